This design comes from an exercise in tuning for small area on the open sky130 flow, not from production work. At most, simulation tests tie the RTL to the original design; equivalence was not proved. Order is by start time. A run may have started before the one above it ended, and the first run may already hold edits. Some runs may be left out. An edit can pass the tests and still lose a function that they never use. Only the layout flow was run in run 2; the RTL was not checked for function there. In runs 3 to 5 and 7 to 9 the design's own scripts or RTL, not TritonCTS, make the clock network. No driver is modelled on the clock port, so clock power and skew are understated where the tree is cut down; a real chip needs a root buffer or a tree. Power is estimated from default activity; no workload was simulated.

`flow/flow/run.sh`:
```
#!/bin/bash
# Standard ORFS layout with smaller port buffers, one shared tie cell and no
# CTS dummy loads.
set -e
export BUFFER_PORTS_ARGS="-buffer_cell sky130_fd_sc_hd__buf_1"
export SKIP_REPAIR_TIE_FANOUT=1
export CTS_ARGS="-sink_clustering_enable -repair_clock_nets -dont_use_dummy_load"
bash standard.sh > standard.log 2>&1
```
`flow/standard.sh`:
```
#!/bin/bash
# synth_recipe.tcl (not shown) runs the flow's synth.tcl, then flattens the netlist and writes it again
# the make line also repeats each setting of config.mk as NAME=value (left out here)
make -C /OpenROAD-flow-scripts/flow DESIGN_CONFIG=/design/flow/config.mk WORK_HOME=/design/flow/orfs CLKGATE_MAP_FILE= SYNTH_SCRIPT=/design/flow/synth_recipe.tcl "${@:-finish}"
```
`flow/config.mk`:
```
export PLATFORM = sky130hd
export DESIGN_NAME = uart_axil_wrap
export DESIGN_NICKNAME = uart_axil_wrap
export VERILOG_FILES = /design/flow/design.v
export SDC_FILE = /design/flow/constraint.sdc
export NUM_CORES = 4
export LEC_CHECK = 0
export CAP_MARGIN = 20
export CORE_MARGIN = 2
export CORE_UTILIZATION = 40
export SLEW_MARGIN = 20
```
`flow/constraint.sdc`:
```
create_clock -name core_clock -period 4.0 [get_ports {clk}]
set_input_delay 0.8000 -clock core_clock [delete_from_list [all_inputs] [get_ports {clk}]]
set_output_delay 0.8000 -clock core_clock [all_outputs]
set_load 0.01 [all_outputs]
```
`flow/design.v`:
```
`timescale 1ns / 1ps
module uart_axil_wrap #
(
    parameter ADDR_WIDTH = 32,     
    parameter DATA_WIDTH = 32      
)
(
    input wire clk,
    input wire rstn,
    input wire [ADDR_WIDTH-1:0] s_axil_awaddr,
    input wire s_axil_awvalid,
    output wire s_axil_awready,
    input wire [DATA_WIDTH-1:0] s_axil_wdata,
    input wire s_axil_wvalid,
    output wire s_axil_wready,
    output wire [1:0] s_axil_bresp,
    output wire s_axil_bvalid,
    input wire s_axil_bready,
    input wire [ADDR_WIDTH-1:0] s_axil_araddr,
    input wire s_axil_arvalid,
    output wire s_axil_arready,
    output wire [DATA_WIDTH-1:0] s_axil_rdata,
    output wire [1:0] s_axil_rresp,
    output wire s_axil_rvalid,
    input wire s_axil_rready,
    output wire [7:0] uart_tx_data,
    output wire uart_tx_start,
    input wire [7:0] uart_rx_data,
    input wire uart_rx_valid,
    input wire uart_tx_busy
);
reg wr_i1, wr_d0, wr_d1, wr_r0, wr_r1;
reg wr_is_tx, wr_is_baud;      
reg bresp_err;
reg [7:0] tx_data_reg;
reg [2:0] baud_sel;
wire aw_zero = (s_axil_awaddr[ADDR_WIDTH-1:4] == 0) && (s_axil_awaddr[1:0] == 2'b00);
wire aw_tx   = aw_zero && (s_axil_awaddr[3:2] == 2'b00);
wire aw_baud = aw_zero && (s_axil_awaddr[3:2] == 2'b11);
wire wr_i0   = !(wr_i1 | wr_d0 | wr_d1 | wr_r0 | wr_r1);
wire wr_go   = wr_d1 && s_axil_wvalid;
always @(posedge clk) begin
    if (!rstn) begin
        wr_i1 <= 1'b0;
        wr_d0 <= 1'b0;
        wr_d1 <= 1'b0;
        wr_r0 <= 1'b0;
        wr_r1 <= 1'b0;
        bresp_err <= 1'b0;
        tx_data_reg <= 8'b0;
        baud_sel <= 3'b0;
    end else begin
        wr_i1 <= wr_i0 | (wr_i1 & !s_axil_awvalid);
        wr_d0 <= wr_i1 & s_axil_awvalid;
        wr_d1 <= wr_d0 | (wr_d1 & !s_axil_wvalid);
        wr_r0 <= wr_go;
        wr_r1 <= (wr_r0 | wr_r1) & !s_axil_bready;
        if (wr_go) begin
            if (wr_is_tx) tx_data_reg <= s_axil_wdata[7:0];
            if (wr_is_baud) baud_sel <= s_axil_wdata[2:0];
            if (!wr_is_tx && !wr_is_baud) bresp_err <= 1'b1;
        end
    end
end
always @(posedge clk) begin
    if (wr_i1) begin
        wr_is_tx <= aw_tx;
        wr_is_baud <= aw_baud;
    end
end
assign s_axil_awready = wr_i1;
assign s_axil_wready  = wr_d1;
assign s_axil_bvalid  = wr_r1;
assign s_axil_bresp   = {bresp_err, 1'b0};
assign uart_tx_data   = tx_data_reg;
assign uart_tx_start  = wr_r0 & wr_is_tx;
reg rd_i1, rd_d, rd_r;
reg [1:0] rd_cls;              
reg [7:0] rdata_reg;
reg rresp_err;
wire ar_zero = (s_axil_araddr[ADDR_WIDTH-1:4] == 0) && (s_axil_araddr[1:0] == 2'b00);
wire rd_i0   = !(rd_i1 | rd_d | rd_r);
wire c_rx    = !rd_cls[1] &  rd_cls[0];
wire c_st    =  rd_cls[1] & !rd_cls[0];
wire c_bd    =  rd_cls[1] &  rd_cls[0];
always @(posedge clk) begin
    rd_cls <= ar_zero ? s_axil_araddr[3:2] : 2'b00;
end
always @(posedge clk) begin
    if (!rstn) begin
        rd_i1 <= 1'b0;
        rd_d <= 1'b0;
        rd_r <= 1'b0;
        rdata_reg <= 8'b0;
        rresp_err <= 1'b0;
    end else begin
        rd_i1 <= rd_i0 | (rd_i1 & !s_axil_arvalid);
        rd_d <= rd_i1 & s_axil_arvalid;
        rd_r <= rd_d | (rd_r & !s_axil_rready);
        if (rd_d) begin
            rdata_reg <= ({8{c_rx}} & uart_rx_data)
                       | ({8{c_st}} & {6'b0, uart_rx_valid, uart_tx_busy})
                       | ({8{c_bd}} & {5'b0, baud_sel});
            rresp_err <= (rd_cls == 2'b00);
        end
    end
end
assign s_axil_arready = rd_i1;
assign s_axil_rvalid  = rd_r;
assign s_axil_rdata   = {{(DATA_WIDTH-8){1'b0}}, rdata_reg};
assign s_axil_rresp   = {rresp_err, 1'b0};
endmodule
```
==> impl_results.md, run 1 <==
- Vias in the first global route: around 1200
- Final Slew Violations: 0
- Htree depth: 2
- Routed vias: approximately 1500
- DP HPWL: 2742 um
- Seq cells post-synth: 33
- Combinational power share: 0.116
- Initial antenna violation count: 0
- Endpoints failing setup: 0
- Reg2reg start: rd_cls[0]
- CP bufs+invs: 1
- Final Util: 0.4897
- CP Cell Sequence: and2_1 > buf_1
- Clk slew on worst S/H paths: ~60 ps
- # hold bufs at CTS: 0
- Status: no timing/DRC/antenna violations
- NumNets Final: between 300 and 400
- # IOs: 163
- Post-Syn Instances: around 170
- Synth Area per Inst: approximately 9.4 sq um
- Cell variety after synth: 29
- Clk buf depth: 2
- Synth area leaders: dfxtp_1, buf_4, mux2i_1, nor2b_1, nor4_1
- P_sw: about 0.15 mW
- Worst hold path cell count: 1
- Cells after DPL: 300
- Worst skew pair latency: 280 ps
- Largest stage delay, worst path: slightly above 400 ps
- Final GP Congestion: approximately 0.81
- Startpoint types: flip-flop
- CTS tree: built
- Number of failing hold endpoints at the final stage: 0
- Core Footprint: slightly below 4000 sq um
- Most frequent cells in the layout: buf_1, dfxtp_1, nor4_1, nor2b_1, mux2i_1
- Max FO, Critical Path: 3
- Fraction of layout cells with a size suffix above 1: 0.03922
- Die height: around 67 um
- Ys Warns: 1
- P per Cell Area: between 300 and 400 nW/um^2
- DR iter-0 viols: 46
- Post-route DRC: 0
- Commonest non-fill, non-tap cell in the layout: buf_1
- Pin count of the biggest net entering global routing: 30
- Starting Density: 0.4091
- Clock sink total: 33
- Area leader, netlist: dfxtp_1
- Non-filler cells, final: approximately 310
- Pleak: between 0.6 and 0.7 nW
- Syn Std Cell Area: roughly 1600 sq um
- Postcts setup bufs: 0
- Relative slew margins: 0.3320
- CP Class: flip-flop to output pin
- Worst Hold Class: flip-flop to flip-flop
- Root Driver: clkbuf_8
- Fmax: around 0.56 GHz
- Crit path max-delay family: flip-flops
- Post-DRT Antenna Nets: 0
- Die area: 4556 sq um
- Syn_nets: between 200 and 300
- Peak supply drop: about 0.00011 V
- Worst hold endpoint: wr_d1
- Seq pwr share: 0.544
- Port bufs: between 100 and 150
- First-pass iteration count of the detailed router: 4
- TritonCTS buffer count: 5
- WP data required: roughly 3200 ps
- Tmin final: between 1500 and 2000 ps
- Internal power: 0.4868 mW
- R2R setup slack: 2790 ps
- Share of the synthesized area in the top cell type: 0.3848
- Tcrit/Tclk final: 0.4478
- Critical R2R Capture: rdata_reg[6]
- # diodes: 0
- Max-cap violations: 0
- Final hold slack: 458.1 ps
- Chip Width: about 67 um
- Hold_sp: wr_d0
- Clock skew: 13.17 ps
- Row count: 23
- GRT Util Overall: 0.1518
- Wire per inst: around 11 um
- Setup TNS: 0 ps
- R2R depth: 3
- Detailed Route WL: 3458 um
- Slowest CP cell: edfxtp_1
- Total gr overflow: 0
- Seq/Total Area, Yosys: 0.4220
- PostCTS Resize Cnt: 0
- Global-route wire length before repair: 5092 um
- Clock group share of total power: 0.340
- RSZ-0062 raised after global routing: no
- Measured slew at the worst slew-check pin: between 1000 and 1500 ps
- DR vias/cell: 4.800
- Area Growth Syn to Fin: 19.71%
- CP endpoint kind: output pin
- Total power: 0.6383 mW
- Switching share of power: 0.2372
- Worst Path Arrival: between 900 and 1000 ps
-- logic make-up (layout without fill, tap and decap cells) --
group	after synthesis	count (layout)	share of synthesized area
flops	33	33	0.4220
buf+inv	35	118	0.1474
simple gates	71	71	0.2599
mux	16	16	0.1008
other cells	1	1	0.002325
compound gates	16	16	0.06750
-- area by class of cell --
class / instances / area, sq um
clock buffers: 5 / 68.82
fillers: 397 / 2012
inverters: 1 / 3.754
multi-input cells: 104 / 694.4
flip-flops and latches: 33 / 680.7
well taps: 50 / 62.56
repair buffers: 112 / 420.4
-- power by group through the flow --
stage / logic [mW] / clock network [mW] / registers [mW]
6_report: 0.0739 / 0.217 / 0.347
5_1_grt: 0.0829 / 0.241 / 0.348
4_1_cts: 0.0747 / 0.229 / 0.347
3_5_place_dp: 0.0742 / 0 / 0.355
3_3_place_gp: 0.0739 / 0 / 0.355
2_1_floorplan: 0.0542 / 0 / 0.354
-- synth_stat cells --
| cell | n |
|---|---|
| buf_4 | 28 |
| o21a_1 | 4 |
| nor4_1 | 16 |
| nand2b_1 | 5 |
| conb_1 | 1 |
| inv_1 | 1 |
| nand3_2 | 1 |
| nor3b_1 | 1 |
| nand2_1 | 7 |
| or4_4 | 2 |
| nand3_1 | 7 |
| a21boi_0 | 5 |
| nand4_1 | 2 |
| a22oi_1 | 2 |
| o22ai_1 | 1 |
| nor3_1 | 2 |
| mux2_2 | 2 |
| clkbuf_1 | 5 |
| and3_1 | 3 |
| a21oi_1 | 2 |
| o21ai_0 | 2 |
| mux2i_1 | 14 |
| buf_2 | 1 |
| and2_1 | 3 |
| nor2b_1 | 16 |
| dfxtp_1 | 31 |
| or4_1 | 1 |
| edfxtp_1 | 2 |
| nor2_1 | 5 |
-- routing by layer --
metal / part of all wire / GRT usage
met5: 0 / 0
met1: 0.44 / 0.1864
met2: 0.47 / 0.2488
met3: 0.071 / 0.04833
met4: 0.014 / 0.05357
-- worst max-delay path by stage --
stage / depth (start not counted) / start / endpoint / slack (ps)
5_1_grt: 3 / rstn / rdata_reg[0] / 2100
4_1_cts: 2 / wr_is_tx / uart_tx_start / 2190
2_1_floorplan: 2 / s_axil_awaddr[7] / wr_is_baud / 2310
6_report: 2 / wr_is_tx / uart_tx_start / 2210
3_3_place_gp: 3 / rstn / rdata_reg[0] / 1990
3_5_place_dp: 3 / rstn / rdata_reg[0] / 1960
-- stage by stage --
| stage | setup slack, ps | cell area, sq um |
|---|---|---|
| final | 2209 | 1931 |
| after global routing | 2104 | 1931 |
| after CTS | 2192 | 1931 |
| after detailed placement | 1958 | 1862 |
| after global placement | 1989 | 1862 |
| after floorplan | 2311 | 1613 |
-- worst reg2reg max path, cell delays in order (launching register included) --
cell and delay [ps]:
dfxtp_1 390, nor2b_1 410, nand3_1 150, a21boi_0 190
==> run 2, diff against run 1 <==
==> flow/design.v (replaced) <==
`timescale 1ns / 1ps
module uart_axil_wrap #
(
    parameter ADDR_WIDTH = 32,     
    parameter DATA_WIDTH = 32      
)
(
    input wire clk,
    input wire rstn,
    input wire [ADDR_WIDTH-1:0] s_axil_awaddr,
    input wire s_axil_awvalid,
    output wire s_axil_awready,
    input wire [DATA_WIDTH-1:0] s_axil_wdata,
    input wire s_axil_wvalid,
    output wire s_axil_wready,
    output wire [1:0] s_axil_bresp,
    output wire s_axil_bvalid,
    input wire s_axil_bready,
    input wire [ADDR_WIDTH-1:0] s_axil_araddr,
    input wire s_axil_arvalid,
    output wire s_axil_arready,
    output wire [DATA_WIDTH-1:0] s_axil_rdata,
    output wire [1:0] s_axil_rresp,
    output wire s_axil_rvalid,
    input wire s_axil_rready,
    output wire [7:0] uart_tx_data,
    output wire uart_tx_start,
    input wire [7:0] uart_rx_data,
    input wire uart_rx_valid,
    input wire uart_tx_busy
);
reg wr_i1, wr_d0, wr_d1, wr_r0, wr_r1;
reg wr_is_tx, wr_is_baud;      
reg bresp_err;
reg [7:0] tx_data_reg;
reg [2:0] baud_sel;
wire aw_zero = ~|{s_axil_awaddr[ADDR_WIDTH-1:4], s_axil_awaddr[1:0]};
wire aw_tx   = aw_zero & ~s_axil_awaddr[3] & ~s_axil_awaddr[2];
wire aw_baud = aw_zero &  s_axil_awaddr[3] &  s_axil_awaddr[2];
wire wr_i0   = ~(wr_i1 | wr_d0 | wr_d1 | wr_r0 | wr_r1);
wire wr_go   = wr_d1 & s_axil_wvalid;
wire tx_load  = rstn & wr_go & wr_is_tx;
wire tx_hold  = rstn & ~(wr_go & wr_is_tx);
wire bd_load  = rstn & wr_go & wr_is_baud;
wire bd_hold  = rstn & ~(wr_go & wr_is_baud);
always @(posedge clk) begin
    wr_i1 <= rstn & (wr_i0 | (wr_i1 & ~s_axil_awvalid));
    wr_d0 <= rstn & wr_i1 & s_axil_awvalid;
    wr_d1 <= rstn & (wr_d0 | (wr_d1 & ~s_axil_wvalid));
    wr_r0 <= rstn & wr_go;
    wr_r1 <= rstn & (wr_r0 | wr_r1) & ~s_axil_bready;
    bresp_err <= rstn & (bresp_err | (wr_go & ~wr_is_tx & ~wr_is_baud));
    tx_data_reg <= ({8{tx_load}} & s_axil_wdata[7:0]) | ({8{tx_hold}} & tx_data_reg);
    baud_sel <= ({3{bd_load}} & s_axil_wdata[2:0]) | ({3{bd_hold}} & baud_sel);
    wr_is_tx <= (wr_i1 & aw_tx) | (~wr_i1 & wr_is_tx);
    wr_is_baud <= (wr_i1 & aw_baud) | (~wr_i1 & wr_is_baud);
end
assign s_axil_awready = wr_i1;
assign s_axil_wready  = wr_d1;
assign s_axil_bvalid  = wr_r1;
assign s_axil_bresp   = {bresp_err, 1'b0};
assign uart_tx_data   = tx_data_reg;
assign uart_tx_start  = wr_r0 & wr_is_tx;
reg rd_i1, rd_d, rd_r;
reg [1:0] rd_cls;              
reg [7:0] rdata_reg;
reg rresp_err;
wire ar_zero = ~|{s_axil_araddr[ADDR_WIDTH-1:4], s_axil_araddr[1:0]};
wire rd_i0   = ~(rd_i1 | rd_d | rd_r);
wire ld_rx   = rstn & rd_d & ~rd_cls[1] &  rd_cls[0];
wire ld_st   = rstn & rd_d &  rd_cls[1] & ~rd_cls[0];
wire ld_bd   = rstn & rd_d &  rd_cls[1] &  rd_cls[0];
wire rd_hold = rstn & ~rd_d;
always @(posedge clk) begin
    rd_cls <= {ar_zero & s_axil_araddr[3], ar_zero & s_axil_araddr[2]};
    rd_i1 <= rstn & (rd_i0 | (rd_i1 & ~s_axil_arvalid));
    rd_d  <= rstn & rd_i1 & s_axil_arvalid;
    rd_r  <= rstn & (rd_d | (rd_r & ~s_axil_rready));
    rdata_reg <= ({8{ld_rx}} & uart_rx_data)
               | ({8{ld_st}} & {6'b0, uart_rx_valid, uart_tx_busy})
               | ({8{ld_bd}} & {5'b0, baud_sel})
               | ({8{rd_hold}} & rdata_reg);
    rresp_err <= (rstn & rd_d & ~rd_cls[1] & ~rd_cls[0]) | (rd_hold & rresp_err);
end
assign s_axil_arready = rd_i1;
assign s_axil_rvalid  = rd_r;
assign s_axil_rdata   = {{(DATA_WIDTH-8){1'b0}}, rdata_reg};
assign s_axil_rresp   = {rresp_err, 1'b0};
endmodule
==> flow/flow/run.sh (replaced) <==
#!/bin/bash
# The standard ORFS layout (standard.sh) with these changes:
#  - synthesis maps logic with an area-oriented ABC script (flow/synth.tcl);
#  - ports are buffered with buf_1 instead of the default buffer;
#  - one shared tie cell drives the constant outputs;
#  - CTS builds one cluster level without dummy loads.
set -e
here=$(pwd)
export MY_ABC_SCRIPT=$here/flow/abc.script
bash standard.sh \
  SYNTH_SCRIPT=$here/flow/synth.tcl \
  "BUFFER_PORTS_ARGS=-buffer_cell sky130_fd_sc_hd__buf_1" \
  SKIP_REPAIR_TIE_FANOUT=1 \
  "CTS_ARGS=${CTS_ARGS_OVERRIDE:--sink_clustering_enable -sink_clustering_size 50 -sink_clustering_max_diameter 300 -repair_clock_nets -dont_use_dummy_load}" \
  finish > standard.log 2>&1
==> flow/flow/abc.script (new file) <==
strash
dc2
&get -n
&dch -f
&nf -R 1000
&put
topo
==> flow/flow/synth.tcl (new file) <==
# The standard flow's synthesis script (synth_recipe.tcl) with one change: ABC maps the
# combinational logic with an area-oriented script (abc.script beside this).
proc synth {args} { yosys synth -nofsm -noshare {*}$args }
proc abc {args} {
  set i [lsearch -exact $args -script]
  if { $i >= 0 } { lset args [expr {$i + 1}] $::env(MY_ABC_SCRIPT) }
  yosys abc {*}$args
}
source $::env(SCRIPTS_DIR)/synth.tcl
# left out here: clear keep_hierarchy, flatten, clean up, hide names made inside functions, write 1_2_yosys.v
==> run 2 against run 1 <==
Combinational power decreased by 7.4%. Power decreased by 10%. Clock-buffer cell count unchanged. Largest power group unchanged.
==> impl_results.md, run 2 <==
- Status: no timing/DRC/antenna violations
- Max-cap violations: 0
- Hold_sp: rdata_reg[1]
- R2R depth: 3
- Port bufs: 112
- DR vias/cell: approximately 4.8
- Reg2reg start: wr_d1
- Measured slew at the worst slew-check pin: between 700 and 800 ps
- Fmax: about 0.5 GHz
- Commonest non-fill, non-tap cell in the layout: buf_1
- Prevailing post-synth register cell: dfxtp_1
- Area leader, netlist: dfxtp_1
- Synth Area per Inst: 9.682 sq um
- Pleak: between 0.5 and 0.6 nW
- Area Growth Syn to Fin: 22.28%
- Setup TNS: 0 ps
- DP HPWL: 2768 um
- Max FO, Critical Path: 9
- Detailed Route WL: 3415 um
- P per Cell Area: between 300 and 400 nW/um^2
- Syn Std Cell Area: 1404 sq um
- Worst Path Arrival: 2300 ps
- # diodes: 0
- Wire per inst: 12.15 um
- Worst hold path cell count: 2
- Startpoint types: input port
- Synth Area in XOR/XNOR: 0
- Endpoints failing setup: 0
- Peak supply drop: approximately 0.00014 V
- Clock skew: 23.28 ps
- Worst Hold Class: flip-flop to flip-flop
- WP data required: 4270 ps
- Cell variety after synth: 23
- Initial antenna violation count: 0
- TritonCTS buffer count: 5
- Total gr overflow: 0
- Pin count of the biggest net entering global routing: 27
- Postcts setup bufs: 0
- Routed vias: roughly 1400
- Commonest cells post-synth: dfxtp_1, buf_4, nor4_1
- Worst Setup SP: rstn
- Share of the synthesized area in the top cell type: 0.4421
- Post-synthesis simple-gate area fraction: 0.1881
- Row count: 21
- Fraction of layout cells with a size suffix above 1: 0.02553
- Worst hold endpoint: rdata_reg[1]
- Clock sink total: 33
- Post-DRT Antenna Nets: 0
- Post-Syn Instances: 145
- # IOs: 163
- Die height: about 63 um
- Number of failing hold endpoints at the final stage: 0
- Root Driver: clkbuf_4
- Area after DPL: 1679 sq um
- Die area: around 4000 sq um
- Largest family of logic cells by synthesized area: simple AND/OR/NAND/NOR gates
- Final GP Congestion: just under 0.8
- Final hold slack: approximately 440 ps
- Tmin final: approximately 2000 ps
- CP Class: input port to flip-flop
- Filler cell count: around 360
- GRT Util Overall: 0.1754
- NumNets Final: 350
- Htree depth: 2
- Clk slew on worst S/H paths: 90 ps
- Chip Width: 63.24 um
- CP endpoint kind: flip-flop
- Starting Density: 0.4174
- DR iter-0 viols: 72
- Number of synthesized flops with an enable pin: 2
- Finished Cell Area: 1717 sq um
- Tcrit/Tclk final: 0.5082
- Compound-Gate Fraction of Synth Area: 0.1640
- Final Slew Violations: 0
- PostCTS Resize Cnt: 0
- Most frequent cells in the layout: buf_1, dfxtp_1, nor4_1
- Relative slew margins: 0.4983
- Vias in the first global route: approximately 1300
- Adder-Cell Fraction of Synth Area: 0
- Seq/Total Area, Yosys: 0.4848
- Core Footprint: 3363 sq um
- Async S/R FF share, synth: 0
- # hold bufs at CTS: 0
- Global-route wire length before repair: 5561 um
- Post-route DRC: 0
- Clk buf depth: 2
- Count leader, synth: dfxtp_1
- Post-synthesis mux area share: 0
- RSZ-0062 raised after global routing: no
- R2R setup slack: about 2600 ps
- Ys Warns: 1
- Syn_nets: between 200 and 300
- Worst skew pair latency: roughly 330 ps
- First-pass iteration count of the detailed router: 4
- Synth area leaders: dfxtp_1, buf_4, a22o_1, nor4_1, edfxtp_1
- CTS tree: built
- Seq cells post-synth: 33
- Critical R2R Capture: tx_data_reg[3]
run 2: layout make-up:
type / instances / area, sq um / area share
timing repair buffer: 113 / 427.9 / 0.2493
tap: 46 / 57.56 / 0.03353
inverter: 4 / 15.01 / 0.008746
sequential: 33 / 680.7 / 0.3965
clock buffer: 5 / 37.54 / 0.02187
multi-input combinational: 80 / 498.0 / 0.2901
run 2: power by group:
| group | internal (mW) | total [mW] | switching (mW) |
|---|---|---|---|
| clock | 0.0586 | 0.156 | 0.0970 |
| sequential | 0.340 | 0.349 | 0.00839 |
| combinational | 0.0285 | 0.0684 | 0.0400 |
| total | 0.427 | 0.573 | 0.145 |
run 2: metal layers:
layer,up-vias,track usage,part of all wire
li1,696,-,-
met1,582,0.2195,0.44
met3,4,0.03929,0.085
met4,0,0.08152,0.012
met2,78,0.2872,0.46
met5,-,0,0
run 2: per-stage QoR:
stage,instances,power (mW),setup slack (ps),utilization
6_report,281,0.5729,1967,0.5104
5_1_grt,281,0.6065,1832,0.5104
4_1_cts,281,0.5805,1952,0.5104
3_5_place_dp,276,0.4249,1617,0.4993
3_3_place_gp,276,0.4249,1623,0.4993
2_1_floorplan,145,0.4024,1933,-
run 2: logic make-up after synthesis:
family / Yosys count
other cells: 1
flops: 33
simple gates: 51
compound gates: 28
buf+inv: 32
run 2: worst max-delay path: stages:
cell and delay (ps):
buf_1 290, clkinv_1 310, a31oi_1 640, a22o_1 260
run 2: worst max-delay path by stage:
| stage | slack [ps] | to | depth (start not counted) |
|---|---|---|---|
| 2_1_floorplan | 1930 | rdata_reg[0] | 4 |
| 3_3_place_gp | 1620 | tx_data_reg[3] | 4 |
| 3_5_place_dp | 1620 | tx_data_reg[3] | 4 |
| 4_1_cts | 1950 | tx_data_reg[3] | 4 |
| 5_1_grt | 1830 | tx_data_reg[3] | 4 |
| 6_report | 1970 | tx_data_reg[3] | 4 |
==> run 3, diff against run 2 <==
==> flow/design.v (replaced) <==
`timescale 1ns / 1ps
module uart_axil_wrap #
(
    parameter ADDR_WIDTH = 32,     
    parameter DATA_WIDTH = 32      
)
(
    input wire clk,
    input wire rstn,
    input wire [ADDR_WIDTH-1:0] s_axil_awaddr,
    input wire s_axil_awvalid,
    output wire s_axil_awready,
    input wire [DATA_WIDTH-1:0] s_axil_wdata,
    input wire s_axil_wvalid,
    output wire s_axil_wready,
    output wire [1:0] s_axil_bresp,
    output wire s_axil_bvalid,
    input wire s_axil_bready,
    input wire [ADDR_WIDTH-1:0] s_axil_araddr,
    input wire s_axil_arvalid,
    output wire s_axil_arready,
    output wire [DATA_WIDTH-1:0] s_axil_rdata,
    output wire [1:0] s_axil_rresp,
    output wire s_axil_rvalid,
    input wire s_axil_rready,
    output wire [7:0] uart_tx_data,
    output wire uart_tx_start,
    input wire [7:0] uart_rx_data,
    input wire uart_rx_valid,
    input wire uart_tx_busy
);
reg [1:0] wp, wc;
reg bresp_err;
reg [7:0] tx_data_reg;
reg [2:0] baud_sel;
wire aw_zero = ~|{s_axil_awaddr[ADDR_WIDTH-1:4], s_axil_awaddr[1:0]};
wire aw_tx   = aw_zero & ~s_axil_awaddr[3] & ~s_axil_awaddr[2];
wire aw_baud = aw_zero &  s_axil_awaddr[3] &  s_axil_awaddr[2];
wire w_idle = ~wp[1] & ~wp[0];
wire w_i1   = w_idle & (wc[1] | wc[0]);
wire w_d1   = wp[1] & ~wp[0];
wire w_r    = wp[1] & wp[0];
wire w_go   = w_d1 & s_axil_wvalid;
wire tx_load = rstn & w_go & ~wc[1] &  wc[0];
wire tx_hold = rstn & ~(w_go & ~wc[1] & wc[0]);
wire bd_load = rstn & w_go &  wc[1] & ~wc[0];
wire bd_hold = rstn & ~(w_go & wc[1] & ~wc[0]);
always @(posedge clk) begin
    wp[0] <= rstn & ((w_i1 & s_axil_awvalid) | w_go | (w_r & ~s_axil_bready));
    wp[1] <= rstn & (wp[1] | wp[0]) & ~(w_r & s_axil_bready);
    wc    <= {2{rstn}} & (w_idle ? {~aw_tx, ~aw_baud} : (wc & {2{~w_r}}));
    bresp_err <= rstn & (bresp_err | (w_go & wc[1] & wc[0]));
    tx_data_reg <= ({8{tx_load}} & s_axil_wdata[7:0]) | ({8{tx_hold}} & tx_data_reg);
    baud_sel <= ({3{bd_load}} & s_axil_wdata[2:0]) | ({3{bd_hold}} & baud_sel);
end
assign s_axil_awready = w_i1;
assign s_axil_wready  = w_d1;
assign s_axil_bvalid  = w_r & ~wc[1] & ~wc[0];
assign s_axil_bresp   = {bresp_err, 1'b0};
assign uart_tx_data   = tx_data_reg;
assign uart_tx_start  = w_r & ~wc[1] & wc[0];
reg [2:0] rs;
reg [7:0] rdata_reg;
reg rresp_err;
wire ar_zero = ~|{s_axil_araddr[ADDR_WIDTH-1:4], s_axil_araddr[1:0]};
wire r_i1    = ~rs[2] & rs[0];
wire r_hs    = r_i1 & s_axil_arvalid;
wire ld_rx   = rstn & rs[2] & ~rs[1] &  rs[0];
wire ld_st   = rstn & rs[2] &  rs[1] & ~rs[0];
wire ld_bd   = rstn & rs[2] &  rs[1] &  rs[0];
wire rd_hold = rstn & ~rs[2];
always @(posedge clk) begin
    rs[2] <= rstn & r_hs;
    rs[1] <= rstn & (rs[2] | (rs[1] & ~s_axil_rready) | (r_hs & ar_zero & s_axil_araddr[3]));
    rs[0] <= rstn & ~rs[2] & ~rs[1] & (~rs[0] | ~s_axil_arvalid | (ar_zero & s_axil_araddr[2]));
    rdata_reg <= ({8{ld_rx}} & uart_rx_data)
               | ({8{ld_st}} & {6'b0, uart_rx_valid, uart_tx_busy})
               | ({8{ld_bd}} & {5'b0, baud_sel})
               | ({8{rd_hold}} & rdata_reg);
    rresp_err <= (rstn & rs[2] & ~rs[1] & ~rs[0]) | (rd_hold & rresp_err);
end
assign s_axil_arready = r_i1;
assign s_axil_rvalid  = ~rs[2] & rs[1];
assign s_axil_rdata   = {{(DATA_WIDTH-8){1'b0}}, rdata_reg};
assign s_axil_rresp   = {rresp_err, 1'b0};
endmodule
==> flow/flow/run.sh (replaced) <==
#!/bin/bash
# The standard ORFS layout (standard.sh) with these changes:
#  - synthesis maps logic with an area-oriented ABC script (flow/synth.tcl,
#    flow/abc.script);
#  - ports are buffered with buf_1 instead of the default buffer;
#  - one shared tie cell drives the constant outputs;
#  - the clock tree is one level of buffers placed by flow/cts_hook.tcl.
# All tool output goes to standard.log (and ORFS's own logs under orfs/).
set -e
here=$(pwd)
export MY_ABC_SCRIPT=$here/flow/abc.script
export CLK_GROUPS=${CLK_GROUPS:-2}
export CLK_BUF=${CLK_BUF:-sky130_fd_sc_hd__clkbuf_8}
bash standard.sh \
  SYNTH_SCRIPT=$here/flow/synth.tcl \
  "BUFFER_PORTS_ARGS=-buffer_cell sky130_fd_sc_hd__buf_1" \
  SKIP_REPAIR_TIE_FANOUT=1 \
  PRE_CTS_TCL=$here/flow/cts_hook.tcl \
  finish > standard.log 2>&1
==> flow/flow/cts_hook.tcl (new file) <==
# Sourced by ORFS's cts.tcl before clock tree synthesis (PRE_CTS_TCL).
# Replaces the H-tree with one level of clock buffers: the sinks are split
# into CLK_GROUPS groups by k-means on their placement and each group gets
# one CLK_BUF buffer at its centroid, driven straight from the clock port.

proc cluster_clock { netname k cell } {
  set block [ord::get_db_block]
  set net [$block findNet $netname]
  set dbu [$block getDbUnitsPerMicron]
  set pts {}
  foreach it [$net getITerms] {
    set bb [[$it getInst] getBBox]
    lappend pts [list [expr { ([$bb xMin] + [$bb xMax]) / 2.0 / $dbu }] \
      [expr { ([$bb yMin] + [$bb yMax]) / 2.0 / $dbu }] [$it getName]]
  }
  set srt [lsort -real -index 0 $pts]
  set n [llength $pts]
  set cs {}
  for { set i 0 } { $i < $k } { incr i } {
    set p [lindex $srt [expr { int(($i + 0.5) * $n / $k) }]]
    lappend cs [lrange $p 0 1]
  }
  for { set iter 0 } { $iter < 50 } { incr iter } {
    set groups [lrepeat $k {}]
    foreach p $pts {
      set best 0
      set bd 1e30
      for { set i 0 } { $i < $k } { incr i } {
        set c [lindex $cs $i]
        set d [expr { abs([lindex $p 0] - [lindex $c 0]) + abs([lindex $p 1] - [lindex $c 1]) }]
        if { $d < $bd } {
          set bd $d
          set best $i
        }
      }
      lset groups $best [concat [lindex $groups $best] [list $p]]
    }
    set cs {}
    foreach g $groups {
      set sx 0
      set sy 0
      foreach p $g {
        set sx [expr { $sx + [lindex $p 0] }]
        set sy [expr { $sy + [lindex $p 1] }]
      }
      set m [expr { max(1, [llength $g]) }]
      lappend cs [list [expr { $sx / $m }] [expr { $sy / $m }]]
    }
  }
  for { set i 0 } { $i < $k } { incr i } {
    set g [lindex $groups $i]
    if { [llength $g] == 0 } { continue }
    set pins {}
    foreach p $g { lappend pins [get_pins [lindex $p 2]] }
    puts "clock group $i: [llength $g] sinks at [lindex $cs $i]"
    insert_buffer -buffer_cell $cell -net $netname -load_pins $pins \
      -location [lindex $cs $i] -buffer_name clkbuf_leaf_$i -net_name clknet_leaf_$i
  }
}

proc clock_tree_synthesis { args } {
  cluster_clock clk $::env(CLK_GROUPS) $::env(CLK_BUF)
  set_propagated_clock [all_clocks]
}
==> run 3 against run 2 <==
Wire length decreased by 6.3%. Cell area down 4.7%. Synthesized cell count grew 2.1%. Combinational power is 23% higher. Critical endpoint is now rdata_reg[1]. Clock power fell by 28%. Hold slack lost 1.4 ps. Flip-flop and latch count down 5. First-iteration DRC count down 22%. Worst setup slack worse by 210 ps. Largest power group unchanged. Sequential power is 15% lower. Critical path depth grew 1. Core utilization shrank 1.3 points. Largest cell class unchanged.
==> impl_results.md, run 3 <==
- Seq/Total Area, Yosys: 0.4183
- Chip Width: approximately 62 um
- Pin count of the biggest net entering global routing: 27
- Vias in the first global route: 1144
- Post-route DRC: 0
- CP Cell Sequence: buf_1 > nand2_1 > nor3_1 > a222oi_1 > nand2_1
- Ys Warns: 1
- Seq pwr share: 0.603
- Clk slew on worst S/H paths: around 100 ps
- Filler cell count: between 300 and 400
- # diodes: 0
- CP bufs+invs: 1
- RSZ-0062 raised after global routing: no
- Worst path most repeated cell: nand2_1
- Slowest CP cell: nor3_1
- Total gr overflow: 0
- Global-route wire length before repair: ~4600 um
- Largest stage delay, worst path: about 690 ps
- Area leader, netlist: dfxtp_1
- Tcrit/Tclk final: 0.5604
- Clock skew: about 24 ps
- Seq cells post-synth: 28
- Relative slew margins: 0.4221
- Final GP Congestion: about 0.75
- Switching share of power: 0.2522
- Synth Area per Inst: roughly 9 sq um
- Commonest cells post-synth: buf_4, dfxtp_1, a22o_1
- Post-Syn Instances: 148
- Critical path depth: 5
- Prevailing post-synth register cell: dfxtp_1
- DR vias/cell: 4.889
- R2R depth: 4
- Post-DRT Antenna Nets: 0
- Status: no timing/DRC/antenna violations
- PostCTS Resize Cnt: 0
- Async S/R FF share, synth: 0
- Most frequent cells in the layout: buf_1, dfxtp_1, a22o_1
- Final hold slack: around 440 ps
- Critical R2R Capture: rdata_reg[1]
- Postcts setup bufs: 0
- Reg2reg start: rs[0]
- Endpoints failing setup: 0
- Area after DPL: about 1600 sq um
- Number of synthesized flops with an enable pin: 0
- Core Footprint: roughly 3300 sq um
- Peak supply drop: 0.0001526 V
- R2R setup slack: roughly 2300 ps
- Combinational power share: 0.170
- Die height: ~62 um
- P_sw: 0.1248 mW
- Syn_nets: ~260
- Syn Std Cell Area: 1340 sq um
- Measured slew at the worst slew-check pin: about 860 ps
- NumNets Final: ~350
- Area Growth Syn to Fin: 22.04%
- Wire per inst: about 11 um
- CP endpoint kind: flip-flop
- Clock group share of total power: 0.227
- Fmax: between 0.4 and 0.5 GHz
- Share of the synthesized area in the top cell type: 0.4183
- Setup TNS: 0 ps
- Number of failing hold endpoints at the final stage: 0
- Fraction of layout cells with a size suffix above 1: 0.008547
- DP HPWL: about 2700 um
- # hold bufs at CTS: 0
- Cell variety after synth: 23
- Worst Path Arrival: ~2400 ps
- Tmin final: 2242 ps
- Crit path max-delay family: simple AND/OR/NAND/NOR gates
- Crit path to: rdata_reg[1]
- # IOs: approximately 160
- Final Slew Violations: 0
- Internal power: 0.3700 mW
- Detailed Route WL: roughly 3200 um
- GRT Util Overall: 0.1528
- Startpoint types: input port
- Finished Cell Area: 1635 sq um
- Worst skew pair latency: approximately 160 ps
- Worst Hold Class: flip-flop to flip-flop
- Initial antenna violation count: 0
- Routed vias: 1369
- Starting Density: 0.4080
- First-pass iteration count of the detailed router: 5
- Worst Setup SP: rstn
- Row count: 21
- Die area: around 3800 sq um
- DR iter-0 viols: 56
- Synth area leaders: dfxtp_1, buf_4, a22o_1, nor4_1, nand2_1
- Commonest non-fill, non-tap cell in the layout: buf_1
- Port bufs: 112
- CP Class: input port to flip-flop
- P per Cell Area: slightly above 300 nW/um^2
- WP data required: roughly 4100 ps
- Max FO, Critical Path: 12
- Total power: about 0.49 mW
- Max-cap violations: 0
- Pleak: 0.5482 nW
==> run 3: worst min-delay path by stage <==
stage / start / end / slack (ps) / cells past startpoint
after global placement: rdata_reg[1] / rdata_reg[1] / 430 / 2
after CTS: rdata_reg[1] / rdata_reg[1] / 450 / 2
after floorplan: rresp_err / rresp_err / 430 / 2
after global routing: rresp_err / rresp_err / 500 / 2
final: rdata_reg[1] / rdata_reg[1] / 440 / 2
after detailed placement: rdata_reg[1] / rdata_reg[1] / 430 / 2
==> run 3: per-stage QoR <==
stage / utilization / setup WS (ps) / std cells
global placement: 0.4895 / 1567 / 278
floorplan: - / 2279 / 148
finish: 0.4979 / 1758 / 280
CTS: 0.4979 / 1734 / 280
global route: 0.4979 / 1549 / 280
detailed placement: 0.4895 / 1527 / 278
==> run 3: worst register-to-register path, delay by kind of cell (launching register included) <==
kind / cells / cell delay (ps)
flops: 1 / 430
compound gates: 1 / 270
simple gates: 2 / 810
buf+inv: 1 / 130
==> run 3: cell families (layout without fill, tap and decap cells) <==
logic type             after synthesis  after routing  synth area share
buffers and inverters               31            117            0.1653
AO/OA/AOI/OAI                       32             32            0.1895
AND/OR/NAND/NOR                     56             56            0.2241
other                                1              1          0.002798
flip-flops                          28             28            0.4183
==> run 3: layout make-up, without the clock buffers <==
class	count	area [sq um]	share of cell area
Sequential cell	28	560.5	0.3428
Multi-Input combinational cell	89	558.0	0.3412
Inverter	3	11.26	0.006886
Timing Repair Buffer	112	420.4	0.2571
Tap cell	46	57.56	0.03520
==> run 3: power groups by stage <==
| stage | Clock [mW] | Combinational, mW | Sequential [mW] |
|---|---|---|---|
| global placement | 0 | 0.0837 | 0.305 |
| global route | 0.126 | 0.0955 | 0.301 |
| detailed placement | 0 | 0.0841 | 0.305 |
| finish | 0.112 | 0.0841 | 0.298 |
| CTS | 0.117 | 0.0846 | 0.298 |
| floorplan | 0 | 0.0592 | 0.304 |
==> run 3: layer usage <==
metal,vias up,wire length (um),GRT usage
met5,-,0,0
met4,0,19,0.009119
met3,3,296,0.01449
met2,80,1536,0.2947
met1,586,1346,0.1914
li1,700,-,-
==> run 4, diff against run 3 <==
--- a/flow/flow/run.sh
+++ b/flow/flow/run.sh
@@ -9,8 +9,8 @@
 set -e
 here=$(pwd)
 export MY_ABC_SCRIPT=$here/flow/abc.script
-export CLK_GROUPS=${CLK_GROUPS:-2}
-export CLK_BUF=${CLK_BUF:-sky130_fd_sc_hd__clkbuf_8}
+export CLK_GROUPS=${CLK_GROUPS:-3}
+export CLK_BUF=${CLK_BUF:-sky130_fd_sc_hd__clkbuf_4}
 bash standard.sh \
   SYNTH_SCRIPT=$here/flow/synth.tcl \
   "BUFFER_PORTS_ARGS=-buffer_cell sky130_fd_sc_hd__buf_1" \
==> run 4 against run 3 <==
Still clean on timing, DRC and antenna. Core utilization decreased by 0.15 points. Cell area decreased by 0.31%. Sequential share of layout area increased by 0.11 points. Critical path type unchanged. Critical endpoint unchanged. Largest power group unchanged. Highest routed layer unchanged.
==> impl_results.md, run 4 <==
- Setup TNS: 0 ps
- R2R setup slack: 2360 ps
- # IOs: around 160
- DR vias/cell: 4.836
- Post-DRT Antenna Nets: 0
- Async S/R FF share, synth: 0
- Commonest cells post-synth: buf_4, dfxtp_1, a22o_1
- Core Footprint: roughly 3300 sq um
- Wire per inst: between 10 and 15 um
- Area after DPL: between 1500 and 2000 sq um
- Worst skew pair latency: ~170 ps
- Row count: 21
- Adder-Cell Fraction of Synth Area: 0
- RSZ-0062 raised after global routing: no
- Worst Path Arrival: 2350 ps
- Pleak: roughly 0.55 nW
- Port bufs: around 110
- Measured slew at the worst slew-check pin: around 860 ps
- Syn Std Cell Area: between 1000 and 1500 sq um
- Cell variety after synth: 23
- Hold_sp: rdata_reg[1]
- Seq/Total Area, Yosys: 0.4183
- Starting Density: 0.4080
- First-pass iteration count of the detailed router: 4
- Chip Width: ~62 um
- CP endpoint kind: flip-flop
- Pin count of the biggest net entering global routing: 27
- Global-route wire length before repair: 4636 um
- Max-cap violations: 0
- Tmin final: between 2000 and 2500 ps
- R2R depth: 4
- Post-route DRC: 0
- Initial antenna violation count: 0
- Startpoint types: input port
- Status: no timing/DRC/antenna violations
- CP Class: input port to flip-flop
- Peak supply drop: ~0.00012 V
- Critical R2R Capture: rdata_reg[1]
- Largest family of logic cells by synthesized area: simple AND/OR/NAND/NOR gates
- Multi-input logic area: 558.0 sq um
- Post-synthesis simple-gate area fraction: 0.2241
- Sequential Area: between 500 and 600 sq um
- Post-Syn Instances: approximately 150
- Filler cell count: ~330
- P per Cell Area: a little under 300 nW/um^2
- GRT Util Overall: 0.1528
- WP data required: 4130 ps
- Synth Area per Inst: just over 9 sq um
- Die area: 3829 sq um
- Synth Area in XOR/XNOR: 0
- Finished Cell Area: 1630 sq um
- PostCTS Resize Cnt: 0
- Synth area leaders: dfxtp_1, buf_4, a22o_1, nor4_1, nand2_1
- Endpoints failing setup: 0
- Worst hold path cell count: 2
- Tcrit/Tclk final: 0.5550
- Ys Warns: 1
- Max FO, Critical Path: 12
- Clk slew on worst S/H paths: 120 ps
- Vias in the first global route: approximately 1100
- Routed vias: approximately 1400
- Area leader, netlist: dfxtp_1
- Detailed Route WL: ~3200 um
- Compound-Gate Fraction of Synth Area: 0.1895
- NumNets Final: between 300 and 400
- Fraction of layout cells with a size suffix above 1: 0.01277
- Final hold slack: approximately 440 ps
- Postcts setup bufs: 0
- Final Slew Violations: 0
- Non-filler cells, final: 281
- # diodes: 0
- Share of the synthesized area in the top cell type: 0.4183
- Reg2reg start: rs[0]
- # hold bufs at CTS: 0
- Number of failing hold endpoints at the final stage: 0
- Most frequent cells in the layout: buf_1, dfxtp_1, a22o_1
- Prevailing post-synth register cell: dfxtp_1
- Clock skew: 36.70 ps
- Fmax: between 0.4 and 0.5 GHz
- Relative slew margins: 0.4229
- Die height: 61.88 um
- Total gr overflow: 0
- Cells after DPL: between 200 and 300
- Worst hold endpoint: rdata_reg[1]
- Seq cells post-synth: 28
- Total power: 0.4859 mW
- Worst Hold Class: flip-flop to flip-flop
- DR iter-0 viols: 44
- Syn_nets: 261
- Number of synthesized flops with an enable pin: 0
- Commonest non-fill, non-tap cell in the layout: buf_1
- Post-synthesis mux area share: 0
- Area Growth Syn to Fin: 21.66%
- Final GP Congestion: ~0.75
- DP HPWL: roughly 2700 um
==> run 4: cell counts after synthesis <==
No cell type changed its count.
==> run 4: kinds of logic after synthesis <==
logic type | count (synthesis)
flip-flops | 28
buffers and inverters | 31
AND/OR/NAND/NOR | 56
AO/OA/AOI/OAI | 32
other | 1
==> run 4: metrics by stage <==
stage / utilization / worst slack (ps)
2_1_floorplan: - / 2279
3_3_place_gp: 0.4895 / 1567
3_5_place_dp: 0.4895 / 1527
4_1_cts: 0.4964 / 1758
5_1_grt: 0.4964 / 1576
6_report: 0.4964 / 1780
==> run 4: metal layers <==
metal / part of all wire / track usage / up-vias
li1: - / - / 703
met1: 0.42 / 0.1977 / 576
met2: 0.49 / 0.2887 / 78
met3: 0.089 / 0.01449 / 2
met4: 0.0031 / 0.006079 / 0
met5: 0 / 0 / -
==> run 4: area by class of cell, without the clock buffers <==
type | count | area share
Inverter | 3 | 0.006907
Tap cell | 46 | 0.03530
Sequential cell | 28 | 0.3438
Timing Repair Buffer | 112 | 0.2579
Multi-Input combinational cell | 89 | 0.3423
==> run 4: worst max path at each step <==
stage | start | endpoint | slack [ps] | depth (start not counted)
final | rstn | rdata_reg[1] | 1780 | 5
after CTS | rstn | rdata_reg[1] | 1760 | 5
after floorplan | s_axil_wvalid | tx_data_reg[0] | 2280 | 4
after detailed placement | rstn | rdata_reg[1] | 1530 | 5
after global routing | rstn | rdata_reg[1] | 1580 | 5
after global placement | rstn | rdata_reg[1] | 1570 | 5
==> run 4: worst max-delay path, stage by stage <==
cell and delay (ps):
buf_1 310, nand2_1 170, nor3_1 690, a222oi_1 270
nand2_1 100
==> run 4: power by group <==
part           internal (mW)  switching (mW)
logic                 0.0357          0.0483
registers              0.288          0.0100
clock network         0.0359          0.0675
total                  0.360           0.126
==> run 5, diff against run 4 <==
--- a/flow/config.mk
+++ b/flow/config.mk
@@ -7,5 +7,6 @@
 export LEC_CHECK = 0
 export CAP_MARGIN = 20
 export CORE_MARGIN = 2
-export CORE_UTILIZATION = 40
+export CORE_UTILIZATION = 65
+export PLACE_DENSITY = 0.75
 export SLEW_MARGIN = 20
==> run 5 against run 4 <==
Still clean. Worst setup slack got worse by 76 ps. Synthesized area stayed put. Final cell count is 6.8% lower. Sequential power about the same. Hold slack better by 24 ps. Register-to-register slack worse by 130 ps. Core utilization increased by 32 points. Power up 0.17%. Clock skew is 22 ps lower. Critical path type unchanged.
==> impl_results.md, run 5 <==
- Pleak: between 0.5 and 0.6 nW
- Measured slew at the worst slew-check pin: 951.4 ps
- Tmin final: 2296 ps
- R2R setup slack: about 2200 ps
- Clock skew: 14.84 ps
- Endpoints failing setup: 0
- WL met2: between 2000 and 2500 um
- Post-route DRC: 0
- NumNets Final: between 300 and 400
- Adder-Cell Fraction of Synth Area: 0
- Synth area leaders: dfxtp_1, buf_4, a22o_1, nor4_1, nand2_1
- CP endpoint kind: flip-flop
- Number of synthesized flops with an enable pin: 0
- DR iter-0 viols: 42
- DP HPWL: around 3300 um
- Max-cap violations: 0
- Fraction of layout cells with a size suffix above 1: 0.01277
- Chip Width: between 40 and 50 um
- Final Util: 0.8189
- Post-synthesis mux area share: 0
- PostCTS Resize Cnt: 0
- Startpoint types: input port
- Max layer used: met4
- Post-Syn Instances: 148
- Postcts setup bufs: 0
- Final GP Congestion: between 0.8 and 0.9
- Starting Density: 0.6830
- Cell variety after synth: 23
- Peak supply drop: 0.0002434 V
- Global-route wire length before repair: a little over 6000 um
- DRT met1 WL: around 1400 um
- Worst Path Arrival: ~2400 ps
- Area Growth Syn to Fin: 19.89%
- Syn_nets: ~260
- Worst Hold Class: flip-flop to flip-flop
- Share of the synthesized area in the top cell type: 0.4183
- Wire per inst: around 15 um
- Initial antenna violation count: 0
- Clk slew on worst S/H paths: about 100 ps
- Number of failing hold endpoints at the final stage: 0
- Prevailing post-synth register cell: dfxtp_1
- Post-synthesis simple-gate area fraction: 0.2241
- RSZ-0062 raised after global routing: no
- Seq/Total Area, Yosys: 0.4183
- Commonest cells post-synth: buf_4, dfxtp_1, a22o_1
- Setup TNS: 0 ps
- GRT Util Overall: 0.3161
- Total gr overflow: 0
- Area leader, netlist: dfxtp_1
- Synth Area in XOR/XNOR: 0
- # IOs: approximately 160
- Seq cells post-synth: 28
- Detailed Route WL: 3909 um
- Ys Warns: 1
- DR vias/cell: between 5 and 6
- Compound-Gate Fraction of Synth Area: 0.1895
- First-pass iteration count of the detailed router: 4
- Largest family of logic cells by synthesized area: simple AND/OR/NAND/NOR gates
- Syn Std Cell Area: around 1300 sq um
- Pin count of the biggest net entering global routing: 27
- Port bufs: approximately 110
- P per Cell Area: 303.0 nW/um^2
- Fmax: approximately 0.44 GHz
- # diodes: 0
- WP data required: between 4000 and 5000 ps
- Vias in the first global route: 1360
- Status: no timing/DRC/antenna violations
- Core Footprint: slightly below 2000 sq um
- Worst skew pair latency: ~160 ps
- Async S/R FF share, synth: 0
- Die area: 2441 sq um
- CP Class: input port to flip-flop
- Most frequent cells in the layout: buf_1, dfxtp_1, a22o_1
- Final Slew Violations: 0
- Row count: 16
- Relative slew margins: 0.3608
- Commonest non-fill, non-tap cell in the layout: buf_1
- Routed vias: 1472
- Max FO, Critical Path: 12
- Die height: ~49 um
- Synth Area per Inst: between 9 and 10 sq um
- Area after DPL: around 1600 sq um
- Finished Cell Area: roughly 1600 sq um
- Final hold slack: 467.5 ps
- Met3 routed WL: ~280 um
- # hold bufs at CTS: 0
- Tcrit/Tclk final: 0.5741
- Post-DRT Antenna Nets: 0
[run 5: cell counts after synthesis]
No cell type changed its count.
[run 5: layer usage]
metal	track usage	vias up
met5	0	-
met1	0.3837	672
met4	0.05556	0
met2	0.6149	85
li1	-	704
met3	0.01534	11
[run 5: layout make-up, without the clock buffers]
type	count	area, sq um
Sequential cell	28	560.5
Multi-Input combinational cell	89	558.0
Timing Repair Buffer	112	420.4
Fill cell	147	355.3
Tap cell	27	33.78
Inverter	3	11.26
[run 5: cells by family after synthesis]
family | after synthesis
and+or+nand+nor | 56
AOI/OAI and AO/OA | 32
buffers and inverters | 31
DFF | 28
other | 1
[run 5: worst max-delay path, stage by stage]
cell	delay, ps
buf_1	300
nand2_1	170
nor3_1	750
a222oi_1	260
nand2_1	110
[run 5: path summary, 6_finish.rpt]
check                                   from      endpoint  cells after the start
worst max-delay path                    rstn  rdata_reg[1]                      5
worst min-delay path            rdata_reg[1]  rdata_reg[1]                      2
worst max register to register         rs[0]  rdata_reg[1]                      4
worst min register to register  rdata_reg[1]  rdata_reg[1]                      2
[run 5: stage by stage]
stage                     power, mW  instances  worst slack (ps)
after floorplan              0.3628        148              2279
after global placement       0.3862        259              1699
after detailed placement     0.3905        259              1593
after CTS                    0.4857        262              1763
after global routing         0.5076        262              1559
final                        0.4867        262              1704
[run 5: power by group]
| part | internal (mW) | leakage, nW | total (mW) | switching, mW |
|---|---|---|---|---|
| clock network | 0.0359 | 0.0138 | 0.101 | 0.0647 |
| logic | 0.0358 | 0.307 | 0.0870 | 0.0512 |
| registers | 0.288 | 0.227 | 0.299 | 0.0110 |
| total | 0.360 | 0.548 | 0.487 | 0.127 |
==> run 6, diff against run 5 <==
--- a/flow/flow/run.sh
+++ b/flow/flow/run.sh
@@ -9,8 +9,8 @@
 set -e
 here=$(pwd)
 export MY_ABC_SCRIPT=$here/flow/abc.script
-export CLK_GROUPS=${CLK_GROUPS:-3}
-export CLK_BUF=${CLK_BUF:-sky130_fd_sc_hd__clkbuf_4}
+export CLK_GROUPS=${CLK_GROUPS:-1}
+export CLK_BUF=${CLK_BUF:-sky130_fd_sc_hd__clkbuf_8}
 bash standard.sh \
   SYNTH_SCRIPT=$here/flow/synth.tcl \
   "BUFFER_PORTS_ARGS=-buffer_cell sky130_fd_sc_hd__buf_1" \
--- a/flow/config.mk
+++ b/flow/config.mk
@@ -7,6 +7,6 @@
 export LEC_CHECK = 0
 export CAP_MARGIN = 20
 export CORE_MARGIN = 2
-export CORE_UTILIZATION = 65
-export PLACE_DENSITY = 0.75
+export CORE_UTILIZATION = 75
+export PLACE_DENSITY = 0.85
 export SLEW_MARGIN = 20
==> run 6 against run 5 <==
The flow now stops in I/O pin placement (3_2_place_iop). Synthesized area unchanged. Synthesized cell count is the same.
==> impl_results.md, run 6 <==
- Cell variety after synth: 23
- Synth area leaders: dfxtp_1, buf_4, a22o_1, nor4_1, nand2_1
- Stop err: [ERROR PPL-0024] Number of IO pins (163) exceeds maximum number of available positions (156). Increase the die perimeter from 185.08um to 221.68um.
- Number of synthesized flops with an enable pin: 0
- Row count: 15
- Share of the synthesized area in the top cell type: 0.4183
- Prevailing post-synth register cell: dfxtp_1
- Seq/Total Area, Yosys: 0.4183
- Async S/R FF share, synth: 0
- Stage reached: I/O pin placement (3_2_place_iop)
- Syn_nets: approximately 260
- Ys Warns: 1
- Post-Syn Instances: approximately 150
- Commonest cells post-synth: buf_4, dfxtp_1, a22o_1
- Chip Width: 46.27 um
- Area leader, netlist: dfxtp_1
- Seq cells post-synth: 28
- Die height: 46.27 um
- Starting Density: 0.7846
- Status: aborted with a tool error
- Syn Std Cell Area: roughly 1300 sq um
- Synth Area per Inst: 9.054 sq um
==> run 6: cell counts after synthesis <==
No cell type changed its count.
==> run 6: cells by family after synthesis <==
group | count (synthesis) | synth area share
other | 1 | 0.002798
AOI/OAI and AO/OA | 32 | 0.1895
and+or+nand+nor | 56 | 0.2241
buffers and inverters | 31 | 0.1653
DFF | 28 | 0.4183
==> run 7, diff against run 6 <==
--- a/flow/flow/run.sh
+++ b/flow/flow/run.sh
@@ -10,7 +10,7 @@
 here=$(pwd)
 export MY_ABC_SCRIPT=$here/flow/abc.script
 export CLK_GROUPS=${CLK_GROUPS:-1}
-export CLK_BUF=${CLK_BUF:-sky130_fd_sc_hd__clkbuf_8}
+export CLK_BUF=${CLK_BUF:-sky130_fd_sc_hd__clkbuf_16}
 bash standard.sh \
   SYNTH_SCRIPT=$here/flow/synth.tcl \
   "BUFFER_PORTS_ARGS=-buffer_cell sky130_fd_sc_hd__buf_1" \
--- a/flow/config.mk
+++ b/flow/config.mk
@@ -7,6 +7,6 @@
 export LEC_CHECK = 0
 export CAP_MARGIN = 20
 export CORE_MARGIN = 2
-export CORE_UTILIZATION = 75
-export PLACE_DENSITY = 0.85
+export CORE_UTILIZATION = 40
+export PLACE_DENSITY = 0.9
 export SLEW_MARGIN = 20
==> run 7 against run 6 <==
Synthesized area unchanged. Synthesized cell count unchanged. The run now finishes clean.
==> impl_results.md, run 7 <==
- Area leader, netlist: dfxtp_1
- Post-Syn Instances: 148
- Share of the synthesized area in the top cell type: 0.4183
- Wire per inst: about 11 um
- Post-route DRC: 0
- P per Cell Area: between 300 and 400 nW/um^2
- # IOs: between 150 and 200
- Internal power: between 0.3 and 0.4 mW
- Synth area leaders: dfxtp_1, buf_4, a22o_1, nor4_1, nand2_1
- Die area: around 3800 sq um
- Measured slew at the worst slew-check pin: slightly above 800 ps
- Post-DRT Antenna Nets: 0
- CP bufs+invs: 2
- Detailed Route WL: ~3100 um
- Slowest CP cell: nor3_1
- Starting Density: 0.4080
- Seq cells post-synth: 28
- Endpoints failing setup: 0
- Largest stage delay, worst path: around 660 ps
- Synth Area in XOR/XNOR: 0
- Most frequent cells in the layout: buf_1, dfxtp_1, a22o_1
- Port bufs: approximately 110
- Compound-Gate Fraction of Synth Area: 0.1895
- Setup TNS: 0 ps
- Die height: approximately 62 um
- Pin count of the biggest net entering global routing: 29
- Clk slew on worst S/H paths: 100 ps
- Switching share of power: 0.2527
- Number of synthesized flops with an enable pin: 0
- Max FO, Critical Path: 12
- Chip Width: 61.88 um
- CP Class: input port to flip-flop
- # diodes: 0
- Fmax: 0.4493 GHz
- Reg2reg start: rs[0]
- Row count: 21
- Commonest non-fill, non-tap cell in the layout: buf_1
- Syn_nets: between 200 and 300
- Clock group share of total power: 0.228
- Clock skew: ~5.4 ps
- Peak supply drop: about 0.0002 V
- Crit path max-delay family: simple AND/OR/NAND/NOR gates
- Relative slew margins: 0.4465
- Worst Path Arrival: approximately 2300 ps
- Startpoint types: input port
- Syn Std Cell Area: roughly 1300 sq um
- RSZ-0062 raised after global routing: no
- DR vias/cell: approximately 5.0
- Combinational power share: 0.171
- Number of failing hold endpoints at the final stage: 0
- Initial antenna violation count: 0
- R2R setup slack: 2340 ps
- Filler cell count: roughly 320
- Pleak: approximately 0.55 nW
- Seq/Total Area, Yosys: 0.4183
- Seq pwr share: 0.602
- Core Footprint: approximately 3300 sq um
- Adder-Cell Fraction of Synth Area: 0
- Hold_sp: rdata_reg[1]
- DP HPWL: approximately 2700 um
- # hold bufs at CTS: 0
- Cell variety after synth: 23
- Routed vias: roughly 1400
- Largest family of logic cells by synthesized area: simple AND/OR/NAND/NOR gates
- CP endpoint kind: flip-flop
- Total power: between 0.4 and 0.5 mW
- Status: no timing/DRC/antenna violations
- Fraction of layout cells with a size suffix above 1: 0.004292
- Worst Hold Class: flip-flop to flip-flop
- Tmin final: ~2200 ps
- Post-synthesis mux area share: 0
- Worst Setup SP: rstn
- Global-route wire length before repair: 4395 um
- First-pass iteration count of the detailed router: 4
- PostCTS Resize Cnt: 0
- Async S/R FF share, synth: 0
- Final Slew Violations: 0
- WP data required: roughly 4100 ps
- Vias in the first global route: between 1000 and 1500
- Ys Warns: 1
- P_sw: ~0.13 mW
- Commonest cells post-synth: buf_4, dfxtp_1, a22o_1
- Tcrit/Tclk final: 0.5565
- Final GP Congestion: just under 0.8
- Synth Area per Inst: 9.054 sq um
- GRT Util Overall: 0.1446
- Max-cap violations: 0
- NumNets Final: approximately 350
- DR iter-0 viols: 97
- CP Cell Sequence: buf_1 > nand2_1 > nor3_1 > a222oi_1 > clkinv_1
- Postcts setup bufs: 0
- Total gr overflow: 0
- Prevailing post-synth register cell: dfxtp_1
- Area Growth Syn to Fin: 21.85%
- Post-synthesis simple-gate area fraction: 0.2241
- Worst skew pair latency: approximately 160 ps
-- run 7: cell counts after synthesis --
No cell type changed its count.
-- run 7: layout make-up, without the clock buffers --
cell class	count	area, sq um	area share
Timing Repair Buffer	112	420.4	0.2575
Inverter	3	11.26	0.006897
Multi-Input combinational cell	89	558.0	0.3418
Sequential cell	28	560.5	0.3433
Tap cell	46	57.56	0.03525
-- run 7: per-layer routing --
layer	vias up	routed length, um	track usage
met5	-	0	0
met4	0	13	0.01216
met3	2	279	0.01449
met2	67	1655	0.2872
met1	617	1193	0.1719
li1	696	-	-
-- run 7: path summary, 6_finish.rpt --
check                                    end  cells past startpoint
worst min-delay path            rdata_reg[1]                      2
worst max-delay path            rdata_reg[2]                      5
worst max register to register  rdata_reg[2]                      4
worst min register to register  rdata_reg[1]                      2
-- run 7: logic make-up (layout without fill, tap and decap cells) --
family | count (synthesis) | count (layout)
flops | 28 | 28
simple gates | 56 | 56
other cells | 1 | 1
compound gates | 32 | 32
buf+inv | 31 | 116
-- run 7: through the flow --
step	utilization	cell area [sq um]	hold WS (ps)	setup WS, ps	std cells
global route	0.4971	1633	454.3	1587	279
global placement	0.4895	1608	426.8	1637	278
CTS	0.4971	1633	444.6	1765	279
detailed placement	0.4895	1608	430.4	1594	278
floorplan	-	1340	426.3	2279	148
finish	0.4971	1633	446.0	1774	279
-- run 7: worst reg2reg max path, stage by stage, from the launching register on --
cell      delay (ps)
dfxtp_1          430
clkinv_1         150
nor3_1           690
a222oi_1         250
clkinv_1         100
-- run 7: power by group through the flow --
stage | combinational, mW | sequential, mW | clock [mW]
after global placement | 0.0832 | 0.304 | 0
after detailed placement | 0.0849 | 0.305 | 0
after global routing | 0.0960 | 0.300 | 0.124
final | 0.0845 | 0.298 | 0.113
after CTS | 0.0853 | 0.298 | 0.115
after floorplan | 0.0592 | 0.304 | 0
==> run 8, diff against run 7 <==
--- a/flow/flow/run.sh
+++ b/flow/flow/run.sh
@@ -9,8 +9,8 @@
 set -e
 here=$(pwd)
 export MY_ABC_SCRIPT=$here/flow/abc.script
-export CLK_GROUPS=${CLK_GROUPS:-1}
-export CLK_BUF=${CLK_BUF:-sky130_fd_sc_hd__clkbuf_16}
+export CLK_GROUPS=${CLK_GROUPS:-3}
+export CLK_BUF=${CLK_BUF:-sky130_fd_sc_hd__clkbuf_4}
 bash standard.sh \
   SYNTH_SCRIPT=$here/flow/synth.tcl \
   "BUFFER_PORTS_ARGS=-buffer_cell sky130_fd_sc_hd__buf_1" \
==> run 8 against run 7 <==
Die area did not move. Largest cell class unchanged. Still clean on timing, DRC and antenna. Sequential power barely moved. Critical path type unchanged. Synthesized area did not move. First-iteration DRC count fell by 12%. Global-route usage rose by 0.24 points.
==> impl_results.md, run 8 <==
- Status: no timing/DRC/antenna violations
- Number of failing hold endpoints at the final stage: 0
- Postcts setup bufs: 0
- Commonest cells post-synth: buf_4, dfxtp_1, a22o_1
- CP bufs+invs: 1
- Relative slew margins: 0.4493
- # IOs: 163
- Area leader, netlist: dfxtp_1
- Tmin final: 2218 ps
- Seq/Total Area, Yosys: 0.4183
- Largest family of logic cells by synthesized area: simple AND/OR/NAND/NOR gates
- Fraction of layout cells with a size suffix above 1: 0.01277
- Pleak: 0.5477 nW
- Syn_nets: around 260
- Starting Density: 0.4080
- Synth area leaders: dfxtp_1, buf_4, a22o_1, nor4_1, nand2_1
- Final Slew Violations: 0
- Row count: 21
- Commonest non-fill, non-tap cell in the layout: buf_1
- R2R setup slack: around 2300 ps
- Number of synthesized flops with an enable pin: 0
- Post-Syn Instances: 148
- Reg2reg start: rs[0]
- CP endpoint kind: flip-flop
- Chip Width: a little over 60 um
- Largest stage delay, worst path: 660 ps
- Ys Warns: 1
- Final GP Congestion: just under 0.8
- Worst Hold Class: flip-flop to flip-flop
- Worst skew pair latency: between 150 and 200 ps
- Setup TNS: 0 ps
- CP Cell Sequence: buf_1 > nand2_1 > nor3_1 > a222oi_1 > nand2_1
- P per Cell Area: approximately 300 nW/um^2
- Post-route DRC: 0
- Pin count of the biggest net entering global routing: 27
- Clk slew on worst S/H paths: 90 ps
- Synth Area per Inst: just over 9 sq um
- Syn Std Cell Area: around 1300 sq um
- Tcrit/Tclk final: 0.5544
- Hold_sp: rdata_reg[1]
- DR iter-0 viols: 85
- Most frequent cells in the layout: buf_1, dfxtp_1, a22o_1
- Die area: 3829 sq um
- First-pass iteration count of the detailed router: 4
- Port bufs: 112
- Worst Setup SP: rstn
- Initial antenna violation count: 0
- DR vias/cell: a little under 5
- Core Footprint: ~3300 sq um
- NumNets Final: 350
- # hold bufs at CTS: 0
- Post-synthesis mux area share: 0
- Seq cells post-synth: 28
- Critical path depth: 5
- RSZ-0062 raised after global routing: no
- Async S/R FF share, synth: 0
- Synth Area in XOR/XNOR: 0
- Global-route wire length before repair: approximately 4500 um
- R2R depth: 4
- Post-synthesis simple-gate area fraction: 0.2241
- Worst path most repeated cell: nand2_1
- Adder-Cell Fraction of Synth Area: 0
- Worst Path Arrival: 2320 ps
- Detailed Route WL: about 3200 um
- Endpoints failing setup: 0
- Prevailing post-synth register cell: dfxtp_1
- PostCTS Resize Cnt: 0
- WP data required: 4100 ps
- Wire per inst: approximately 11 um
- Crit path max-delay family: simple AND/OR/NAND/NOR gates
- Sequential Area: between 500 and 600 sq um
- Worst hold path cell count: 2
- Peak supply drop: ~0.00011 V
- Post-DRT Antenna Nets: 0
- # diodes: 0
- Final Util: 0.4964
- Cell variety after synth: 23
- Clock skew: 15.69 ps
- Vias in the first global route: 1091
- Measured slew at the worst slew-check pin: 819.8 ps
- Filler cell count: 320
- DP HPWL: ~2700 um
- Routed vias: approximately 1400
- Share of the synthesized area in the top cell type: 0.4183
- Die height: a little over 60 um
- Total gr overflow: 0
- Fmax: ~0.45 GHz
- Area Growth Syn to Fin: 21.66%
- GRT Util Overall: 0.1470
- Slowest CP cell: nor3_1
- CP Class: input port to flip-flop
- Startpoint types: input port
- Max FO, Critical Path: 12
- Max-cap violations: 0
- Multi-input logic area: approximately 560 sq um
- Compound-Gate Fraction of Synth Area: 0.1895
==> run 8: cell types whose count changed in the layout (fill, tap and decap cells not counted) <==
cell	previous run	this run
clkbuf_4	0	3
clkbuf_16	1	0
==> run 8: layout make-up, without the clock buffers <==
class,count,area share
Inverter,3,0.006907
Multi-Input combinational cell,89,0.3423
Sequential cell,28,0.3438
Tap cell,46,0.03530
Timing Repair Buffer,112,0.2579
==> run 8: cell families after synthesis <==
family / after synthesis
other: 1
AND/OR/NAND/NOR: 56
buffers and inverters: 31
flip-flops: 28
AO/OA/AOI/OAI: 32
==> run 8: final timing paths <==
path | end
worst max-delay path | rdata_reg[1]
worst min-delay path | rdata_reg[1]
worst max register to register | rdata_reg[1]
worst min register to register | rdata_reg[1]
==> run 8: power by group <==
part / internal [mW] / total, mW / switching [mW]
clock network: 0.0359 / 0.102 / 0.0661
registers: 0.288 / 0.298 / 0.0102
logic: 0.0358 / 0.0845 / 0.0487
total: 0.360 / 0.485 / 0.125
==> run 8: layer usage <==
metal	global-route usage	share of wire	up-vias
li1	-	-	701
met1	0.1765	0.38	620
met2	0.2842	0.51	67
met3	0.01863	0.099	4
met4	0.01824	0.0091	0
met5	0	0	-
==> run 8: metrics by stage <==
step	hold WS, ps	setup slack [ps]	area, sq um	power, mW	instances
after floorplan	426.3	2279	1340	0.3628	148
after CTS	443.6	1772	1630	0.4875	281
after detailed placement	430.4	1594	1608	0.3895	278
after global placement	426.8	1637	1608	0.3872	278
after global routing	454.7	1590	1630	0.5139	281
final	444.2	1782	1630	0.4850	281
==> run 8: tightest hold or removal path: stages, from the launching register on <==
cell	delay [ps]
dfxtp_1	320
nand2_1	50
nand2_1	40
==> run 9, diff against run 8 <==
--- a/flow/flow/run.sh
+++ b/flow/flow/run.sh
@@ -4,7 +4,9 @@
 #    flow/abc.script);
 #  - ports are buffered with buf_1 instead of the default buffer;
 #  - one shared tie cell drives the constant outputs;
-#  - the clock tree is one level of buffers placed by flow/cts_hook.tcl.
+#  - the clock tree is one level of buffers placed by flow/cts_hook.tcl
+#    (three clkbuf_4, each at the centroid of a group of registers; the
+#    registers are packed densely, PLACE_DENSITY 0.9, to keep clock wires short).
 # All tool output goes to standard.log (and ORFS's own logs under orfs/).
 set -e
 here=$(pwd)
==> run 9 against run 8 <==
Still clean on timing, DRC and antenna. Sequential share of layout area did not move. Worst setup slack did not move. Final cell count did not move. Via count did not move. Synthesized area did not move. First-iteration DRC count did not move. Critical path type unchanged.
==> impl_results.md, run 9 <==
- P per Cell Area: 297.5 nW/um^2
- Die height: roughly 62 um
- Starting Density: 0.4080
- CP endpoint kind: flip-flop
- Port bufs: between 100 and 150
- Synth Area per Inst: ~9.1 sq um
- Number of synthesized flops with an enable pin: 0
- Commonest non-fill, non-tap cell in the layout: buf_1
- Seq cells post-synth: 28
- Combinational power share: 0.174
- CP Cell Sequence: buf_1 > nand2_1 > nor3_1 > a222oi_1 > nand2_1
- Die area: around 3800 sq um
- Clock skew: about 16 ps
- Fmax: roughly 0.45 GHz
- Wire per inst: 11.35 um
- CP Class: input port to flip-flop
- DR vias/cell: between 4 and 5
- Post-route DRC: 0
- Critical R2R Capture: rdata_reg[1]
- Switching share of power: 0.2579
- Most frequent cells in the layout: buf_1, dfxtp_1, a22o_1
- P_sw: around 0.13 mW
- Final GP Congestion: ~0.8
- Number of failing hold endpoints at the final stage: 0
- Post-Syn Instances: approximately 150
- Cells after DPL: approximately 280
- RSZ-0062 raised after global routing: no
- Global-route wire length before repair: roughly 4500 um
- PostCTS Resize Cnt: 0
- Async S/R FF share, synth: 0
- Reg2reg start: rs[0]
- Worst path most repeated cell: nand2_1
- Worst hold path cell count: 2
- WP data required: about 4100 ps
- Routed vias: ~1400
- Vias in the first global route: 1091
- Core Footprint: between 3000 and 4000 sq um
- DP HPWL: 2706 um
- Syn Std Cell Area: 1340 sq um
- Ys Warns: 1
- NumNets Final: 350
- Total power: around 0.48 mW
- Fraction of layout cells with a size suffix above 1: 0.01277
- Crit path to: rdata_reg[1]
- Setup TNS: 0 ps
- Area leader, netlist: dfxtp_1
- Final hold slack: between 400 and 500 ps
- Clock group share of total power: 0.210
- Relative slew margins: 0.4493
- R2R depth: 4
- Worst Hold Class: flip-flop to flip-flop
- Row count: 21
- Prevailing post-synth register cell: dfxtp_1
- # IOs: roughly 160
- Status: no timing/DRC/antenna violations
- Total gr overflow: 0
- Worst Setup SP: rstn
- Largest stage delay, worst path: ~660 ps
- GRT Util Overall: 0.1470
- Area Growth Syn to Fin: 21.66%
- Worst skew pair latency: approximately 160 ps
- Slowest CP cell: nor3_1
- Postcts setup bufs: 0
- Chip Width: between 60 and 70 um
- # diodes: 0
- Detailed Route WL: ~3200 um
- Share of the synthesized area in the top cell type: 0.4183
- Worst Path Arrival: 2320 ps
- Seq pwr share: 0.615
- Non-filler cells, final: ~280
- Measured slew at the worst slew-check pin: between 800 and 900 ps
- Pleak: approximately 0.55 nW
- Pin count of the biggest net entering global routing: 27
- Max FO, Critical Path: 12
- Final Slew Violations: 0
- Post-DRT Antenna Nets: 0
- Peak supply drop: about 0.00011 V
- # hold bufs at CTS: 0
- First-pass iteration count of the detailed router: 4
- R2R setup slack: ~2300 ps
- Synth area leaders: dfxtp_1, buf_4, a22o_1, nor4_1, nand2_1
- Cell variety after synth: 23
- Tcrit/Tclk final: 0.5544
- Syn_nets: between 200 and 300
- Clk slew on worst S/H paths: 90 ps
- Internal power: ~0.36 mW
- DR iter-0 viols: 85
- Max-cap violations: 0
- Tmin final: approximately 2200 ps
- Commonest cells post-synth: buf_4, dfxtp_1, a22o_1
- Initial antenna violation count: 0
- Seq/Total Area, Yosys: 0.4183
- Endpoints failing setup: 0
- Startpoint types: input port
run 9: cell families (layout without fill, tap and decap cells):
logic type      count (synthesis)  after routing  share of synthesized area
buf+inv                        31            118                     0.1653
flops                          28             28                     0.4183
compound gates                 32             32                     0.1895
simple gates                   56             56                     0.2241
other cells                     1              1                   0.002798
run 9: critical path: cells and delay by family:
| kind | cells | cell delay [ps] |
|---|---|---|
| AND/OR/NAND/NOR | 3 | 940 |
| buffers and inverters | 1 | 340 |
| AO/OA/AOI/OAI | 1 | 240 |
run 9: routing by layer:
metal / part of all wire / vias to the layer above / GRT usage
met5: 0 / - / 0
met4: 0.0091 / 0 / 0.01824
met3: 0.099 / 4 / 0.01863
met2: 0.51 / 67 / 0.2842
met1: 0.38 / 620 / 0.1765
li1: - / 701 / -
run 9: worst min-delay path by stage:
stage            startpoint            to
2_1_floorplan     rresp_err     rresp_err
3_3_place_gp   rdata_reg[1]  rdata_reg[1]
3_5_place_dp   rdata_reg[1]  rdata_reg[1]
4_1_cts        rdata_reg[1]  rdata_reg[1]
5_1_grt        rdata_reg[1]  rdata_reg[1]
6_report       rdata_reg[1]  rdata_reg[1]
run 9: cell type report, without the clock buffers:
class / count / area [sq um]
multi-input combinational: 89 / 558.0
timing repair buffer: 112 / 420.4
sequential: 28 / 560.5
fill: 320 / 1654
tap: 46 / 57.56
inverter: 3 / 11.26
run 9: power by group through the flow:
stage          logic [mW]  clock network (mW)  registers, mW
6_report           0.0845               0.102          0.298
3_3_place_gp       0.0832                   0          0.304
5_1_grt            0.0960               0.118          0.300
2_1_floorplan      0.0592                   0          0.304
3_5_place_dp       0.0849                   0          0.305
4_1_cts            0.0853               0.104          0.298
run 9: metrics by stage:
step | worst slack (ps) | utilization | cell area (sq um)
floorplan | 2279 | - | 1340
finish | 1782 | 0.4964 | 1630
detailed placement | 1594 | 0.4895 | 1608
global route | 1590 | 0.4964 | 1630
CTS | 1772 | 0.4964 | 1630
global placement | 1637 | 0.4895 | 1608

## separate check: timing with driven ports
The flow's constraints put no driver on any port. The routed layouts listed below were extracted and timed again, unchanged, in two steps.
Step 1 assumes that a clkbuf_16 drives the clock port and a buf_2 every other input.
Step 2 also shifts input and output timing later by t, the mid clock arrival at the registers, as if the neighbouring blocks saw the same clock.
a / b / c = no drivers / after step 1 / after step 2; a / b = the first two.
run	shift t [ns]	slack for setup (ns)	latest minus earliest clock arrival (ns)
run 1	0.297	2.209 / 2.186 / 2.002	0.013 / 0.013
run 2	0.337	1.967 / 1.961 / 1.624	0.023 / 0.024
run 3	0.176	1.758 / 1.763 / 1.587	0.026 / 0.026
run 4	0.186	1.780 / 1.782 / 1.596	0.037 / 0.036
run 5	0.188	1.704 / 1.712 / 1.525	0.015 / 0.015
run 7	0.188	1.774 / 1.774 / 1.586	0.006 / 0.005
run 8	0.191	1.782 / 1.790 / 1.600	0.016 / 0.015
run 9	0.191	1.782 / 1.790 / 1.600	0.016 / 0.015
After both steps every run listed still meets setup and hold. The setup slack of run 2, which loses most, moves by -0.006 ns with the drivers and by -0.343 ns with both steps.
